From an optimization exercise on the open Yosys and OpenROAD flow, aimed at small area; shortcuts taken in it are not production practice. Only simulation tests tie the RTL to the original design; equivalence was not proved. Order is by start time. A run may have started before the one above it ended, and the first run may already hold edits. Not every run is shown, and edits may drop behaviour that the tests do not exercise. Power and IR drop assume default switching activity.

==> flow/design.v <==
`timescale 1ns / 1ps
module gen_clk_100hz(
    input clk, rst,
    output reg clk_100hz,
    output tick_100hz
    );
    parameter clk_1khz_limit = 9;
    integer cnt_1khz;
    parameter clk_100hz_limit = 2;
    integer cnt_100hz;
    reg clk_1khz;
    wire tick_1khz = !(cnt_1khz < clk_1khz_limit) && !clk_1khz;
    assign tick_100hz = tick_1khz && !(cnt_100hz < clk_100hz_limit) && !clk_100hz;
    always @(negedge rst, posedge clk) begin
        if (!rst) begin
            cnt_1khz <= 0;
            clk_1khz <= 0;
        end 
        else if (cnt_1khz < clk_1khz_limit) begin
            cnt_1khz <= cnt_1khz + 1;
        end 
        else begin
            cnt_1khz <= 0;
            clk_1khz <= ~clk_1khz;
        end
    end
    always @(negedge rst, posedge clk) begin
        if (!rst) begin
            cnt_100hz <= 0;
            clk_100hz <= 0;
        end 
        else if (tick_1khz) begin
            if (cnt_100hz < clk_100hz_limit) begin
                cnt_100hz <= cnt_100hz + 1;
            end 
            else begin
                cnt_100hz <= 0;
                clk_100hz <= ~clk_100hz;
            end
        end
    end
endmodule
`timescale 1ns / 1ps
module one_shot_en_sw(
    input clk, enable,
    output reg eout
    );
    reg enable_prev;
    always @(posedge clk) begin
        if (enable && !enable_prev) eout <= 1;
        else eout <= 0;
        enable_prev <= enable;
    end
endmodule
module one_shot_en_sw_ce(
    input clk, ce, enable,
    output reg eout
    );
    reg enable_prev;
    always @(posedge clk) begin
        if (ce) begin
            if (enable && !enable_prev) eout <= 1;
            else eout <= 0;
            enable_prev <= enable;
        end
    end
endmodule
`timescale 1ns / 1ps
module main_logic(
    input clk, rst,
    input [11:0] button_sw_oneshot,
    output reg [7:0] display_money_binary,
    output reg [3:0] note_state,
    output reg [2:0] note_played,
    output reg [3:0] prod_count_current,
    output reg [8*16-1:0] line1_text, line2_text,
    output reg [6:0] ddram_address
    );
    parameter coin_btn_cnt_limit = 20000;
    parameter return_cnt_limit = 10000;
    parameter note_1_limit = 1000;
    parameter note_2_limit = 2000;
    parameter note_3_limit = 3000;
    parameter note_4_limit = 4000;
    parameter warning_cnt_limit = 20000;
    wire move_up_sw, move_down_sw;
    assign move_up_sw = button_sw_oneshot[10];
    assign move_down_sw = button_sw_oneshot[4];
    wire select_toggle_sw;
    assign select_toggle_sw = button_sw_oneshot[7];
    wire [2:0] coin_sw;
    assign coin_sw = button_sw_oneshot[2:0];
    wire buy_sw;
    assign buy_sw = button_sw_oneshot[9];
    wire return_sw;
    assign return_sw = button_sw_oneshot[3];
    wire prod_add_sw;
    assign prod_add_sw = button_sw_oneshot[5];
    wire admin_mode_sw;
    assign admin_mode_sw = button_sw_oneshot[11];
    parameter cursor_upper_limit = 0;
    parameter cursor_lower_limit = 3;
    parameter prod1_id = 1;
    parameter prod2_id = 2;
    parameter prod3_id = 3;
    parameter prod4_id = 4;
    parameter prod1_price = 10;
    parameter prod2_price = 12;
    parameter prod3_price = 15;
    parameter prod4_price = 18;
    parameter prod_limit = 9;
    parameter prod1_init_count = 9;
    parameter prod2_init_count = 1;
    parameter prod3_init_count = 0;
    parameter prod4_init_count = 4;
    parameter note_100w = 1;
    parameter note_500w = 2;
    parameter note_1000w = 3;
    parameter note_prod1 = 4;
    parameter note_prod2 = 5;
    parameter note_prod3 = 6;
    parameter note_prod4 = 7;
    parameter note_buy_prod1 = 8;
    parameter note_buy_prod2 = 9;
    parameter note_buy_prod3 = 10;
    parameter note_buy_prod4 = 11;
    parameter note_warn = 12;
    parameter warn_none             = 0;
    parameter warn_not_enough_money = 1;
    parameter warn_buy_product      = 2;
    parameter warn_admin_mode       = 3;
    parameter [8*16-1:0] not_enough_money_line1 = {
        8'h4e, 8'h6f, 8'h74, 8'h20, 8'h65, 8'h6e, 8'h6f, 8'h75, 8'h67, 8'h68, 8'h20, 
        8'h6d, 8'h6f, 8'h6e, 8'h65, 8'h79
    };
    parameter [8*16-1:0] not_enough_money_line2 = {
        8'h66, 8'h6f, 8'h72, 8'h20,
        8'h20, 8'h20, 8'h20, 8'h20, 8'h20, 8'h20, 8'h20, 8'h20, 8'h20, 8'h20, 8'h20, 8'h20
    };
    parameter [8*16-1:0] buy_product_line1 = {
        8'h54, 8'h68, 8'h61, 8'h6e, 8'h6b, 8'h20, 8'h79, 8'h6f, 8'h75, 8'h20, 8'h66, 8'h6f, 8'h72,
        8'h20, 8'h20, 8'h20
    };
    parameter [8*16-1:0] buy_product_line2 = {
        8'h62, 8'h75, 8'h79, 8'h69, 8'h6e, 8'h67, 8'h20,
        8'h20, 8'h20, 8'h20, 8'h20, 8'h20, 8'h20, 8'h20, 8'h20, 8'h20
    };
    parameter [8*16-1:0] admin_mode_line1 = {
        8'h59, 8'h6f, 8'h75, 8'h20, 8'h61, 8'h72, 8'h65, 8'h20, 8'h6f, 8'h6e, 8'h20,
        8'h20, 8'h20, 8'h20, 8'h20, 8'h20
    };
    parameter [8*16-1:0] admin_mode_line2 = {
        8'h61, 8'h64, 8'h6d, 8'h69, 8'h6e, 8'h20, 8'h6d, 8'h6f, 8'h64, 8'h65,
        8'h20, 8'h20, 8'h20, 8'h20, 8'h20, 8'h20
    };
    parameter [8*2*4-1:0] prod_num = {
        8'h31, 8'h2e, 
        8'h32, 8'h2e, 
        8'h33, 8'h2e,
        8'h34, 8'h2e
    };
    parameter [8*5*4-1:0] product = {
        8'h43, 8'h6f, 8'h6b, 8'h65, 8'h20,
        8'h57, 8'h61, 8'h74, 8'h65, 8'h72,
        8'h4a, 8'h75, 8'h69, 8'h63, 8'h65,
        8'h43, 8'h69, 8'h64, 8'h65, 8'h72
        };
    parameter [8*2*4-1:0] price_text = {
        8'h31, 8'h30,  
        8'h31, 8'h32,  
        8'h31, 8'h35,  
        8'h31, 8'h38   
        };
    parameter [8*16-1:0] line1_init_text = {
        prod_num[8*2*4-1:8*2*3], product[8*5*4-1:8*5*3], 8'h20,
        price_text[8*2*4-1:8*2*3], 
        8'h30, 8'h30, 8'h57, 8'h20, 8'h20, 8'h5e
    };
    parameter [8*16-1:0] line2_init_text = {
        prod_num[8*2*3-1:8*2*2], product[8*5*3-1:8*5*2], 8'h20,
        price_text[8*2*3-1:8*2*2], 
        8'h30, 8'h30, 8'h57, 8'h20, 8'h20, 8'h76
    };
    integer coin_btn_cnt;
    integer return_cnt;
    integer note_cnt;
    integer warning_cnt;
    reg [2:0] cursor_pos;
    reg selected;
    reg [2:0] selected_item;
    reg [7:0] inserted_money;
    reg [7*9-1:0] total_money_history;
    reg history_disabled;
    reg coin_btn_state;
    reg return_state;
    reg [2:0] warning_state;
    reg [2:0] warning_prod_id;
    reg admin_mode_state;
    reg [2:0] line1_prod, line2_prod;
    reg [3:0] prod1_count, prod2_count, prod3_count, prod4_count;
    reg [7:0] display_money_binary_r;
    reg [3:0] note_state_r;
    reg [2:0] note_played_r;
    reg [3:0] prod_count_current_r;
    reg [8*16-1:0] line1_text_r, line2_text_r;
    reg [6:0] ddram_address_r;
    always @(negedge rst, posedge clk) begin
        if (!rst) begin
            selected_item <= 0; cursor_pos <= 0; selected <= 0;
            inserted_money <= 0; total_money_history <= 0;
            history_disabled <= 0; display_money_binary_r <= 0;
            prod_count_current_r <= prod1_init_count;
            prod1_count <= prod1_init_count;
            prod2_count <= prod2_init_count;
            prod3_count <= prod3_init_count;
            prod4_count <= prod4_init_count;
            coin_btn_state <= 0; return_state <= 0; admin_mode_state <= 0;
            warning_state <= warn_none; warning_prod_id <= 0;
            note_state_r <= 0; note_played_r <= 0;
            coin_btn_cnt <= 0; return_cnt <= 0; 
            note_cnt <= 0; warning_cnt <= 0;
            ddram_address_r <= 7'hd;
            line1_text_r <= line1_init_text;
            line2_text_r <= line2_init_text;
            display_money_binary <= 0;
            note_state <= 0; note_played <= 0;
            prod_count_current <= prod1_init_count;
            ddram_address <= 7'hd;
            line1_text <= line1_init_text;
            line2_text <= line2_init_text;
        end
        else begin
            if (move_up_sw || move_down_sw) begin
                if (move_up_sw) begin
                    if (cursor_pos > cursor_upper_limit) begin
                        cursor_pos = cursor_pos - 1;
                        ddram_address_r = 7'hd;
                    end
                end
                else if (move_down_sw) begin
                    if (cursor_pos < cursor_lower_limit) begin
                        cursor_pos = cursor_pos + 1;
                        ddram_address_r = 7'h4d;
                    end
                end
                case (cursor_pos)
                    0 : prod_count_current_r = prod1_count;
                    1 : prod_count_current_r = prod2_count;
                    2 : prod_count_current_r = prod3_count;
                    3 : prod_count_current_r = prod4_count;
                    default : prod_count_current_r = 0;
                endcase
            end
            else if (select_toggle_sw) begin
                if (selected_item != 0 && cursor_pos + 1 == selected_item) begin
                    selected_item = 0;
                    selected = 0;
                end
                else begin
                    case (cursor_pos)
                        0 : begin
                            if (prod1_count != 0) begin
                                selected_item = prod1_id;
                                note_state_r = note_prod1;
                                warning_prod_id = prod1_id;
                                selected = 1;
                            end 
                        end
                        1 : begin
                            if (prod2_count != 0) begin
                                selected_item = prod2_id;
                                note_state_r = note_prod2;
                                warning_prod_id = prod2_id;
                                selected = 1;
                            end 
                        end
                        2 : begin
                            if (prod3_count != 0) begin
                                selected_item = prod3_id;
                                note_state_r = note_prod3;
                                warning_prod_id = prod3_id;
                                selected = 1;
                            end 
                        end
                        3 : begin
                            if (prod4_count != 0) begin
                                selected_item = prod4_id;
                                note_state_r = note_prod4;
                                warning_prod_id = prod4_id;
                                selected = 1;
                            end 
                        end
                        default : selected_item = 0;
                    endcase
                end
            end
            else if (coin_sw != 0) begin
                case (coin_sw)
                    3'b100 : inserted_money = 1;
                    3'b010 : inserted_money = 5;
                    3'b001 : inserted_money = 10;
                    default : inserted_money = 0;
                endcase
                if (total_money_history[7*9-1:7*8] + inserted_money < 100) begin
                    case (coin_sw)
                        3'b100 : note_state_r = note_100w;
                        3'b010 : note_state_r = note_500w;
                        3'b001 : note_state_r = note_1000w;
                        default : note_state_r = 0;
                    endcase
                    total_money_history[7*8-1:0] = total_money_history[7*9-1:7*1];
                    total_money_history[7*9-1:7*8] = total_money_history[7*8-1:7*7] + inserted_money;
                    display_money_binary_r = inserted_money;
                    coin_btn_state = 1;
                end
                else 
                    inserted_money = 0;
            end
            else if (buy_sw) begin
                case (selected_item)
                    prod1_id: begin
                        if (prod1_count > 0 && total_money_history[7*9-1:7*8] >= prod1_price) begin
                            prod1_count = prod1_count - 1;
                            total_money_history[7*9-1:7*8] = total_money_history[7*9-1:7*8] - prod1_price;
                            warning_state = warn_buy_product;
                            prod_count_current_r = prod1_count;
                            note_state_r = note_buy_prod1;
                        end
                        else if (total_money_history[7*9-1:7*8] < prod1_price) begin
                            warning_state = warn_not_enough_money;
                            note_state_r = note_warn;
                        end
                        else if (prod1_count == 0) begin
                            note_state_r = note_warn;
                        end
                    end
                    prod2_id: begin
                        if (prod2_count > 0 && total_money_history[7*9-1:7*8] >= prod2_price) begin
                            prod2_count = prod2_count - 1;
                            total_money_history[7*9-1:7*8] = total_money_history[7*9-1:7*8] - prod2_price;
                            warning_state = warn_buy_product;
                            prod_count_current_r = prod2_count;
                            note_state_r = note_buy_prod2;
                        end
                        else if (total_money_history[7*9-1:7*8] < prod2_price) begin
                            warning_state = warn_not_enough_money;
                            note_state_r = note_warn;
                        end
                        else if (prod2_count == 0) begin
                            note_state_r = note_warn;
                        end
                    end
                    prod3_id: begin
                        if (prod3_count > 0 && total_money_history[7*9-1:7*8] >= prod3_price) begin
                            prod3_count = prod3_count - 1;
                            total_money_history[7*9-1:7*8] = total_money_history[7*9-1:7*8] - prod3_price;
                            warning_state = warn_buy_product;
                            prod_count_current_r = prod3_count;
                            note_state_r = note_buy_prod3;
                        end
                        else if (total_money_history[7*9-1:7*8] < prod3_price) begin
                            warning_state = warn_not_enough_money;
                            note_state_r = note_warn;
                        end
                        else if (prod3_count == 0) begin
                            note_state_r = note_warn;
                        end
                    end
                    prod4_id: begin
                        if (prod4_count > 0 && total_money_history[7*9-1:7*8] >= prod4_price) begin
                            prod4_count = prod4_count - 1;
                            total_money_history[7*9-1:7*8] = total_money_history[7*9-1:7*8] - prod4_price;
                            warning_state = warn_buy_product;
                            prod_count_current_r = prod4_count;
                            note_state_r = note_buy_prod4;
                        end
                        else if (total_money_history[7*9-1:7*8] < prod4_price) begin
                            warning_state = warn_not_enough_money;
                            note_state_r = note_warn;
                        end
                        else if (prod4_count == 0) begin
                            note_state_r = note_warn;
                        end
                    end
                endcase
                if (selected_item != 0) begin
                    total_money_history[7*8-1:7*0] = 0;
                    history_disabled = 1;
                    selected_item = 0;
                    selected = 0;
                end
                display_money_binary_r = total_money_history[7*9-1:7*8];
            end
            else if (return_sw) begin
                display_money_binary_r = total_money_history[7*9-1:7*8];
                return_state = 1;
            end
            else if (prod_add_sw) begin
                if (admin_mode_state) begin
                    case (cursor_pos)
                        0 : begin
                            if (prod1_count < prod_limit) begin
                                prod1_count = prod1_count + 1;
                                prod_count_current_r = prod1_count;
                            end
                        end
                        1 : begin
                            if (prod2_count < prod_limit) begin
                                prod2_count = prod2_count + 1;
                                prod_count_current_r = prod2_count;
                            end
                        end
                        2 : begin
                            if (prod3_count < prod_limit) begin
                                prod3_count = prod3_count + 1;
                                prod_count_current_r = prod3_count;
                            end
                        end
                        3 : begin
                            if (prod4_count < prod_limit) begin
                                prod4_count = prod4_count + 1;
                                prod_count_current_r = prod4_count;
                            end
                        end
                    endcase
                end
            end
            else if (admin_mode_sw) begin
                admin_mode_state = ~admin_mode_state;
                if (admin_mode_state) warning_state = warn_admin_mode;
            end
            if (coin_btn_state) begin
                if (coin_btn_cnt == coin_btn_cnt_limit) begin
                    coin_btn_cnt = 0;
                    coin_btn_state = 0;
                    display_money_binary_r = total_money_history[7*9-1:7*8];
                end 
                else coin_btn_cnt = coin_btn_cnt + 1;
            end
            else if (return_state) begin
                if (return_cnt == return_cnt_limit) begin
                    return_cnt = 0;
                    if (!history_disabled) begin
                        total_money_history[7*9-1:7*1] = total_money_history[7*8-1:7*0];
                        total_money_history[7*1-1:7*0] = 8'd0;
                        display_money_binary_r = total_money_history[7*9-1:7*8];
                        if (total_money_history == 0) return_state = 0;                 
                    end
                    else begin
                        if (total_money_history[7*9-1:7*8] != 0) begin
                            total_money_history[7*9-1:7*8] = total_money_history[7*9-1:7*8] - 1;
                            display_money_binary_r = total_money_history[7*9-1:7*8];
                        end
                        else begin
                            return_state = 0;
                            history_disabled = 0;
                        end
                    end
                end
                else return_cnt = return_cnt + 1;
            end
            if (note_state_r != 0) begin
                if (note_cnt == note_4_limit) begin
                    note_cnt = 0;
                    note_state_r = 0;
                    note_played_r = 0;
                end
                else begin
                    if (note_cnt < note_1_limit) note_played_r = 1;
                    else if (note_cnt < note_2_limit) note_played_r = 2;
                    else if (note_cnt < note_3_limit) note_played_r = 3;
                    else if (note_cnt < note_4_limit) note_played_r = 4;
                    else note_played_r = 0;
                    note_cnt = note_cnt + 1;
                end
            end
            if (warning_state != 0) begin
                if (warning_cnt == warning_cnt_limit) begin
                    warning_cnt = 0;
                    warning_prod_id = 0;
                    warning_state = 0;
                end
                else warning_cnt = warning_cnt + 1;
            end
            case (warning_state)
                warn_none : begin
                    case (cursor_pos)
                        0 : begin
                            line1_prod = prod1_id;
                            line2_prod = prod2_id;
                        end
                        1 : begin
                            if (ddram_address_r == 7'h4d) begin
                                line1_prod = prod1_id;
                                line2_prod = prod2_id;
                            end
                            else if (ddram_address_r == 7'hd) begin
                                line1_prod = prod2_id;
                                line2_prod = prod3_id;
                            end
                        end
                        2 : begin
                            if (ddram_address_r == 7'h4d) begin
                                line1_prod = prod2_id;
                                line2_prod = prod3_id;
                            end
                            else if (ddram_address_r == 7'hd) begin
                                line1_prod = prod3_id;
                                line2_prod = prod4_id;
                            end
                        end
                        3 : begin
                            line1_prod = prod3_id;
                            line2_prod = prod4_id;
                        end
                        default : begin
                            line1_prod = prod1_id;
                            line2_prod = prod2_id;
                        end
                    endcase
                    case (line1_prod)
                        1 : begin
                            line1_text_r[8*16-1:8*14] = prod_num[8*2*4-1:8*2*3]; 
                            line1_text_r[8*14-1:8*9] = product[8*5*4-1:8*5*3];
                            line1_text_r[8*8-1:8*6] = price_text[8*2*4-1:8*2*3];
                            if (admin_mode_state) line1_text_r[8*2-1:8*1] = 8'h30 + prod1_count;
                            else begin
                                if (prod1_count == 0) line1_text_r[8*2-1:8*1] = 8'h58;  
                                else line1_text_r[8*2-1:8*1] = 8'h20;  
                            end
                            if (line1_prod == selected_item) line1_text_r[8*3-1:8*2] = 8'h2a;  
                            else line1_text_r[8*3-1:8*2] = 8'h20;  
                        end
                        2 : begin
                            line1_text_r[8*16-1:8*14] = prod_num[8*2*3-1:8*2*2]; 
                            line1_text_r[8*14-1:8*9] = product[8*5*3-1:8*5*2];
                            line1_text_r[8*8-1:8*6] = price_text[8*2*3-1:8*2*2];
                            if (admin_mode_state) line1_text_r[8*2-1:8*1] = 8'h30 + prod2_count;
                            else begin
                                if (prod2_count == 0) line1_text_r[8*2-1:8*1] = 8'h58;  
                                else line1_text_r[8*2-1:8*1] = 8'h20;  
                            end
                            if (line1_prod == selected_item) line1_text_r[8*3-1:8*2] = 8'h2a;  
                            else line1_text_r[8*3-1:8*2] = 8'h20;  
                        end
                        3 : begin
                            line1_text_r[8*16-1:8*14] = prod_num[8*2*2-1:8*2*1];
                            line1_text_r[8*14-1:8*9] = product[8*5*2-1:8*5*1];
                            line1_text_r[8*8-1:8*6] = price_text[8*2*2-1:8*2*1];
                            if (admin_mode_state) line1_text_r[8*2-1:8*1] = 8'h30 + prod3_count;
                            else begin
                                if (prod3_count == 0) line1_text_r[8*2-1:8*1] = 8'h58;  
                                else line1_text_r[8*2-1:8*1] = 8'h20;  
                            end
                            if (line1_prod == selected_item) line1_text_r[8*3-1:8*2] = 8'h2a;  
                            else line1_text_r[8*3-1:8*2] = 8'h20;  
                        end
                        4 : begin
                            line1_text_r[8*16-1:8*14] = prod_num[8*2*1-1:8*2*0];
                            line1_text_r[8*14-1:8*9] = product[8*5*1-1:8*5*0];
                            line1_text_r[8*8-1:8*6] = price_text[8*2*1-1:8*2*0];
                            if (admin_mode_state) line1_text_r[8*2-1:8*1] = 8'h30 + prod4_count;
                            else begin
                                if (prod4_count == 0) line1_text_r[8*2-1:8*1] = 8'h58;  
                                else line1_text_r[8*2-1:8*1] = 8'h20;  
                            end
                            if (line1_prod == selected_item) line1_text_r[8*3-1:8*2] = 8'h2a;  
                            else line1_text_r[8*3-1:8*2] = 8'h20;  
                        end
                        default : begin
                            line1_text_r[8*16-1:8*14] = prod_num[8*2*4-1:8*2*3];
                            line1_text_r[8*14-1:8*9] = product[8*5*4-1:8*5*3];
                            line1_text_r[8*8-1:8*6] = price_text[8*2*4-1:8*2*3];
                            line1_text_r[8*3-1:8*2] = 8'h20;  
                            line1_text_r[8*2-1:8*1] = 8'h20;  
                        end
                    endcase
                    case (line2_prod)
                        1 : begin
                            line2_text_r[8*16-1:8*14] = prod_num[8*2*4-1:8*2*3];
                            line2_text_r[8*14-1:8*9] = product[8*5*4-1:8*5*3];
                            line2_text_r[8*8-1:8*6] = price_text[8*2*4-1:8*2*3];
                            if (admin_mode_state) line2_text_r[8*2-1:8*1] = 8'h30 + prod1_count;
                            else begin
                                if (prod1_count == 0) line2_text_r[8*2-1:8*1] = 8'h58;  
                                else line2_text_r[8*2-1:8*1] = 8'h20;  
                            end
                            if (line2_prod == selected_item) line2_text_r[8*3-1:8*2] = 8'h2a;  
                            else line2_text_r[8*3-1:8*2] = 8'h20;  
                        end
                        2 : begin
                            line2_text_r[8*16-1:8*14] = prod_num[8*2*3-1:8*2*2];
                            line2_text_r[8*14-1:8*9] = product[8*5*3-1:8*5*2];
                            line2_text_r[8*8-1:8*6] = price_text[8*2*3-1:8*2*2];
                            if (admin_mode_state) line2_text_r[8*2-1:8*1] = 8'h30 + prod2_count;
                            else begin
                                if (prod2_count == 0) line2_text_r[8*2-1:8*1] = 8'h58;  
                                else line2_text_r[8*2-1:8*1] = 8'h20;  
                            end
                            if (line2_prod == selected_item) line2_text_r[8*3-1:8*2] = 8'h2a;  
                            else line2_text_r[8*3-1:8*2] = 8'h20;  
                        end
                        3 : begin
                            line2_text_r[8*16-1:8*14] = prod_num[8*2*2-1:8*2*1];
                            line2_text_r[8*14-1:8*9] = product[8*5*2-1:8*5*1];
                            line2_text_r[8*8-1:8*6] = price_text[8*2*2-1:8*2*1];
                            if (admin_mode_state) line2_text_r[8*2-1:8*1] = 8'h30 + prod3_count;
                            else begin
                                if (prod3_count == 0) line2_text_r[8*2-1:8*1] = 8'h58;  
                                else line2_text_r[8*2-1:8*1] = 8'h20;  
                            end
                            if (line2_prod == selected_item) line2_text_r[8*3-1:8*2] = 8'h2a;  
                            else line2_text_r[8*3-1:8*2] = 8'h20;  
                        end
                        4 : begin
                            line2_text_r[8*16-1:8*14] = prod_num[8*2*1-1:8*2*0];
                            line2_text_r[8*14-1:8*9] = product[8*5*1-1:8*5*0];
                            line2_text_r[8*8-1:8*6] = price_text[8*2*1-1:8*2*0];
                            if (admin_mode_state) line2_text_r[8*2-1:8*1] = 8'h30 + prod4_count;
                            else begin
                                if (prod4_count == 0) line2_text_r[8*2-1:8*1] = 8'h58;  
                                else line2_text_r[8*2-1:8*1] = 8'h20;  
                            end
                            if (line2_prod == selected_item) line2_text_r[8*3-1:8*2] = 8'h2a;  
                            else line2_text_r[8*3-1:8*2] = 8'h20;  
                        end
                        default : begin
                            line2_text_r[8*16-1:8*14] = prod_num[8*2*3-1:8*2*2];
                            line2_text_r[8*14-1-1:8*9] = product[8*5*3-1:8*5*2];
                            line2_text_r[8*8-1:8*6] = price_text[8*2*3-1:8*2*2];
                            line2_text_r[8*3-1:8*2] = 8'h20;  
                            line2_text_r[8*2-1:8*1] = 8'h20;  
                        end
                    endcase
                    line1_text_r[8*9-1:8*8] = 8'h20;  
                    line1_text_r[8*6-1:8*3] = {8'h30, 8'h30, 8'h57};  
                    line1_text_r[8*1-1:8*0] = 8'h5e;  
                    line2_text_r[8*9-1:8*8] = 8'h20;  
                    line2_text_r[8*6-1:8*3] = {8'h30, 8'h30, 8'h57};  
                    line2_text_r[8*1-1:8*0] = 8'h76;  
                end
                warn_not_enough_money : begin
                    line1_text_r = not_enough_money_line1;
                    line2_text_r = not_enough_money_line2;
                    case (warning_prod_id)
                        prod1_id : line2_text_r[8*12-1:8*7] = product[8*5*4-1:8*5*3];
                        prod2_id : line2_text_r[8*12-1:8*7] = product[8*5*3-1:8*5*2];
                        prod3_id : line2_text_r[8*12-1:8*7] = product[8*5*2-1:8*5*1];
                        prod4_id : line2_text_r[8*12-1:8*7] = product[8*5*1-1:8*5*0];
                    endcase
                end
                warn_buy_product : begin
                    line1_text_r = buy_product_line1;
                    line2_text_r = buy_product_line2;
                    case (warning_prod_id)
                        prod1_id : line2_text_r[8*8-1:8*3] = product[8*5*4-1:8*5*3];
                        prod2_id : line2_text_r[8*8-1:8*3] = product[8*5*3-1:8*5*2];
                        prod3_id : line2_text_r[8*8-1:8*3] = product[8*5*2-1:8*5*1];
                        prod4_id : line2_text_r[8*8-1:8*3] = product[8*5*1-1:8*5*0];
                    endcase
                end
                warn_admin_mode : begin
                    line1_text_r = admin_mode_line1;
                    line2_text_r = admin_mode_line2;
                end
            endcase
            display_money_binary <= display_money_binary_r;
            note_state <= note_state_r; note_played <= note_played_r;
            prod_count_current <= prod_count_current_r;
            ddram_address <= ddram_address_r;
            line1_text <= line1_text_r;
            line2_text <= line2_text_r;
        end
    end
endmodule
`timescale 1ns / 1ps
module money_to_fnd_array(
    input clk, rst,
    input [7:0] display_money_binary,
    output reg [7:0] seg_com, seg_array
    );
    reg [4*3-1:0] display_money_bcd;
    parameter binary_w = 8;
    integer i, j;
    reg [4*3-1:0] bcd_work;
    always @(negedge rst, posedge clk) begin
        if (!rst) display_money_bcd <= 0;
        else begin
            bcd_work = display_money_bcd;
            for(i = 0; i <= binary_w+(binary_w-4)/3; i = i+1) bcd_work[i] = 0;
            bcd_work[binary_w-1:0] = display_money_binary;
            for(i = 0; i <= binary_w-4; i = i+1) begin
                for(j = 0; j <= i/3; j = j+1) begin
                    if (bcd_work[binary_w-i+4*j -: 4] > 4)
                    bcd_work[binary_w-i+4*j -: 4] = bcd_work[binary_w-i+4*j -: 4] + 4'd3;
                end
            end
            display_money_bcd <= bcd_work;
        end
    end
    parameter d0 = 8'b1111_1100;
    parameter d1 = 8'b0110_0000;
    parameter d2 = 8'b1101_1010;
    parameter d3 = 8'b1111_0010;
    parameter d4 = 8'b0110_0110;
    parameter d5 = 8'b1011_0110;
    parameter d6 = 8'b1011_1110;
    parameter d7 = 8'b1110_0000;
    parameter d8 = 8'b1111_1110;
    parameter d9 = 8'b1111_0110;
    parameter com0 = 8'b1111_1110;
    parameter com1 = 8'b1111_1101;
    parameter com2 = 8'b1111_1011;
    parameter com3 = 8'b1111_0111;
    reg [2:0] fnd_array_cnt;
    always @(negedge rst, posedge clk) begin
        if (!rst) fnd_array_cnt <= 0;
        else begin
            if (fnd_array_cnt == 3) fnd_array_cnt <= 0;
            else fnd_array_cnt <= fnd_array_cnt + 1;
        end
    end
    always @(negedge rst, posedge clk) begin
        if (!rst) begin
            seg_com <= com0;
            seg_array <= d0;
        end
        else begin
            case (fnd_array_cnt)
                0 : begin
                    seg_com <= com0;
                    seg_array <= d0;
                end
                1 : begin
                    seg_com <= com1;
                    seg_array <= d0;
                end
                2 : begin
                    seg_com <= com2;
                    case (display_money_bcd[4*1-1:4*0])
                        4'd0 : seg_array <= d0;
                        4'd1 : seg_array <= d1;
                        4'd2 : seg_array <= d2;
                        4'd3 : seg_array <= d3;
                        4'd4 : seg_array <= d4;
                        4'd5 : seg_array <= d5;
                        4'd6 : seg_array <= d6;
                        4'd7 : seg_array <= d7;
                        4'd8 : seg_array <= d8;
                        4'd9 : seg_array <= d9;
                        default : seg_array <= d0;
                    endcase
                end
                3 : begin
                    seg_com <= com3;
                    case (display_money_bcd[4*2-1:4*1])
                        4'd0 : seg_array <= d0;
                        4'd1 : seg_array <= d1;
                        4'd2 : seg_array <= d2;
                        4'd3 : seg_array <= d3;
                        4'd4 : seg_array <= d4;
                        4'd5 : seg_array <= d5;
                        4'd6 : seg_array <= d6;
                        4'd7 : seg_array <= d7;
                        4'd8 : seg_array <= d8;
                        4'd9 : seg_array <= d9;
                        default : seg_array <= d0;
                    endcase
                end
            endcase
        end
    end
endmodule
`timescale 1ns / 1ps
module item_based_piezo(
    input clk, rst,
    input [3:0] note_state,
    input [2:0] note_played,
    output reg piezo
    );
    reg [11:0] piezo_limit;
    parameter xx = 12'd0;
    parameter do_ = 12'd38;
    parameter re = 12'd34;
    parameter mi = 12'd30;
    parameter fa = 12'd29;
    parameter so = 12'd26;
    parameter la = 12'd23;
    parameter ti = 12'd20;
    parameter high_do = 12'd19;
    parameter note_100w = 1;
    parameter note_500w = 2;
    parameter note_1000w = 3;
    parameter note_prod1 = 4;
    parameter note_prod2 = 5;
    parameter note_prod3 = 6;
    parameter note_prod4 = 7;
    parameter note_buy_prod1 = 8;
    parameter note_buy_prod2 = 9;
    parameter note_buy_prod3 = 10;
    parameter note_buy_prod4 = 11;
    parameter note_warn = 12;
    parameter [12*4-1:0] note_100w_lut = { do_, mi, so, so };
    parameter [12*4-1:0] note_500w_lut = { re, fa, la, la };
    parameter [12*4-1:0] note_1000w_lut = { mi, so, ti, ti };
    parameter [12*4-1:0] note_prod1_lut = { do_, xx, do_, xx };
    parameter [12*4-1:0] note_prod2_lut = { re, xx, re, xx };
    parameter [12*4-1:0] note_prod3_lut = { mi, xx, mi, xx };
    parameter [12*4-1:0] note_prod4_lut = { fa, xx, fa, xx };
    parameter [12*4-1:0] note_buy_prod1_lut = { do_, re, mi, fa };
    parameter [12*4-1:0] note_buy_prod2_lut = { re, mi, fa, so };
    parameter [12*4-1:0] note_buy_prod3_lut = { mi, fa, so, la };
    parameter [12*4-1:0] note_buy_prod4_lut = { fa, so, la, ti };
    parameter [12*4-1:0] note_warn_lut = { ti, ti, ti, ti };
    always @(negedge rst, posedge clk) begin
        if (!rst) begin
            piezo_limit <= xx;
        end
        else begin
            case (note_played)
                1 : begin
                    case (note_state)
                        note_100w : piezo_limit <= note_100w_lut[12*4-1:12*3];
                        note_500w : piezo_limit <= note_500w_lut[12*4-1:12*3];
                        note_1000w : piezo_limit <= note_1000w_lut[12*4-1:12*3];
                        note_prod1 : piezo_limit <= note_prod1_lut[12*4-1:12*3];
                        note_prod2 : piezo_limit <= note_prod2_lut[12*4-1:12*3];
                        note_prod3 : piezo_limit <= note_prod3_lut[12*4-1:12*3];
                        note_prod4 : piezo_limit <= note_prod4_lut[12*4-1:12*3];
                        note_buy_prod1 : piezo_limit <= note_buy_prod1_lut[12*4-1:12*3];
                        note_buy_prod2 : piezo_limit <= note_buy_prod2_lut[12*4-1:12*3];
                        note_buy_prod3 : piezo_limit <= note_buy_prod3_lut[12*4-1:12*3];
                        note_buy_prod4 : piezo_limit <= note_buy_prod4_lut[12*4-1:12*3];
                        note_warn : piezo_limit <= note_warn_lut[12*4-1:12*3];
                        default : piezo_limit <= xx;
                    endcase
                end
                2 : begin
                    case (note_state)
                        note_100w : piezo_limit <= note_100w_lut[12*3-1:12*2];
                        note_500w : piezo_limit <= note_500w_lut[12*3-1:12*2];
                        note_1000w : piezo_limit <= note_1000w_lut[12*3-1:12*2];
                        note_prod1 : piezo_limit <= note_prod1_lut[12*3-1:12*2];
                        note_prod2 : piezo_limit <= note_prod2_lut[12*3-1:12*2];
                        note_prod3 : piezo_limit <= note_prod3_lut[12*3-1:12*2];
                        note_prod4 : piezo_limit <= note_prod4_lut[12*3-1:12*2];
                        note_buy_prod1 : piezo_limit <= note_buy_prod1_lut[12*3-1:12*2];
                        note_buy_prod2 : piezo_limit <= note_buy_prod2_lut[12*3-1:12*2];
                        note_buy_prod3 : piezo_limit <= note_buy_prod3_lut[12*3-1:12*2];
                        note_buy_prod4 : piezo_limit <= note_buy_prod4_lut[12*3-1:12*2];
                        note_warn : piezo_limit <= note_warn_lut[12*3-1:12*2];
                        default : piezo_limit <= xx;
                    endcase
                end
                3 : begin
                    case (note_state)
                        note_100w : piezo_limit <= note_100w_lut[12*2-1:12*1];
                        note_500w : piezo_limit <= note_500w_lut[12*2-1:12*1];
                        note_1000w : piezo_limit <= note_1000w_lut[12*2-1:12*1];
                        note_prod1 : piezo_limit <= note_prod1_lut[12*2-1:12*1];
                        note_prod2 : piezo_limit <= note_prod2_lut[12*2-1:12*1];
                        note_prod3 : piezo_limit <= note_prod3_lut[12*2-1:12*1];
                        note_prod4 : piezo_limit <= note_prod4_lut[12*2-1:12*1];
                        note_buy_prod1 : piezo_limit <= note_buy_prod1_lut[12*2-1:12*1];
                        note_buy_prod2 : piezo_limit <= note_buy_prod2_lut[12*2-1:12*1];
                        note_buy_prod3 : piezo_limit <= note_buy_prod3_lut[12*2-1:12*1];
                        note_buy_prod4 : piezo_limit <= note_buy_prod4_lut[12*2-1:12*1];
                        note_warn : piezo_limit <= note_warn_lut[12*2-1:12*1];
                        default : piezo_limit <= xx;
                    endcase
                end
                4 : begin
                    case (note_state)
                        note_100w : piezo_limit <= note_100w_lut[12*1-1:12*0];
                        note_500w : piezo_limit <= note_500w_lut[12*1-1:12*0];
                        note_1000w : piezo_limit <= note_1000w_lut[12*1-1:12*0];
                        note_prod1 : piezo_limit <= note_prod1_lut[12*1-1:12*0];
                        note_prod2 : piezo_limit <= note_prod2_lut[12*1-1:12*0];
                        note_prod3 : piezo_limit <= note_prod3_lut[12*1-1:12*0];
                        note_prod4 : piezo_limit <= note_prod4_lut[12*1-1:12*0];
                        note_buy_prod1 : piezo_limit <= note_buy_prod1_lut[12*1-1:12*0];
                        note_buy_prod2 : piezo_limit <= note_buy_prod2_lut[12*1-1:12*0];
                        note_buy_prod3 : piezo_limit <= note_buy_prod3_lut[12*1-1:12*0];
                        note_buy_prod4 : piezo_limit <= note_buy_prod4_lut[12*1-1:12*0];
                        note_warn : piezo_limit <= note_warn_lut[12*1-1:12*0];
                        default : piezo_limit <= xx;
                    endcase
                end
                default : begin
                    piezo_limit <= xx;
                end
            endcase
        end
    end
    integer piezo_cnt;
    always @(negedge rst, posedge clk) begin
        if (!rst) begin
            piezo <= 0;
            piezo_cnt <= 0;
        end 
        else if (piezo_cnt >= piezo_limit/2) begin
            piezo <= ~piezo;
            piezo_cnt <= 0;
        end
        else piezo_cnt <= piezo_cnt + 1;
    end
endmodule
`timescale 1ns / 1ps
module prod_based_led(
    input clk, rst,
    input [3:0] prod_count_current,
    output [3:0] cled_r, cled_g, cled_b
    );
    reg led_r, led_g, led_b;
    always @(negedge rst, posedge clk) begin
        if (!rst) begin
            led_r <= 0;
            led_g <= 0;
            led_b <= 0;
        end 
        else begin
            if (prod_count_current < 1) begin
                led_r <= 0;
                led_g <= 0;
                led_b <= 0;
            end
            else if (prod_count_current < 4) begin
                led_r <= 1;
                led_g <= 0;
                led_b <= 0;
            end
            else if (prod_count_current < 7) begin
                led_r <= 0;
                led_g <= 1;
                led_b <= 0;
            end
            else if (prod_count_current < 9) begin
                led_r <= 0;
                led_g <= 0;
                led_b <= 1;
            end
            else begin
                led_r <= 1;
                led_g <= 1;
                led_b <= 1;
            end
        end
    end
    assign cled_r = {led_r, led_r, led_r, led_r};
    assign cled_g = {led_g, led_g, led_g, led_g};
    assign cled_b = {led_b, led_b, led_b, led_b};
endmodule
`timescale 1ns / 1ps
module text_lcd_display(
    input clk, rst,
    input [11:0] button_sw,
    input [8*16-1:0] line1_text, line2_text,
    input [6:0] ddram_address,
    output lcd_e, 
    output reg lcd_rs, lcd_rw,
    output reg [7:0] lcd_data
    );
    genvar i;
    wire clk_100hz, tick_100hz;
    gen_clk_100hz clk_gen(
        .clk(clk), .rst(rst),
        .clk_100hz(clk_100hz), .tick_100hz(tick_100hz)
    );
    wire [11:0] button_oneshot_sw;
    generate
        for (i = 0; i < 12; i = i + 1) begin
            one_shot_en_sw_ce button_oneshot(
                .clk(clk), .ce(tick_100hz),
                .enable(button_sw[i]),
                .eout(button_oneshot_sw[i])
            );
        end
    endgenerate
    wire [8*16-1:0] line1_text_oneshot, line2_text_oneshot;
    generate
        for (i = 0; i < 8*16; i = i + 1) begin
            one_shot_en_sw_ce line1_text_oneshot_inst(
                .clk(clk), .ce(tick_100hz),
                .enable(line1_text[i]),
                .eout(line1_text_oneshot[i])
            );
            one_shot_en_sw_ce line2_text_oneshot_inst(
                .clk(clk), .ce(tick_100hz),
                .enable(line2_text[i]),
                .eout(line2_text_oneshot[i])
            );
        end
    endgenerate
    reg [3:0] text_lcd_state;
    parameter delay           = 0;
    parameter function_set    = 1;
    parameter entry_mode      = 2;
    parameter disp_onoff      = 3;
    parameter line1           = 4;
    parameter line2           = 5;
    parameter delay_t         = 6;
    parameter clear_disp      = 7;
    parameter delay_cnt         = 70;
    parameter function_set_cnt  = 30;
    parameter entry_mode_cnt    = 30;
    parameter disp_onoff_cnt    = 30;
    parameter line1_cnt         = 20;
    parameter line2_cnt         = 20;
    parameter delay_t_cnt       = 400;
    parameter clear_disp_cnt    = 200;
    integer text_lcd_cnt;
    always @(negedge rst, posedge clk) begin
        if (!rst) text_lcd_state <= delay;
        else if (tick_100hz) begin
            case (text_lcd_state)
                delay :         if (text_lcd_cnt == delay_cnt)           text_lcd_state <= function_set;
                function_set :  if (text_lcd_cnt == function_set_cnt)    text_lcd_state <= disp_onoff;
                disp_onoff :    if (text_lcd_cnt == disp_onoff_cnt)      text_lcd_state <= entry_mode;
                entry_mode :    if (text_lcd_cnt == entry_mode_cnt)      text_lcd_state <= line1;
                line1 :         if (text_lcd_cnt == line1_cnt)           text_lcd_state <= line2;
                line2 :         if (text_lcd_cnt == line2_cnt)           text_lcd_state <= delay_t;
                delay_t : begin
                    if (text_lcd_cnt == delay_t_cnt) text_lcd_state <= delay_t;
                    else if (button_oneshot_sw != 0) text_lcd_state <= line1;
                    else if (line1_text_oneshot != 0 || line2_text_oneshot != 0) text_lcd_state <= line1;
                end
                default : text_lcd_state <= delay;
            endcase
        end
    end
    always @(negedge rst, posedge clk) begin
        if (!rst) text_lcd_cnt <= 0;
        else if (tick_100hz) begin
            case (text_lcd_state)
                delay :         if (text_lcd_cnt == delay_cnt)           text_lcd_cnt <= 0; else text_lcd_cnt <= text_lcd_cnt + 1;
                function_set :  if (text_lcd_cnt == function_set_cnt)    text_lcd_cnt <= 0; else text_lcd_cnt <= text_lcd_cnt + 1;
                disp_onoff :    if (text_lcd_cnt == disp_onoff_cnt)      text_lcd_cnt <= 0; else text_lcd_cnt <= text_lcd_cnt + 1;
                entry_mode :    if (text_lcd_cnt == entry_mode_cnt)      text_lcd_cnt <= 0; else text_lcd_cnt <= text_lcd_cnt + 1;
                line1 :         if (text_lcd_cnt == line1_cnt)           text_lcd_cnt <= 0; else text_lcd_cnt <= text_lcd_cnt + 1;
                line2 :         if (text_lcd_cnt == line2_cnt)           text_lcd_cnt <= 0; else text_lcd_cnt <= text_lcd_cnt + 1;
                delay_t : begin
                    if (text_lcd_cnt == delay_t_cnt) text_lcd_cnt <= 0; 
                    else if (button_oneshot_sw != 0) text_lcd_cnt <= 0;
                    else if (line1_text_oneshot != 0 || line2_text_oneshot != 0) text_lcd_cnt <= 0;
                    else text_lcd_cnt <= text_lcd_cnt + 1;
                end
                default: text_lcd_cnt <= 0;
            endcase
        end
    end
    always @(negedge rst, posedge clk) begin
        if (!rst) begin
            lcd_rs <= 1;
            lcd_rw <= 1;
            lcd_data <= 8'b00000000;
        end else if (tick_100hz) begin
            case (text_lcd_state)
                function_set : begin
                    lcd_rs <= 0;
                    lcd_rw <= 0;
                    lcd_data <= 8'b00111000;
                end 
                disp_onoff : begin
                    lcd_rs <= 0;
                    lcd_rw <= 0;
                    lcd_data <= 8'b00001111;
                end
                entry_mode : begin
                    lcd_rs <= 0;
                    lcd_rw <= 0;
                    lcd_data <= 8'b00000110;
                end
                line1 : begin
                    lcd_rw <= 0;
                    if (text_lcd_cnt == 0) lcd_rs <= 0;
                    else lcd_rs <= 1;
                    case (text_lcd_cnt)
                        0: lcd_data <= 8'b10000000;
                        1 : lcd_data <= line1_text[8*16-1:8*15];
                        2 : lcd_data <= line1_text[8*15-1:8*14];
                        3 : lcd_data <= line1_text[8*14-1:8*13];
                        4 : lcd_data <= line1_text[8*13-1:8*12];
                        5 : lcd_data <= line1_text[8*12-1:8*11];
                        6 : lcd_data <= line1_text[8*11-1:8*10];
                        7 : lcd_data <= line1_text[8*10-1:8*9];
                        8 : lcd_data <= line1_text[8*9-1:8*8];
                        9 : lcd_data <= line1_text[8*8-1:8*7];
                        10 : lcd_data <= line1_text[8*7-1:8*6];
                        11 : lcd_data <= line1_text[8*6-1:8*5];
                        12 : lcd_data <= line1_text[8*5-1:8*4];
                        13 : lcd_data <= line1_text[8*4-1:8*3];
                        14 : lcd_data <= line1_text[8*3-1:8*2];
                        15 : lcd_data <= line1_text[8*2-1:8*1];
                        16 : lcd_data <= line1_text[8*1-1:8*0];
                        default : lcd_data <= 8'h20;  
                    endcase
                end
                line2 : begin
                    lcd_rw <= 0;
                    if (text_lcd_cnt == 0) lcd_rs <= 0;
                    else lcd_rs <= 1;
                    case (text_lcd_cnt)
                        0: lcd_data <= 8'b11000000;
                        1 : lcd_data <= line2_text[8*16-1:8*15];
                        2 : lcd_data <= line2_text[8*15-1:8*14];
                        3 : lcd_data <= line2_text[8*14-1:8*13];
                        4 : lcd_data <= line2_text[8*13-1:8*12];
                        5 : lcd_data <= line2_text[8*12-1:8*11];
                        6 : lcd_data <= line2_text[8*11-1:8*10];
                        7 : lcd_data <= line2_text[8*10-1:8*9];
                        8 : lcd_data <= line2_text[8*9-1:8*8];
                        9 : lcd_data <= line2_text[8*8-1:8*7];
                        10 : lcd_data <= line2_text[8*7-1:8*6];
                        11 : lcd_data <= line2_text[8*6-1:8*5];
                        12 : lcd_data <= line2_text[8*5-1:8*4];
                        13 : lcd_data <= line2_text[8*4-1:8*3];
                        14 : lcd_data <= line2_text[8*3-1:8*2];
                        15 : lcd_data <= line2_text[8*2-1:8*1];
                        16 : lcd_data <= line2_text[8*1-1:8*0];
                        default : lcd_data <= 8'h20;  
                    endcase
                end
                delay_t : begin
                    lcd_rs <= 0;
                    lcd_rw <= 0;
                    lcd_data <= 8'b10000000 + ddram_address;
                end
                clear_disp : begin
                    lcd_rs <= 0;
                    lcd_rw <= 0;
                    lcd_data <= 8'b00000001;
                end
                default: begin
                    lcd_rs <= 1;
                    lcd_rw <= 1;
                    lcd_data <= 8'b00000000;
                end
            endcase
        end
    end
    assign lcd_e = clk_100hz;
endmodule
`timescale 1ns / 1ps
module vending_machine(
    input clk, rst,
    input [11:0] button_sw,
    output [7:0] seg_com, seg_array,
    output piezo,
    output [3:0] cled_r, cled_g, cled_b,
    output lcd_e, lcd_rs, lcd_rw,
    output [7:0] lcd_data
    );
    genvar i;
    wire [11:0] button_sw_oneshot;
    generate
        for (i = 0; i < 12; i = i + 1) begin
            one_shot_en_sw button_sw_oneshot_inst(
                .clk(clk),
                .enable(button_sw[i]),
                .eout(button_sw_oneshot[i])
            );
        end
    endgenerate
    wire [7:0] display_money_binary;
    wire [3:0] note_state;
    wire [2:0] note_played;
    wire [3:0] prod_count_current;
    wire [8*16-1:0] line1_text, line2_text;
    wire [6:0] ddram_address;
    main_logic main_logic(
        .clk(clk), .rst(rst),
        .button_sw_oneshot(button_sw_oneshot),
        .display_money_binary(display_money_binary),
        .note_state(note_state), .note_played(note_played),
        .prod_count_current(prod_count_current),
        .line1_text(line1_text), .line2_text(line2_text),
        .ddram_address(ddram_address)
    );
    money_to_fnd_array fnd_array(
        .clk(clk), .rst(rst),
        .display_money_binary(display_money_binary),
        .seg_com(seg_com), .seg_array(seg_array)
    );
    item_based_piezo item_piezo(
        .clk(clk), .rst(rst),
        .note_state(note_state), .note_played(note_played),
        .piezo(piezo)
    );
    prod_based_led led(
        .clk(clk), .rst(rst),
        .prod_count_current(prod_count_current),
        .cled_r(cled_r), .cled_g(cled_g), .cled_b(cled_b)
    );
    text_lcd_display text_lcd(
        .clk(clk), .rst(rst),
        .button_sw(button_sw),
        .line1_text(line1_text), .line2_text(line2_text),
        .ddram_address(ddram_address),
        .lcd_e(lcd_e), .lcd_rs(lcd_rs), .lcd_rw(lcd_rw),
        .lcd_data(lcd_data)
    );
endmodule
==> flow/run.sh <==
#!/bin/bash
# synth_recipe.tcl (not shown) runs the flow's synth.tcl, then flattens the netlist and writes it again
# the make line also repeats each setting of config.mk as NAME=value (left out here)
make -C /OpenROAD-flow-scripts/flow DESIGN_CONFIG=/design/flow/config.mk WORK_HOME=/design/flow/orfs CLKGATE_MAP_FILE= SYNTH_SCRIPT=/design/flow/synth_recipe.tcl finish
==> flow/config.mk <==
export PLATFORM = sky130hd
export DESIGN_NAME = vending_machine
export DESIGN_NICKNAME = vending_machine
export VERILOG_FILES = /design/flow/design.v
export SDC_FILE = /design/flow/constraint.sdc
export NUM_CORES = 4
export LEC_CHECK = 0
export CAP_MARGIN = 20
export CORE_MARGIN = 2
export CORE_UTILIZATION = 40
export SLEW_MARGIN = 20
==> flow/constraint.sdc <==
create_clock -name core_clock -period 10.0 [get_ports {clk}]
set_input_delay 2.0000 -clock core_clock [delete_from_list [all_inputs] [get_ports {clk}]]
set_output_delay 2.0000 -clock core_clock [all_outputs]
set_load 0.01 [all_outputs]
==> impl_metrics.ini, run 1 <==
[outcome]
status = finished clean

[yosys]
synth_top_area_share_pct = 28.9
synth_area_leaders = dfrtp_1 29%, edfxtp_1 19%, nand2_1 4.0%, dfstp_2 3.9%, nor2_1 2.9%
synthArstFlopShare_pct = 65.9
synth_commonest_cells = 476 x dfrtp_1, 442 x nand2_1, 320 x nor2_1
synth_cell_types = 111
synth.largest_area_cell = dfrtp_1
yosysWarnings = 8
syn_area_um2 = 41200
yosysSeqAreaShare_pct = 52.6
synthCells = 4077
ys_seq_elements = 815
avgSynthCellArea_um2 = 10.1
yosysMostFrequentCell = dfrtp_1
synth_ff_type = dfrtp_1
synth_edf_count = 258

[critical_path]
crit_required_ns = 10.61
path_common_cell = o21ai_1
critical_path.top_delay_family = simple AND/OR/NAND/NOR gates
cp_slowest_stage_delay_ns = 0.92
cp-end-kind = flip-flop
crit_chain = inv_1 > ha_1 > and4bb_2 > o211ai_2 > o21ai_1 > nor4_1 > o21a_1 > or3_1 > clkinv_1 > nor3_2 > o21ai_1 > or4_1 > o211ai_1
worst-path-max-fanout = 23
path_buf_inv = 2
worstSetupStartpointType = flip-flop
crit_type = reg -> reg
worst_path_max_delay_cell = nor3_2
cp.arrival_ns = 6.62

[global_route]
grt_max_degree = 160
grt_pass1_wl_um = 179000
grt_usage_pct = 21.2
grt-ovfl-total = 0
antenna_found_initial = 1
grt_pass1_vias = 30400

[timing]
fin_worst_skew_ns = 0.0734
setup_viol = 0
finalCriticalPeriod_ns = 6.01
slew-limit-headroom_pct = 25.3
fmax_ghz = 0.166
max_slew.worst_pin.slew_ns = 1.11
finalHoldViolations = 0
post-route-period-util_pct = 60.1
tns_ns = 0
rsz0062_at_grt = false
maxSlewViolCount = 0

[floorplanning]
core-area_um2 = 102000
start_util_pct = 40.4
pin_count = 54
die_area_um2 = 106000
placementRows = 117
die_width_um = 325
die_h_um = 325

[place]
dpl.hpwl_um = 78600
place_congestion = 0.944
io_buffers = 48

[finish]
final_core_util_pct = 45.2
areaGrowthSynthToFinish_pct = 11.9
multi_input_area_um2 = 18300
fillers = 9655
drive_above_1_share_pct = 7.95
nets = 4190
seq_area_um2 = 21700

[power_and_ir_drop]
peakVddDrop_v = 0.000143
p_per_area_nw_per_um2 = 232
leakagePower_nw = 18.6

[route]
viasPerCell = 5.72
drc_errors = 0
vias = 31700
drtIter0Drc = 3070
antenna_left = 0
post_drt_wl_per_cell_um = 20.4
routed_wl_um = 113000
dr.pass1.iters = 6

[clock_tree]
clock-sinks = 815
cts_inserted_buffers = 89
cts_max_path_buffers = 3
cts_setup_buffers = 0
path_clk_slew_ns = 0.06
clockRootBuffer = clkbuf_16
hold_buffers = 0
ctsResizeCount = 0
clk_latency_ns = 0.70
cts_tree = built
htreeDepth = 3

[hold_path]
hold_path_class = reg -> reg

[flow_run]
cap_violations = 0
[layer usage]
layer  up-vias  part of all wire (%)  global-route usage, %
met5         -                     0                      0
met2      1089                    45                   32.3
met4         0                   3.3                   7.21
li1      14800                     -                      -
met1     15500                    46                   30.5
met3       230                   6.5                   3.48
[metrics by stage]
stage	hold WS (ns)	setup slack [ns]	power, mW	cells	instance area, um^2
after floorplan	0.367	3.99	6.30	4106	41300
after global placement	0.369	4.28	7.28	5365	43000
after detailed placement	0.383	4.07	7.30	5365	43000
after CTS	0.396	4.02	10.7	5532	46100
after global routing	0.400	3.68	11.3	5532	46100
final	0.393	3.99	10.7	5533	46100
[path summary, 6_finish.rpt]
check	from	end	slack [ns]	cells past startpoint
min reg2reg	genblk1[4].button_sw_oneshot_inst.enable_prev	genblk1[4].button_sw_oneshot_inst.eout	0.39	1
max reg2reg	main_logic.total_money_history[57]	main_logic.line1_text[11]	3.99	13
max	main_logic.total_money_history[57]	main_logic.line1_text[11]	3.99	13
max in group asynchronous	rst	main_logic.return_cnt[18]	7.09	2
min	genblk1[4].button_sw_oneshot_inst.enable_prev	genblk1[4].button_sw_oneshot_inst.eout	0.39	1
min in group asynchronous	rst	text_lcd.clk_gen.cnt_1khz[22]	1.40	1
[power breakdown]
part | total [mW] | switching (mW) | leakage (nW) | internal [mW]
logic | 2.74 | 1.74 | 7.45 | 1.00
clock network | 3.40 | 1.44 | 1.47 | 1.96
registers | 4.57 | 0.644 | 9.69 | 3.93
[final cells by class]
class | instances | area share, %
clock buffers | 119 | 5.34
diodes | 1 | 0.00543
well taps | 1368 | 3.71
inverters | 139 | 1.15
repair buffers | 93 | 1.89
clock inverters | 48 | 1.25
flip-flops and latches | 815 | 47.0
multi-input cells | 2950 | 39.7
[cell usage in the layout, fill, tap and decap left out, drive strengths merged, types with 127 or more instances in the layout]
master / synthesis / layout
nor2: 323 / 323
a21oi: 183 / 183
nor2b: 173 / 173
nand3: 156 / 156
dfrtp: 476 / 476
inv: 134 / 138
xnor2: 127 / 127
nand2: 442 / 442
edfxtp: 258 / 258
o21ai: 234 / 234
[cells by family after synthesis]
kind of cell	count (synthesis)	synth area share, %
compound gates	912	15.0
flops	815	52.6
other cells	2	0.0182
xor+xnor	222	4.74
simple gates	1665	20.7
mux	32	0.826
buf+inv	341	3.39
fa+ha+maj	88	2.69
[registers in the layout, indices dropped and copies added (netlist names), 41 cells and up, named ones only]
signal                                                count
text_lcd.genblk2.line1_text_oneshot_inst.eout            45
main_logic.line2_text_r                                  73
text_lcd.genblk2.line2_text_oneshot_inst.eout            69
main_logic.line1_text                                    41
main_logic.total_money_history                           63
text_lcd.genblk2.line2_text_oneshot_inst.enable_prev     69
text_lcd.genblk2.line1_text_oneshot_inst.enable_prev     45
==> run 2: changes to the inputs <==
==> flow/design.v (replaced) <==
`timescale 1ns / 1ps
module gen_clk_100hz(
    input clk, rst,
    output reg clk_100hz,
    output tick_100hz
    );
    localparam [5:0] SUB_RESET = 6'h2f;   
    localparam [5:0] SUB_LAST  = 6'h14;   
    reg [5:0] sub;
    wire last = (sub == SUB_LAST);
    assign tick_100hz = last && !clk_100hz;
    always @(negedge rst, posedge clk) begin
        if (!rst) begin
            sub <= SUB_RESET;
            clk_100hz <= 0;
        end
        else if (last) begin
            sub <= 6'd0;
            clk_100hz <= ~clk_100hz;
        end
        else sub <= {sub[4:0], ~(sub[5] ^ sub[4])};
    end
endmodule
`timescale 1ns / 1ps
module one_shot_en_sw #(parameter W = 1) (
    input clk,
    input [W-1:0] enable,
    output reg [W-1:0] eout
    );
    reg [W-1:0] enable_prev;
    always @(posedge clk) begin
        eout <= enable & ~enable_prev;
        enable_prev <= enable;
    end
endmodule
`timescale 1ns / 1ps
module main_logic(
    input clk, rst,
    input [11:0] button_sw_oneshot,
    output reg [6:0] display_money_binary,
    output reg [3:0] note_state,
    output reg [2:0] note_played,
    output reg [2:0] led_class,        
    output reg ddram_sel,              
    output [13:0] text_view
    );
    localparam [14:0] COIN_LAST   = 15'h45e6;   
    localparam [13:0] RETURN_LAST = 14'h036a;   
    localparam [9:0]  NOTE_LAST   = 10'h2b2;    
    localparam [14:0] WARN_LAST   = 15'h45e6;   
    wire up = button_sw_oneshot[10];
    wire down = button_sw_oneshot[4];
    wire select_b = button_sw_oneshot[7];
    wire [2:0] coin_sw = button_sw_oneshot[2:0];
    wire buy_b = button_sw_oneshot[9];
    wire return_b = button_sw_oneshot[3];
    wire add_b = button_sw_oneshot[5];
    wire admin_b = button_sw_oneshot[11];
    reg [1:0] cursor_pos;
    reg sel_valid;                     
    reg [1:0] sel_idx;                 
    reg [6:0] top;                     
    reg [55:0] hist;                   
    reg history_disabled;
    reg coin_btn_state, return_state, admin_mode_state;
    reg [14:0] coin_btn_cnt;
    reg [13:0] return_cnt;
    reg [1:0] warning_state;           
    reg warn_valid;                    
    reg [1:0] warn_idx;                
    reg [14:0] warning_cnt;
    reg [9:0] note_cnt;                
    reg [3:0] count0, count1, count2, count3;
    function [2:0] class_of(input [3:0] c);
        if (c < 1) class_of = 3'b000;
        else if (c < 4) class_of = 3'b100;
        else if (c < 7) class_of = 3'b010;
        else if (c < 9) class_of = 3'b001;
        else class_of = 3'b111;
    endfunction
    function [3:0] count_at(input [1:0] i, input [3:0] c0, c1, c2, c3);
        case (i)
            2'd0 : count_at = c0;
            2'd1 : count_at = c1;
            2'd2 : count_at = c2;
            default : count_at = c3;
        endcase
    endfunction
    wire a_move = up | down;
    wire a_sel = !a_move & select_b;
    wire a_coin = !a_move & !select_b & (coin_sw != 0);
    wire rest = !a_move & !select_b & (coin_sw == 0);
    wire a_buy = rest & buy_b;
    wire a_ret = rest & !buy_b & return_b;
    wire a_add = rest & !buy_b & !return_b & add_b;
    wire a_adm = rest & !buy_b & !return_b & !add_b & admin_b;
    wire move_up = up & (cursor_pos != 2'd0);
    wire move_down = !up & down & (cursor_pos != 2'd3);
    wire [1:0] cursor_next = move_up ? cursor_pos - 2'd1 :
                             move_down ? cursor_pos + 2'd1 : cursor_pos;
    wire [1:0] rd_idx = a_move ? cursor_next : a_buy ? sel_idx : cursor_pos;
    wire [3:0] rd = count_at(rd_idx, count0, count1, count2, count3);
    wire rd_zero = (rd == 0);
    reg price_ok, price_eq;            
    always @(*) begin
        case (sel_idx)
            2'd0 : begin price_ok = top >= 10; price_eq = top == 10; end
            2'd1 : begin price_ok = top >= 12; price_eq = top == 12; end
            2'd2 : begin price_ok = top >= 15; price_eq = top == 15; end
            default : begin price_ok = top >= 18; price_eq = top == 18; end
        endcase
    end
    wire buy_sel = a_buy & sel_valid;
    wire buy_ok = buy_sel & !rd_zero & price_ok;
    wire add_ok = a_add & admin_mode_state & (rd != 4'd9);
    wire [3:0] count_new = buy_ok ? rd - 4'd1 : rd + 4'd1;
    wire count_wr = buy_ok | add_ok;
    wire sel_match = sel_valid & (sel_idx == cursor_pos);
    wire sel_clear = a_sel & sel_match;
    wire sel_set = a_sel & !sel_match & !rd_zero;
    reg [6:0] ins;
    reg coin_fits;                     
    always @(*) begin
        case (coin_sw)
            3'b100 : begin ins = 7'd1; coin_fits = top != 99; end
            3'b010 : begin ins = 7'd5; coin_fits = top < 95; end
            3'b001 : begin ins = 7'd10; coin_fits = top < 90; end
            default : begin ins = 7'd0; coin_fits = 1'b1; end
        endcase
    end
    wire coin_ok = a_coin & coin_fits;
    wire cs1 = coin_btn_state | coin_ok;
    wire rs1 = return_state | a_ret;
    wire dis1 = history_disabled | buy_sel;
    wire adm1 = admin_mode_state ^ a_adm;
    wire [1:0] ws1 = a_adm & adm1 ? 2'd3 :
                     buy_ok ? 2'd2 :
                     buy_sel & !price_ok ? 2'd1 : warning_state;
    wire [3:0] note1 = sel_set ? {2'b01, cursor_pos} :
                       coin_ok ? {2'b00, coin_sw == 3'b001 ? 2'd3 : coin_sw == 3'b010 ? 2'd2 :
                                         coin_sw == 3'b100 ? 2'd1 : 2'd0} :
                       buy_ok ? {2'b10, sel_idx} :
                       buy_sel ? 4'd12 : note_state;
    wire coin_last = coin_btn_state & (coin_btn_cnt == COIN_LAST);
    wire ret_last = return_state & (return_cnt == RETURN_LAST);
    wire ret_fire = !cs1 & ret_last;
    wire top1_zero = buy_ok ? price_eq : (top == 0);
    wire ret_shift = ret_fire & !dis1;
    wire countdown = ret_fire & dis1 & !top1_zero;
    wire ret_end = ret_fire & (dis1 ? top1_zero : (hist == 0));
    wire [6:0] add_b_in = coin_ok ? ins : buy_ok ? ~price7(sel_idx) : 7'h7f;
    wire add_cin = buy_ok & !countdown;
    wire [6:0] sum = top + add_b_in + add_cin;
    wire [6:0] top_next = ret_shift ? hist[55:49] :
                          (coin_ok | buy_ok | countdown) ? sum : top;
    function [6:0] price7(input [1:0] i);
        case (i)
            2'd0 : price7 = 7'd10;
            2'd1 : price7 = 7'd12;
            2'd2 : price7 = 7'd15;
            default : price7 = 7'd18;
        endcase
    endfunction
    wire load_disp_top = (cs1 & coin_last) | ret_shift | countdown | a_buy | a_ret;
    wire note_on = (note1 != 0);
    wire note_last = (note_played != 0) & (note_cnt == NOTE_LAST);
    wire note_end = note_on & note_last & (note_played == 3'd4);
    wire warn_last = (warning_state != 0) & (warning_cnt == WARN_LAST);
    always @(negedge rst, posedge clk) begin
        if (!rst) begin
            cursor_pos <= 0; ddram_sel <= 0;
            sel_valid <= 0;
            top <= 0; hist <= 0; history_disabled <= 0;
            coin_btn_state <= 0; return_state <= 0; admin_mode_state <= 0;
            warning_state <= 0; warn_valid <= 0;
            count0 <= 4'd9; count1 <= 4'd1; count2 <= 4'd0; count3 <= 4'd4;
            display_money_binary <= 0;
            note_state <= 0; note_played <= 0;
            led_class <= 3'b111;
        end
        else begin
            cursor_pos <= cursor_next;
            if (move_up) ddram_sel <= 0;
            else if (move_down) ddram_sel <= 1;
            if (sel_clear | buy_sel) sel_valid <= 0;
            else if (sel_set) sel_valid <= 1;
            if (count_wr) begin
                case (rd_idx)
                    2'd0 : count0 <= count_new;
                    2'd1 : count1 <= count_new;
                    2'd2 : count2 <= count_new;
                    default : count3 <= count_new;
                endcase
            end
            if (a_move | count_wr) led_class <= class_of(a_move ? rd : count_new);
            top <= top_next;
            if (coin_ok) hist <= {top, hist[55:7]};
            else if (ret_shift) hist <= {hist[48:0], 7'd0};
            else if (buy_sel) hist <= 0;
            history_disabled <= dis1 & !(ret_fire & dis1 & top1_zero);
            if (load_disp_top) display_money_binary <= top_next;
            else if (coin_ok) display_money_binary <= ins;
            coin_btn_state <= cs1 & !coin_last;
            return_state <= rs1 & !ret_end;
            admin_mode_state <= adm1;
            note_state <= note_end ? 4'd0 : note1;
            if (note_on) begin
                if (note_played == 0) note_played <= 1;
                else if (note_last) note_played <= (note_played == 3'd4) ? 3'd0 : note_played + 3'd1;
            end
            warning_state <= warn_last ? 2'd0 : ws1;
            if (warn_last) warn_valid <= 0;
            else if (sel_set) warn_valid <= 1;
        end
    end
    always @(posedge clk) begin
        if (sel_set) sel_idx <= cursor_pos;
        if (sel_set) warn_idx <= cursor_pos;
        coin_btn_cnt <= coin_btn_state ?
            {coin_btn_cnt[13:0], ~(coin_btn_cnt[14] ^ coin_btn_cnt[13])} : 15'd1;
        warning_cnt <= (warning_state != 0) ?
            {warning_cnt[13:0], ~(warning_cnt[14] ^ warning_cnt[13])} : 15'd1;
        if (return_state) begin
            if (!cs1)
                return_cnt <= ret_last ? 14'd0 :
                    {return_cnt[12:0], ~(return_cnt[13] ^ return_cnt[12] ^ return_cnt[11] ^ return_cnt[1])};
        end
        else return_cnt <= cs1 ? 14'd0 : 14'd1;
        if (note_played == 0) note_cnt <= 10'd0;
        else if (note_on)
            note_cnt <= note_last ? 10'd0 : {note_cnt[8:0], ~(note_cnt[9] ^ note_cnt[6])};
    end
    wire [1:0] w = cursor_pos - ddram_sel;
    wire [1:0] w2 = w + 2'd1;
    wire [3:0] n1 = count_at(w, count0, count1, count2, count3);
    wire [3:0] n2 = count_at(w2, count0, count1, count2, count3);
    wire [3:0] code1 = admin_mode_state ? n1 : {3'b101, n1 != 0};
    wire [3:0] code2 = admin_mode_state ? n2 : {3'b101, n2 != 0};
    wire star1 = sel_valid & (sel_idx == w);
    wire star2 = sel_valid & (sel_idx == w2);
    assign text_view = (warning_state == 2'd0) ?
        {2'd0, w, code1, star1, code2, star2} :
        {warning_state, warn_valid, warn_valid ? warn_idx : 2'd0, 9'd0};
endmodule
`timescale 1ns / 1ps
module money_to_fnd_array(
    input clk, rst,
    input [6:0] display_money_binary,
    output [7:0] seg_com, seg_array
    );
    function [7:0] to_bcd(input [6:0] bin);
        reg [11:0] w;
        integer i, j;
        begin
            w = {5'd0, bin};
            for (i = 0; i <= 4; i = i + 1)
                for (j = 0; j <= i/3; j = j + 1)
                    if (w[8-i+4*j -: 4] > 4)
                        w[8-i+4*j -: 4] = w[8-i+4*j -: 4] + 4'd3;
            to_bcd = w[7:0];
        end
    endfunction
    reg [1:0] shown;
    reg first;
    wire [1:0] scan = first ? 2'd0 : shown + 2'd1;    
    wire [7:0] bcd = to_bcd(display_money_binary);
    reg [3:0] digit_next, digit;
    always @(negedge rst, posedge clk) begin
        if (!rst) begin
            shown <= 0;
            first <= 1;
        end
        else begin
            shown <= scan;
            first <= 0;
        end
    end
    always @(posedge clk) begin
        digit_next <= scan[0] ? bcd[3:0] : bcd[7:4];
        digit <= digit_next;
    end
    localparam [79:0] SEGS = {8'b1111_0110, 8'b1111_1110, 8'b1110_0000, 8'b1011_1110,
                              8'b1011_0110, 8'b0110_0110, 8'b1111_0010, 8'b1101_1010,
                              8'b0110_0000, 8'b1111_1100};
    wire [7:0] seg = SEGS[8*digit +: 8];
    assign seg_com = ~(8'd1 << shown);
    assign seg_array = shown[1] ? seg : 8'b1111_1100;
endmodule
`timescale 1ns / 1ps
module item_based_piezo(
    input clk, rst,
    input [3:0] note_state,
    input [2:0] note_played,
    output reg piezo
    );
    localparam [2:0] xx = 3'd0, do_ = 3'd1, re = 3'd2, mi = 3'd3,
                     fa = 3'd4, so = 3'd5, la = 3'd6, ti = 3'd7;
    function [2:0] note_of(input [3:0] st, input [2:0] pl);
        reg [11:0] lut;
        begin
            case (st)
                4'd1 : lut = {do_, mi, so, so};
                4'd2 : lut = {re, fa, la, la};
                4'd3 : lut = {mi, so, ti, ti};
                4'd4 : lut = {do_, xx, do_, xx};
                4'd5 : lut = {re, xx, re, xx};
                4'd6 : lut = {mi, xx, mi, xx};
                4'd7 : lut = {fa, xx, fa, xx};
                4'd8 : lut = {do_, re, mi, fa};
                4'd9 : lut = {re, mi, fa, so};
                4'd10: lut = {mi, fa, so, la};
                4'd11: lut = {fa, so, la, ti};
                4'd12: lut = {ti, ti, ti, ti};
                default: lut = 12'd0;
            endcase
            case (pl)
                3'd1 : note_of = lut[11:9];
                3'd2 : note_of = lut[8:6];
                3'd3 : note_of = lut[5:3];
                3'd4 : note_of = lut[2:0];
                default: note_of = xx;
            endcase
        end
    endfunction
    reg [2:0] note;
    reg [4:0] half;
    always @(*) begin
        case (note)
            do_ : half = 5'd19;
            re  : half = 5'd17;
            mi  : half = 5'd15;
            fa  : half = 5'd14;
            so  : half = 5'd13;
            la  : half = 5'd11;
            ti  : half = 5'd10;
            default : half = 5'd0;
        endcase
    end
    reg [4:0] piezo_cnt;
    wire flip = (piezo_cnt >= half);
    always @(negedge rst, posedge clk) begin
        if (!rst) begin
            note <= xx;
            piezo <= 0;
        end
        else begin
            note <= note_of(note_state, note_played);
            if (flip) piezo <= ~piezo;
        end
    end
    always @(posedge clk) piezo_cnt <= flip ? 5'd0 : piezo_cnt + 1'b1;
endmodule
`timescale 1ns / 1ps
module prod_based_led(
    input clk, rst,
    input [2:0] led_class,
    output [3:0] cled_r, cled_g, cled_b
    );
    reg led_r, led_g, led_b;
    always @(negedge rst, posedge clk) begin
        if (!rst) {led_r, led_g, led_b} <= 3'b000;
        else {led_r, led_g, led_b} <= led_class;
    end
    assign cled_r = {led_r, led_r, led_r, led_r};
    assign cled_g = {led_g, led_g, led_g, led_g};
    assign cled_b = {led_b, led_b, led_b, led_b};
endmodule
`timescale 1ns / 1ps
module text_lcd_display(
    input clk, rst,
    input [11:0] button_sw,
    input [13:0] text_view,
    input ddram_sel,
    output lcd_e,
    output reg lcd_rs, lcd_rw,
    output reg [7:0] lcd_data
    );
    wire tick_100hz;
    gen_clk_100hz clk_gen(
        .clk(clk), .rst(rst),
        .clk_100hz(lcd_e), .tick_100hz(tick_100hz)
    );
    wire [1:0] mode = text_view[13:12];
    function [7:0] name_char(input [1:0] idx, input [2:0] j);
        reg [39:0] n;
        begin
            case (idx)
                2'd0 : n = "Coke ";
                2'd1 : n = "Water";
                2'd2 : n = "Juice";
                default : n = "Cider";
            endcase
            case (j)
                3'd0 : name_char = n[39:32];
                3'd1 : name_char = n[31:24];
                3'd2 : name_char = n[23:16];
                3'd3 : name_char = n[15:8];
                default : name_char = n[7:0];
            endcase
        end
    endfunction
    function [7:0] stock_char(input [3:0] code);
        if (code < 10) stock_char = 8'h30 + code;
        else if (code == 10) stock_char = "X";
        else stock_char = " ";
    endfunction
    function stock_rise(input [3:0] a, input [3:0] b);
        stock_rise = |(stock_char(b) & ~stock_char(a));
    endfunction
    function [7:0] str_char(input [127:0] str, input [3:0] p);
        str_char = str[8*(15 - p) +: 8];
    endfunction
    function [7:0] text_char(input l, input [3:0] p, input [13:0] v);
        reg [1:0] idx;
        reg [3:0] code;
        reg star;
        reg [2:0] id;
        begin
            idx = v[11:10] + l;
            code = l ? v[4:1] : v[9:6];
            star = l ? v[0] : v[5];
            id = v[11:9];
            text_char = " ";
            case (v[13:12])
                2'd0 : case (p)
                    4'd0 : text_char = 8'h31 + idx;
                    4'd1 : text_char = ".";
                    4'd2, 4'd3, 4'd4, 4'd5, 4'd6 : text_char = name_char(idx, p - 4'd2);
                    4'd7 : text_char = " ";
                    4'd8 : text_char = "1";
                    4'd9 : text_char = (idx == 0) ? "0" : (idx == 1) ? "2" : (idx == 2) ? "5" : "8";
                    4'd10, 4'd11 : text_char = "0";
                    4'd12 : text_char = "W";
                    4'd13 : text_char = star ? "*" : " ";
                    4'd14 : text_char = stock_char(code);
                    default : text_char = l ? "v" : "^";
                endcase
                2'd1 : if (!l) text_char = str_char("Not enough money", p);
                       else if (p < 4) text_char = str_char("for             ", p);
                       else if (p < 9 && id[2]) text_char = name_char(id[1:0], p - 4'd4);
                2'd2 : if (!l) text_char = str_char("Thank you for   ", p);
                       else if (p < 8) text_char = str_char("buying          ", p);
                       else if (p < 13 && id[2]) text_char = name_char(id[1:0], p - 4'd8);
                default : text_char = l ? str_char("admin mode      ", p) : str_char("You are on      ", p);
            endcase
        end
    endfunction
    function text_rise_of(input [13:0] a, input [13:0] b);
        if (a[13:12] != b[13:12]) text_rise_of = 1;
        else case (b[13:12])
            2'd0 : text_rise_of = (a[11:10] != b[11:10]) || stock_rise(a[9:6], b[9:6]) ||
                                  stock_rise(a[4:1], b[4:1]) || (!a[5] && b[5]) || (!a[0] && b[0]);
            2'd3 : text_rise_of = 0;
            default : text_rise_of = (a[11:9] != b[11:9]);
        endcase
    endfunction
    reg [11:0] button_prev;
    reg [13:0] view_prev;
    reg button_rise, text_rise;
    always @(posedge clk) begin
        if (tick_100hz) begin
            button_prev <= button_sw;
            button_rise <= |(button_sw & ~button_prev);
            view_prev <= text_view;
            text_rise <= text_rise_of(view_prev, text_view);
        end
    end
    reg [2:0] text_lcd_state;
    localparam [2:0] delay = 0, function_set = 1, entry_mode = 2, disp_onoff = 3,
                     line1 = 4, line2 = 5, delay_t = 6;
    localparam delay_cnt = 70, function_set_cnt = 30, entry_mode_cnt = 30,
               disp_onoff_cnt = 30, line1_cnt = 20, line2_cnt = 20, delay_t_cnt = 400;
    reg [8:0] text_lcd_cnt;
    reg [8:0] limit;
    always @(*) begin
        case (text_lcd_state)
            delay : limit = delay_cnt;
            function_set, entry_mode, disp_onoff : limit = function_set_cnt;
            line1, line2 : limit = line1_cnt;
            default : limit = delay_t_cnt;
        endcase
    end
    wire at_limit = (text_lcd_cnt == limit);
    always @(negedge rst, posedge clk) begin
        if (!rst) begin
            text_lcd_state <= delay;
            text_lcd_cnt <= 0;
        end
        else if (tick_100hz) begin
            if (text_lcd_state == delay_t) begin
                if (at_limit || button_rise || text_rise) text_lcd_cnt <= 0;
                else text_lcd_cnt <= text_lcd_cnt + 1'b1;
                if (!at_limit && (button_rise || text_rise)) text_lcd_state <= line1;
            end
            else if (text_lcd_state == 3'd7) begin
                text_lcd_state <= delay;
                text_lcd_cnt <= 0;
            end
            else begin
                if (at_limit) begin
                    text_lcd_cnt <= 0;
                    case (text_lcd_state)
                        delay : text_lcd_state <= function_set;
                        function_set : text_lcd_state <= disp_onoff;
                        disp_onoff : text_lcd_state <= entry_mode;
                        entry_mode : text_lcd_state <= line1;
                        line1 : text_lcd_state <= line2;
                        default : text_lcd_state <= delay_t;
                    endcase
                end
                else text_lcd_cnt <= text_lcd_cnt + 1'b1;
            end
        end
    end
    wire [3:0] char_pos = text_lcd_cnt[3:0] - 4'd1;
    reg [7:0] line_byte;
    always @(*) begin
        if (text_lcd_cnt == 0) line_byte = (text_lcd_state == line1) ? 8'h80 : 8'hc0;
        else if (text_lcd_cnt <= 16) line_byte = text_char(text_lcd_state != line1, char_pos, text_view);
        else line_byte = 8'h20;
    end
    always @(negedge rst, posedge clk) begin
        if (!rst) begin
            lcd_rs <= 1;
            lcd_rw <= 1;
            lcd_data <= 8'h00;
        end
        else if (tick_100hz) begin
            case (text_lcd_state)
                function_set : {lcd_rs, lcd_rw, lcd_data} <= {2'b00, 8'b00111000};
                disp_onoff :   {lcd_rs, lcd_rw, lcd_data} <= {2'b00, 8'b00001111};
                entry_mode :   {lcd_rs, lcd_rw, lcd_data} <= {2'b00, 8'b00000110};
                line1, line2 : {lcd_rs, lcd_rw, lcd_data} <= {text_lcd_cnt != 0, 1'b0, line_byte};
                delay_t :      {lcd_rs, lcd_rw, lcd_data} <= {2'b00, ddram_sel ? 8'hcd : 8'h8d};
                default :      {lcd_rs, lcd_rw, lcd_data} <= {2'b11, 8'h00};
            endcase
        end
    end
endmodule
`timescale 1ns / 1ps
module vending_machine(
    input clk, rst,
    input [11:0] button_sw,
    output [7:0] seg_com, seg_array,
    output piezo,
    output [3:0] cled_r, cled_g, cled_b,
    output lcd_e, lcd_rs, lcd_rw,
    output [7:0] lcd_data
    );
    wire [9:0] oneshot;
    one_shot_en_sw #(.W(10)) button_sw_oneshot_inst(
        .clk(clk),
        .enable({button_sw[11:9], button_sw[7], button_sw[5:0]}),
        .eout(oneshot)
    );
    wire [11:0] button_sw_oneshot = {oneshot[9:7], 1'b0, oneshot[6], 1'b0, oneshot[5:0]};
    wire [6:0] display_money_binary;
    wire [3:0] note_state;
    wire [2:0] note_played;
    wire [2:0] led_class;
    wire ddram_sel;
    wire [13:0] text_view;
    main_logic main_logic(
        .clk(clk), .rst(rst),
        .button_sw_oneshot(button_sw_oneshot),
        .display_money_binary(display_money_binary),
        .note_state(note_state), .note_played(note_played),
        .led_class(led_class),
        .ddram_sel(ddram_sel),
        .text_view(text_view)
    );
    money_to_fnd_array fnd_array(
        .clk(clk), .rst(rst),
        .display_money_binary(display_money_binary),
        .seg_com(seg_com), .seg_array(seg_array)
    );
    item_based_piezo item_piezo(
        .clk(clk), .rst(rst),
        .note_state(note_state), .note_played(note_played),
        .piezo(piezo)
    );
    prod_based_led led(
        .clk(clk), .rst(rst),
        .led_class(led_class),
        .cled_r(cled_r), .cled_g(cled_g), .cled_b(cled_b)
    );
    text_lcd_display text_lcd(
        .clk(clk), .rst(rst),
        .button_sw(button_sw),
        .text_view(text_view), .ddram_sel(ddram_sel),
        .lcd_e(lcd_e), .lcd_rs(lcd_rs), .lcd_rw(lcd_rw),
        .lcd_data(lcd_data)
    );
endmodule
==> impl_metrics.ini, run 2 <==
[power_and_ir_drop]
pwr-share-seq_pct = 34.5
p_sw_share_pct = 40.4
pwr-share-clk_pct = 23.9
peakVddDrop_v = 0.000120
internal_power_mw = 3.12
switchingPower_mw = 2.11
leakagePower_nw = 7.50
p_per_area_nw_per_um2 = 286
power_frac_comb_pct = 41.5

[critical_path]
crit_chain = inv_1 > ha_1 > a21bo_2 > o32a_4 > a311oi_4 > a211oi_1 > nor2_2 > a31o_4 > clkinv_4 > a21o_1 > fa_1 > fa_1 > nor2b_1 > o21ai_0 > nand2b_1 > a21o_1 > a21oi_1 > xnor2_1 > a311oi_1 > a211oi_2 > a21o_1
path_common_cell = a21o_1
cp.arrival_ns = 6.14
cp_slowest_stage_delay_ns = 0.62
worst-path-max-fanout = 16
worstSetupStartpointType = flip-flop
crit_type = reg -> reg
cp-end-kind = flip-flop
path_buf_inv = 2
critical_path.top_delay_family = compound AO/OA/AOI/OAI gates
worst_path_max_delay_cell = a311oi_4
crit_required_ns = 10.43

[global_route]
grt_pass1_wl_um = 71600
grt_pass1_vias = 13600
antenna_found_initial = 0
grt-ovfl-total = 0
grt_usage_pct = 20.6
grt_max_degree = 110

[finish]
largestRegisters = main_logic.hist x56, main_logic.coin_btn_cnt x15, main_logic.warning_cnt x15
design_area_um2 = 18300
final_common_cell = nand2_1
nets = 1973
drive_above_1_share_pct = 8.23
areaGrowthSynthToFinish_pct = 11.3
diodes = 0
final_cell_mix = 198 x nand2_1, 190 x nor2_1, 131 x dfrtp_1
final_core_util_pct = 45.0
fillers = 3968
largest_reg_flops = 56
top_register = main_logic.hist

[floorplanning]
placementRows = 74
pin_count = 54
die_h_um = 207
core-area_um2 = 40700
die_width_um = 207
start_util_pct = 40.4
die_area_um2 = 42800

[clock_tree]
clk_latency_ns = 0.54
cts_tree = built
cts_max_path_buffers = 3
cts_setup_buffers = 0
path_clk_slew_ns = 0.05
ctsResizeCount = 0
htreeDepth = 2
clockRootBuffer = clkbuf_16
clock-sinks = 263
cts_inserted_buffers = 34
hold_buffers = 0

[yosys]
synth_top_area_share_pct = 19.9
synth_edf_count = 44
yosysWarnings = 7
yosysSeqAreaShare_pct = 39.2
synth_cell_types = 109
yosysMostFrequentCell = nand2_1
ys_seq_elements = 263
synth.largest_area_cell = dfrtp_1
synth_commonest_cells = 198 x nand2_1, 190 x nor2_1, 131 x dfrtp_1
syn_area_um2 = 16500
synth_area_leaders = dfrtp_1 20%, dfxtp_1 8.9%, edfxtp_1 8.0%, ha_1 6.5%, nand2_1 4.5%
synthCells = 1898
synthArstFlopShare_pct = 55.5
synth_ff_type = dfrtp_1
avgSynthCellArea_um2 = 8.67

[timing]
rsz0062_at_grt = false
setup_viol = 0
fmax_ghz = 0.175
hold_ws_ns = 0.328
maxSlewViolCount = 0
slew-limit-headroom_pct = 29.9
tns_ns = 0
post-route-period-util_pct = 57.1
finalHoldViolations = 0
finalCriticalPeriod_ns = 5.71
max_slew.worst_pin.slew_ns = 1.05
fin_worst_skew_ns = 0.0265

[outcome]
status = finished clean

[route]
post_drt_wl_per_cell_um = 18.0
drtIter0Drc = 1274
viasPerCell = 5.79
drc_errors = 0
vias = 14100
antenna_left = 0
dr.pass1.iters = 6
routed_wl_um = 43600

[place]
place_congestion = 0.944
placedInstanceArea_um2 = 17200
io_buffers = 48
dpl.hpwl_um = 29700

[flow_run]
cap_violations = 0

[hold_path]
hold_path_class = reg -> reg
==> run 2: cell types whose count changed in the layout (fill, tap and decap cells not counted), moves of 73 or more <==
cell      change
nor2_1      -128
nor4_1       -80
o21ai_0     -130
and3_1       -74
xnor2_1      -95
dfrtp_1     -345
xor2_1       -79
nor2b_1     -142
edfxtp_1    -214
a22oi_1      -73
nand2_1     -244
==> run 2: kinds of logic after synthesis <==
logic type	count (synthesis)	synth area share (%)
AO/OA/AOI/OAI	489	19.7
buffers and inverters	240	6.20
flip-flops	263	39.2
adder cells (fa/ha/maj)	89	6.90
XOR/XNOR	49	2.65
other	2	0.0456
multiplexers	59	4.09
AND/OR/NAND/NOR	707	21.1
==> run 2: final timing paths <==
check / start / to / slack (ns) / cells past startpoint
max reg2reg: main_logic.cursor_pos[0] / main_logic.display_money_binary[6] / 4.29 / 21
max in group asynchronous: rst / item_piezo.note[0] / 7.06 / 2
max: main_logic.cursor_pos[0] / main_logic.display_money_binary[6] / 4.29 / 21
min: fnd_array.digit_next[0] / fnd_array.digit[0] / 0.33 / 0
min reg2reg: fnd_array.digit_next[0] / fnd_array.digit[0] / 0.33 / 0
min in group asynchronous: rst / main_logic.hist[37] / 1.54 / 1
==> run 2: cell type report <==
type                       instances  area, um^2  share of cell area, %
inverter                         106         403                   2.20
multi-input combinational       1399        9020                   49.2
clock inverter                    12         166                  0.908
clock buffer                      50         992                   5.42
tap                              532         666                   3.63
timing repair buffer              66         617                   3.37
sequential                       263        6450                   35.2
==> run 2: per-stage QoR <==
stage                     total power, mW  std cells  worst slack [ns]
after floorplan                      3.42       1902              5.27
after global placement               3.91       2366              4.44
after detailed placement             3.98       2366              4.35
after CTS                            5.26       2428              4.32
after global routing                 5.63       2428              3.88
final                                5.23       2428              4.29
==> run 2: power by group through the flow <==
stage	logic (mW)	registers, mW	clock network, mW
finish	2.17	1.81	1.25
global route	2.43	1.86	1.34
CTS	2.17	1.81	1.29
detailed placement	2.16	1.82	0
global placement	2.10	1.81	0
floorplan	1.77	1.65	0
==> run 2: layer usage <==
| layer | wire length (um) | GRT usage, % | up-vias | share of wire, % |
|---|---|---|---|---|
| li1 | - | - | 6747 | - |
| met1 | 20000 | 28.3 | 6806 | 46 |
| met2 | 20000 | 32.3 | 421 | 46 |
| met3 | 2260 | 3.70 | 93 | 5.2 |
| met4 | 1300 | 7.67 | 0 | 3.0 |
| met5 | 0 | 0 | - | 0 |

## port drivers added, routing unchanged
The flow's constraints put no driver on any port. The routed layouts listed below were extracted and timed again, unchanged, in two steps.
Step 1 (the two cells are an assumption about what drives the block):
set clk [get_ports {clk}]
set_driving_cell -lib_cell sky130_fd_sc_hd__clkbuf_16 $clk
set_driving_cell -lib_cell sky130_fd_sc_hd__buf_2 [delete_from_list [all_inputs] $clk]
Step 2 adds t to the input delays and takes it off the output delays; t is the mean of the earliest and latest rising clock arrival at the registers after step 1. Input paths then give back, and output paths get back, about the clock's delay inside the block.
Slacks: ideal ports / drivers / drivers and shift; pairs: ideal ports / drivers.
run | shift t [ns] | setup WS [ns] | worst data-port slew with drivers (ns)
run 1 | 0.734 | 3.992 / 3.992 / 3.992 | 0.06
run 2 | 0.582 | 4.291 / 4.291 / 4.291 | 0.04
After both steps every run listed still meets setup and hold.
